Background: an optimization exercise with open tools, aiming at small area. Do not read the settings as production practice.
The RTL was checked by simulation tests, not by an equivalence proof against the original design.
Runs are listed by start time; runs that overlapped did not see each other's results, and the first one shown may already differ from the original design.
The series may have gaps, and a smaller design here may also do less where the tests do not look.

`flow/run.sh`:
```
#!/bin/bash
# synth_recipe.tcl (not shown) runs the flow's synth.tcl, then flattens the netlist and writes it again
# the make line also repeats each setting of config.mk as NAME=value (left out here)
make -C /OpenROAD-flow-scripts/flow DESIGN_CONFIG=/design/flow/config.mk WORK_HOME=/design/flow/orfs CLKGATE_MAP_FILE= SYNTH_SCRIPT=/design/flow/synth_recipe.tcl finish
```
`flow/config.mk`:
```
export PLATFORM = sky130hd
export DESIGN_NAME = life16
export DESIGN_NICKNAME = life16
export VERILOG_FILES = /design/flow/design.v
export SDC_FILE = /design/flow/constraint.sdc
export NUM_CORES = 4
export LEC_CHECK = 0
export CAP_MARGIN = 20
export CORE_MARGIN = 2
export CORE_UTILIZATION = 40
export SLEW_MARGIN = 20
```
`flow/constraint.sdc`:
```
create_clock -name core_clock -period 5.0 [get_ports {clk}]
set_input_delay 1.0000 -clock core_clock [delete_from_list [all_inputs] [get_ports {clk}]]
set_output_delay 1.0000 -clock core_clock [all_outputs]
set_load 0.01 [all_outputs]
```
`flow/design.v`:
```
module life16(
    input clk,
    input load,
    input [255:0] data,
    output reg [255:0] q);
reg [3:0] sum;    
always @(posedge clk) begin
    if (load) begin q <= data; end
    else begin
        for (integer count = 0 ; count < 256 ; count++) begin
        if (count == 0) begin
            sum = q[1] + q[15] + q[16] + q[17] + q[31] + q[240] + q[241] +  q[255]; 
        end else if (count == 15) begin
            sum = q[14] + q[16] + q[0] + q[31] + q[240] + q[254] + q[30]  + q[255];
        end else if (count == 240) begin
            sum = q[0] + q[1] + q[15] + q[239] + q[241] + q[224] + q[225] + q[255];
        end else if (count == 255) begin
            sum = q[0] + q[14] +  q[15] + q[224] + q[238] + q[240] + q[239] + q[254];
        end else if (count > 0 && count < 15) begin
            sum = q[count -1] + q[count +1] + q[count +16] + q[count +15] + q[count +17] + q[count + 240] + q[count +239] + q[count +241];
        end else if (count % 16 == 0) begin 
            sum = q[count -1] + q[count +1] + q[count +15] + q[count +16] + q[count +17] + q[count -15] + q[count -16] + q[count +31];
        end else if (count % 16 == 15)  begin
            sum = q[count -1] + q[count +1] + q[count +15] + q[count -15]  + q[count +16] + q[count -16] + q[count -17]  + q[count -31];
        end else if (count > 240 && count < 255) begin
            sum = q[count -1] + q[count +1] + q[count - 15] + q[count - 16] + q[count - 17] + q[count - 240] + q[count - 241] + q[count - 239];
        end else begin
            sum = q[count -1] + q[count +1] + q[count -15] + q[count -16]  + q[count -17] + q[count +15] + q[count +16] + q[count +17];
        end
        if ((sum == 0 || sum == 1) || (sum >= 4)) begin
         	q[count] <= 0;
    	end else if (sum == 3) begin
         	q[count] <= 1;
    	end
    end
    end
end
endmodule
```
==> reports/results.tsv, run 1 <==
stage	metric	value	unit
synth	Synth Register Bits	256	
critical_path	worst stage delay on the critical path	560	ps
timing	Setup Viol. Count Final	0	
route	drt first pass iters	7	
global_routing	total grt overflow	0	
global_routing	first-pass GRT wire length	256000	um
global_routing	initial antenna violation count	3	
timing	RSZ-0062 raised after global routing	no	
timing	final max-slew violation count	0	
die	Die H	380	um
placed_design	DP HPWL	142000	um
clocking	TritonCTS clock tree	yes	
clocking	clock sink total	256	
placed_design	post-place setup slack	696	ps
critical_path	Setup Crit Path Kind	reg2reg	
synth	Avg Cell Area, Syn	9.95	sq um
die	die area	145000	sq um
critical_path	WP data required	5380	ps
synth	most area-consuming cells after synthesis	fa_1 (36%), ha_1 (17%), edfxtp_1 (14%)	
status	status	no timing/DRC/antenna violations	
critical_path	Crit. End Element	register	
critical_path	cells along the critical path	inv_1 -> fa_1 -> fa_1 -> fa_1 -> inv_1 -> ha_1 -> inv_1 -> fa_1 -> nor4b_1 -> a21oi_1 -> or3_1	
timing	minimum clock period	4370	ps
clocking	CTS Buf Count	44	
timing	maximum operating frequency	229	MHz
critical_path	worst r2r src	q[8]$_DFFE_PP_	
global_routing	GRT Util Overall	23.2	%
synth	Yosys warnings	1	
critical_path	worst-path fanout max	6	
synth	Gate Count Post-Synth	5687	
min_path	hold endpoint	q[2]$_DFFE_PP_	
synth	share of the synthesized area in the top cell type	36.2	%
timing	Slew headroom	32.0	%
route	Vias per Instance	4.95	
finish	antenna diode count	0	
critical_path	RR Endpoint	q[248]$_DFFE_PP_	
die	Core Box Area	141000	sq um
synth	Mapped Area	56600	sq um
clocking	Post-CTS Setup Bufs	0	
timing	Least-Margin Pin Slew	1020	ps
timing	Fin Clk Skew	12.3	ps
clocking	CTS resizes	0	
min_path	Hold Startpoint	q[17]$_DFFE_PP_	
min_path	Hold Crit Depth	2	
critical_path	worst reg-to-reg path cell count	11	
die	chip width	380	um
finish	most frequent cells in the layout	inv_1 (2047), fa_1 (1023), ha_1 (768)	
synth	area leader, netlist	fa_1	
finish	max reg flops	256	
clocking	clock latency (worst-skew pair)	630	ps
clocking	CTS H-tree depth	2	
route	drt total wl	165000	um
clocking	Root Driver	clkbuf_16	
critical_path	crit path DAT	4750	ps
finish	most common cell after layout, fill and taps aside	inv_1	
critical_path	Most common cell on crit path	fa_1	
timing	Tcrit/Tclk final	87.4	%
placed_design	Final Wtd Congestion	0.872	
finish	Layout area overhead	16.3	%
synth	synthesized net count	7736	
timing	TNS Setup	0	ps
clocking	Max clock buf depth	3	
critical_path	CP max-delay cell	fa_1	
finish	share of cells above drive strength 1	2.79	%
clocking	CTS clk-pin slew, worst paths	60	ps
die	initial core utilization	40.1	%
route	DRC viols	0	
global_routing	vias in the first global route	43800	
route	wire per inst	20.0	um
synth	post-synthesis cell type count	15	
finish	largest registers	q (256)	
critical_path	startpoint types	register	
route	Antenna Nets Post-Route	0	
route	Detailed Route Iter0 Violations	2119	
min_path	Hold Crit Class	reg2reg	
critical_path	worst reg2reg setup slack	630	ps
route	routed vias	40800	
die	num ports	514	
finish	final core occ	46.7	%
global_routing	largest net degree at the start of global routing	100	
flow_run	max cap viols	0	
timing	final-report hold violation count	0	
synth	sequential area share after synthesis	13.6	%
timing	min setup slack post-route	628	ps
finish	final net count	8366	
finish	most flop-heavy register	q	
clocking	hold_buf cts	0	
die	# rows	138	
placed_design	I/O Buffers	513	
==> metal layers <==
metal,track usage [%],vias to the layer above,share of wire (%)
met3,4.57,227,5.9
met5,0,-,0.022
met2,38.9,925,48
met1,29.9,20700,42
met4,7.77,6,3.8
li1,-,18900,-
==> worst max path at each step <==
stage / endpoint / slack, ps / depth (start not counted) / from
global placement: q[28]$_DFFE_PP_ / 720 / 11 / q[11]$_DFFE_PP_
global route: q[248]$_DFFE_PP_ / 450 / 11 / q[8]$_DFFE_PP_
floorplan: q[34]$_DFFE_PP_ / 1160 / 11 / q[33]$_DFFE_PP_
CTS: q[248]$_DFFE_PP_ / 650 / 11 / q[8]$_DFFE_PP_
finish: q[248]$_DFFE_PP_ / 630 / 11 / q[8]$_DFFE_PP_
detailed placement: q[24]$_DFFE_PP_ / 700 / 11 / q[23]$_DFFE_PP_
==> final cells by class <==
type / count / area, sq um
timing repair buffer: 641 / 6180
multi-input combinational: 3327 / 40700
clock inverter: 15 / 110
tap: 1890 / 2360
sequential: 256 / 7690
clock buffer: 56 / 1170
inverter: 2047 / 7680
fill: 13300 / 75200
==> synth_stat cells <==
master and instances:
nand2_1 256, or3_1 256, a21oi_1 250, buf_6 45
nor4b_1 256, edfxtp_1 256, inv_1 2047, nor2_1 6
buf_4 7, clkbuf_1 5, fa_1 1023, a22oi_1 6
ha_1 768, nor3b_1 250, mux2i_1 256
==> critical path: cells and delay by family, from the launching register on <==
kind	cells	cell delay (ps)
adder cells (fa/ha/maj)	5	2210
buffers and inverters	3	660
AO/OA/AOI/OAI	1	120
AND/OR/NAND/NOR	2	630
flip-flops	1	500
==> metrics by stage <==
stage               area (sq um)  cells  hold slack (ps)
floorplan                  56600   5687              748
global placement           64600   8161              704
detailed placement         64600   8161              708
CTS                        65800   8232              722
global route               65800   8232              740
finish                     65800   8232              723
==> cells by family (layout without fill, tap and decap cells) <==
kind of cell	Yosys count	in the layout	share of synthesized area, %
buffers and inverters	2104	2759	14.6
and+or+nand+nor	1024	1024	11.8
adders and majority gates	1791	1791	53.2
AOI/OAI and AO/OA	256	256	2.29
DFF	256	256	13.6
muxes	256	256	4.53
Power of run 1 is left out: the tool's default activity adds up to more than one toggle a clock period on the data nets, which glitch-free logic cannot reach.
--- run 2: outline of the changes from run 1 ---
flow/design.v: 38 -> 1028 lines; modules unchanged: 0
  life16: edited, 38 -> 1028 lines, shown in part
==> module life16 as of run 2, first 21 of 1028 lines <==
module life16(input clk, input load, input [255:0] data, output reg [255:0] q);
wire [255:0] nx, t0, t1;
assign t0[0] = q[15]^q[0]^q[1]; assign t1[0] = (q[15]&q[0])|(q[15]&q[1])|(q[0]&q[1]);
assign t0[1] = q[0]^q[1]^q[2]; assign t1[1] = (q[0]&q[1])|(q[0]&q[2])|(q[1]&q[2]);
assign t0[2] = q[1]^q[2]^q[3]; assign t1[2] = (q[1]&q[2])|(q[1]&q[3])|(q[2]&q[3]);
assign t0[3] = q[2]^q[3]^q[4]; assign t1[3] = (q[2]&q[3])|(q[2]&q[4])|(q[3]&q[4]);
assign t0[4] = q[3]^q[4]^q[5]; assign t1[4] = (q[3]&q[4])|(q[3]&q[5])|(q[4]&q[5]);
assign t0[5] = q[4]^q[5]^q[6]; assign t1[5] = (q[4]&q[5])|(q[4]&q[6])|(q[5]&q[6]);
assign t0[6] = q[5]^q[6]^q[7]; assign t1[6] = (q[5]&q[6])|(q[5]&q[7])|(q[6]&q[7]);
assign t0[7] = q[6]^q[7]^q[8]; assign t1[7] = (q[6]&q[7])|(q[6]&q[8])|(q[7]&q[8]);
assign t0[8] = q[7]^q[8]^q[9]; assign t1[8] = (q[7]&q[8])|(q[7]&q[9])|(q[8]&q[9]);
assign t0[9] = q[8]^q[9]^q[10]; assign t1[9] = (q[8]&q[9])|(q[8]&q[10])|(q[9]&q[10]);
assign t0[10] = q[9]^q[10]^q[11]; assign t1[10] = (q[9]&q[10])|(q[9]&q[11])|(q[10]&q[11]);
assign t0[11] = q[10]^q[11]^q[12]; assign t1[11] = (q[10]&q[11])|(q[10]&q[12])|(q[11]&q[12]);
assign t0[12] = q[11]^q[12]^q[13]; assign t1[12] = (q[11]&q[12])|(q[11]&q[13])|(q[12]&q[13]);
assign t0[13] = q[12]^q[13]^q[14]; assign t1[13] = (q[12]&q[13])|(q[12]&q[14])|(q[13]&q[14]);
assign t0[14] = q[13]^q[14]^q[15]; assign t1[14] = (q[13]&q[14])|(q[13]&q[15])|(q[14]&q[15]);
assign t0[15] = q[14]^q[15]^q[0]; assign t1[15] = (q[14]&q[15])|(q[14]&q[0])|(q[15]&q[0]);
assign t0[16] = q[31]^q[16]^q[17]; assign t1[16] = (q[31]&q[16])|(q[31]&q[17])|(q[16]&q[17]);
assign t0[17] = q[16]^q[17]^q[18]; assign t1[17] = (q[16]&q[17])|(q[16]&q[18])|(q[17]&q[18]);
assign t0[18] = q[17]^q[18]^q[19]; assign t1[18] = (q[17]&q[18])|(q[17]&q[19])|(q[18]&q[19]);
==> run 2 against run 1 <==
Effect of this change:
- wire length is 25% lower
- clock skew is 9.0 ps higher
- synthesized area down 37%
- register-to-register slack better by 1400 ps
==> reports/results.tsv, run 2 <==
stage	metric	value	unit
die	chip width	302	um
synth	EDFF count, synth	0	
global_routing	first-pass GRT wire length	189000	um
global_routing	GRT Util Overall	26.6	%
placed_design	DP HPWL	101000	um
timing	maximum operating frequency	340	MHz
clocking	clock sink total	256	
route	wire per inst	20.3	um
synth	Synth Register Bits	256	
timing	Slew headroom	39.9	%
die	# rows	109	
finish	most flop-heavy register	q	
placed_design	I/O Buffers	513	
synth	Gate Count Post-Synth	4485	
timing	RSZ-0062 raised after global routing	no	
timing	final-report hold violation count	0	
route	routed vias	35000	
critical_path	worst stage delay on the critical path	700	ps
clocking	hold_buf cts	0	
timing	Final Hold Slack	518	ps
critical_path	Setup Crit Path Kind	reg2out	
die	die area	90900	sq um
finish	Layout area overhead	21.0	%
synth	area leader, netlist	dfxtp_1	
timing	Setup Viol. Count Final	0	
finish	multi-input logic area	28300	sq um
finish	largest registers	q (256)	
route	drt first pass iters	5	
placed_design	placed cell count	6063	
synth	most area-consuming cells after synthesis	dfxtp_1 (14%), fa_1 (14%), ha_1 (8.7%)	
critical_path	CP max-delay cell	dfxtp_1	
timing	Least-Margin Pin Slew	901	ps
clocking	CTS clk-pin slew, worst paths	60	ps
finish	most common cell after layout, fill and taps aside	clkdlybuf4s50_1	
die	Die H	302	um
flow_run	max cap viols	0	
synth	most frequent cell after synthesis	inv_1	
clocking	CTS Buf Count	40	
global_routing	largest net degree at the start of global routing	165	
clocking	CTS resizes	0	
clocking	Root Driver	clkbuf_16	
synth	asr flop ratio synth	0	%
critical_path	cells along the critical path	clkdlybuf4s50_1	
global_routing	vias in the first global route	32700	
route	Antenna Nets Post-Route	0	
critical_path	critical path buffer and inverter count	1	
synth	synthesized net count	5246	
finish	Cell Count, Final, Fillers Out	6130	
die	initial core utilization	40.2	%
critical_path	worst-path fanout max	7	
route	drt total wl	124000	um
die	num ports	514	
finish	max reg flops	256	
synth	Avg Cell Area, Syn	7.90	sq um
synth	top post-synthesis cells by count	inv_1 (422), nand2_1 (363), a21oi_1 (359)	
critical_path	WP data required	4000	ps
timing	Tcrit/Tclk final	58.9	%
critical_path	Top delay family on crit path	flip-flops	
status	status	no timing/DRC/antenna violations	
finish	Register Area	5120	sq um
placed_design	Final Wtd Congestion	0.920	
global_routing	total grt overflow	0	
finish	most frequent cells in the layout	clkdlybuf4s50_1 (512), inv_1 (422), nand2_1 (363)	
timing	final max-slew violation count	0	
clocking	CTS H-tree depth	2	
route	Detailed Route Iter0 Violations	2575	
clocking	Post-CTS Setup Bufs	0	
finish	share of cells above drive strength 1	2.56	%
route	Vias per Instance	5.70	
synth	Main synth FF type	dfxtp_1	
synth	Yosys warnings	1	
synth	sequential area share after synthesis	14.5	%
clocking	TritonCTS clock tree	yes	
clocking	clock latency (worst-skew pair)	580	ps
die	Core Box Area	88100	sq um
finish	Fillers	8638	
placed_design	placed cell areas	41600	sq um
finish	final net count	5701	
clocking	Max clock buf depth	3	
critical_path	Crit. End Element	output pin	
min_path	Hold Crit Class	reg2reg	
timing	TNS Setup	0	ps
finish	cell area after layout	42900	sq um
route	DRC viols	0	
synth	share of the synthesized area in the top cell type	14.5	%
critical_path	crit path DAT	1940	ps
critical_path	startpoint types	register	
synth	post-synthesis cell type count	79	
timing	Fin Clk Skew	21.3	ps
synth	Mapped Area	35400	sq um
global_routing	initial antenna violation count	1	
timing	minimum clock period	2940	ps
run 2: cell count changes in the layout (fill, tap and decap cells not counted), sizes merged, moves of 291 or more:
cell	before	now
inv	2047	425
fa	1023	256
ha	768	247
o21ai	0	300
xnor2	0	291
run 2: worst paths after layout:
kind / cells after the start / startpoint / slack [ps] / endpoint
setup / recovery: 1 / q[163]$_DFF_P_ / 2060 / q[163]
hold / removal: 2 / q[216]$_DFF_P_ / 520 / q[216]$_DFF_P_
setup reg to reg: 9 / q[208]$_DFF_P_ / 2060 / q[193]$_DFF_P_
hold reg to reg: 2 / q[216]$_DFF_P_ / 520 / q[216]$_DFF_P_
run 2: kinds of logic after synthesis:
logic type | count (synthesis) | share of synthesized area [%]
adders and majority gates | 504 | 23.2
muxes | 38 | 1.13
and+or+nand+nor | 1502 | 22.5
AOI/OAI and AO/OA | 1184 | 20.8
buffers and inverters | 527 | 5.74
xor gates and xnor gates | 474 | 12.1
DFF | 256 | 14.5
run 2: worst register-to-register path, cell delays in order (launching register included):
cell,delay [ps]
dfxtp_1,440
inv_1,160
fa_1,690
inv_1,70
ha_1,250
xnor2_1,430
mux2_2,390
and3_1,180
a21oi_1,120
o211ai_1,100
run 2: layer usage:
| metal | routed length, um | vias up | global-route usage (%) |
|---|---|---|---|
| li1 | - | 17100 | - |
| met1 | 54900 | 16700 | 35.8 |
| met2 | 56600 | 1004 | 43.0 |
| met3 | 8110 | 191 | 4.24 |
| met4 | 4600 | 0 | 9.46 |
| met5 | 0 | - | 0 |
run 2: layout make-up:
| type | count | area share, % |
|---|---|---|
| clock buffer | 59 | 2.76 |
| tap | 1165 | 3.40 |
| multi-input combinational | 3702 | 65.9 |
| clock inverter | 7 | 0.0993 |
| timing repair buffer | 517 | 12.1 |
| antenna | 1 | 0.00584 |
| inverter | 423 | 3.72 |
| sequential | 256 | 12.0 |
run 2: per-stage QoR:
step                      utilization, %  worst slack, ps
after floorplan                        -             2330
after detailed placement            47.2             2000
after global routing                48.6             1940
final                               48.6             2060
after global placement              47.2             2020
after CTS                           48.6             2040
Power of run 2 is left out for the same reason.
==> run 3, diff against run 2 <==
==> flow/flow/run.sh (new file) <==
#!/bin/bash
# Own layout flow: the standard ORFS flow (standard.sh, unchanged synthesis), with
# minimum-size port buffers and a clock tree built from smaller buffers without dummy loads.
set -euo pipefail
bash standard.sh synth > synth.log 2>&1
bash standard.sh \
  "BUFFER_PORTS_ARGS=-buffer_cell sky130_fd_sc_hd__buf_1" \
  "CTS_ARGS=-sink_clustering_enable -repair_clock_nets -dont_use_dummy_load -buf_list {sky130_fd_sc_hd__clkbuf_4 sky130_fd_sc_hd__clkbuf_8}" \
  finish > layout.log 2>&1
==> flow/standard.sh (new file) <==
#!/bin/bash
# synth_recipe.tcl (not shown) runs the flow's synth.tcl, then flattens the netlist and writes it again
# the make line also repeats each setting of config.mk as NAME=value (left out here)
make -C /OpenROAD-flow-scripts/flow DESIGN_CONFIG=/design/flow/config.mk WORK_HOME=/design/flow/orfs CLKGATE_MAP_FILE= SYNTH_SCRIPT=/design/flow/synth_recipe.tcl "${@:-finish}"
removed: flow/run.sh
==> run 3 against run 2 <==
Effect of this change:
- synthesized cell count is the same
- clock-buffer cell count is the same
- global-route usage shrank 0.65 points
- core utilization shrank 4.1 points
- critical path depth grew 8
- still clean on timing, DRC and antenna
- register-to-register slack is essentially flat
- first-iteration DRC count shrank 5.9%
- die area is the same
- cell area shrank 8.4%
- largest cell class unchanged
==> reports/results.tsv, run 3 <==
stage	metric	value	unit
status	status	no timing/DRC/antenna violations	
route	routed vias	34900	
timing	Setup Viol. Count Final	0	
synth	area leader, netlist	dfxtp_1	
synth	EDFF count, synth	0	
clocking	clock sink total	256	
finish	Cell Count, Final, Fillers Out	6127	
critical_path	worst-path fanout max	6	
timing	Slew headroom	25.2	%
finish	most common cell after layout, fill and taps aside	buf_1	
die	chip width	302	um
synth	share of the synthesized area in the top cell type	14.5	%
critical_path	WP data required	5570	ps
route	DRC viols	0	
route	wire per inst	19.9	um
timing	TNS Setup	0	ps
clocking	CTS clk-pin slew, worst paths	60	ps
flow_run	max cap viols	0	
global_routing	largest net degree at the start of global routing	195	
placed_design	Final Wtd Congestion	0.926	
clocking	TritonCTS clock tree	yes	
timing	Tcrit/Tclk final	59.1	%
min_path	Hold Crit Class	in2reg	
clocking	CTS Buf Count	59	
die	die area	90900	sq um
finish	Layout area overhead	10.9	%
synth	most frequent cell after synthesis	inv_1	
route	drt first pass iters	6	
synth	Yosys warnings	1	
critical_path	RR Endpoint	q[197]$_DFF_P_	
die	Core Box Area	88100	sq um
synth	post-synthesis cell type count	79	
timing	Final Hold Slack	476	ps
die	num ports	514	
finish	final net count	5723	
finish	final core occ	44.6	%
route	Antenna Nets Post-Route	0	
synth	Gate Count Post-Synth	4485	
synth	most area-consuming cells after synthesis	dfxtp_1 (14%), fa_1 (14%), ha_1 (8.7%)	
timing	minimum clock period	2950	ps
clocking	CTS H-tree depth	2	
min_path	Hold Startpoint	data[175]	
global_routing	GRT Util Overall	25.9	%
finish	Fillers	9088	
synth	top post-synthesis cells by count	inv_1 (422), nand2_1 (363), a21oi_1 (359)	
die	initial core utilization	40.2	%
global_routing	initial antenna violation count	3	
synth	asr flop ratio synth	0	%
die	# rows	109	
critical_path	Crit. End Element	register	
clocking	hold_buf cts	0	
clocking	clock latency (worst-skew pair)	710	ps
finish	most flop-heavy register	q	
critical_path	crit path DAT	3530	ps
die	Die H	302	um
timing	final max-slew violation count	0	
critical_path	worst r2r src	q[212]$_DFF_P_	
placed_design	placed cell count	6066	
global_routing	total grt overflow	0	
timing	Fin Clk Skew	52.5	ps
finish	max reg flops	256	
critical_path	worst reg2reg setup slack	2050	ps
route	Detailed Route Iter0 Violations	2423	
synth	Synth Register Bits	256	
critical_path	startpoint types	register	
synth	Avg Cell Area, Syn	7.90	sq um
route	drt total wl	122000	um
synth	Main synth FF type	dfxtp_1	
finish	share of cells above drive strength 1	2.66	%
placed_design	I/O Buffers	513	
clocking	CTS resizes	0	
min_path	Hold Crit Depth	2	
global_routing	vias in the first global route	32200	
clocking	Post-CTS Setup Bufs	0	
min_path	hold endpoint	q[175]$_DFF_P_	
clocking	Max clock buf depth	3	
critical_path	worst reg-to-reg path cell count	9	
timing	maximum operating frequency	339	MHz
route	Vias per Instance	5.69	
global_routing	first-pass GRT wire length	185000	um
timing	final-report hold violation count	0	
synth	synthesized net count	5246	
synth	sequential area share after synthesis	14.5	%
clocking	Root Driver	clkbuf_8	
placed_design	DP HPWL	100000	um
finish	largest registers	q (256)	
timing	Least-Margin Pin Slew	1120	ps
finish	most frequent cells in the layout	buf_1 (512), inv_1 (422), nand2_1 (363)	
critical_path	Setup Crit Path Kind	reg2reg	
timing	RSZ-0062 raised after global routing	no	
synth	Mapped Area	35400	sq um
==> run 3: worst max-delay path, cell delays in order, from the launching register on <==
cell      delay (ps)
dfxtp_1          400
inv_1            210
fa_1             700
inv_1             70
ha_1             250
xnor2_1          420
mux2_2           380
and3_1           170
a21oi_1          130
o211ai_1         110
==> run 3: cell families (layout without fill, tap and decap cells) <==
| logic type | count (synthesis) | after routing | synth area share, % |
|---|---|---|---|
| AO/OA/AOI/OAI | 1184 | 1184 | 20.8 |
| AND/OR/NAND/NOR | 1502 | 1502 | 22.5 |
| multiplexers | 38 | 38 | 1.13 |
| buffers and inverters | 527 | 1002 | 5.74 |
| adder cells (fa/ha/maj) | 504 | 504 | 23.2 |
| XOR/XNOR | 474 | 474 | 12.1 |
| other | 0 | 2 | 0 |
| flip-flops | 256 | 256 | 14.5 |
==> run 3: worst max-delay path by stage <==
stage,to,cells past startpoint,startpoint,slack [ps]
global placement,q[193]$_DFF_P_,9,q[208]$_DFF_P_,2230
global route,q[197]$_DFF_P_,9,q[212]$_DFF_P_,1860
detailed placement,q[197]$_DFF_P_,9,q[212]$_DFF_P_,2120
CTS,q[193]$_DFF_P_,9,q[208]$_DFF_P_,2110
finish,q[197]$_DFF_P_,9,q[212]$_DFF_P_,2050
floorplan,q[31]$_DFF_P_,10,q[16]$_DFF_P_,2330
==> run 3: area by class of cell <==
| cell class | instances | area [sq um] | share of cell area, % |
|---|---|---|---|
| diodes | 2 | 5.00 | 0.0127 |
| clock buffers | 59 | 812 | 2.07 |
| inverters | 423 | 1590 | 4.06 |
| multi-input cells | 3702 | 28300 | 72.0 |
| flip-flops and latches | 256 | 5120 | 13.1 |
| well taps | 1165 | 1460 | 3.71 |
| repair buffers | 520 | 2020 | 5.14 |
==> run 3: through the flow <==
stage          setup WS [ps]  area (sq um)
2_1_floorplan           2330         35400
3_3_place_gp            2230         38400
3_5_place_dp            2120         38400
4_1_cts                 2110         39300
5_1_grt                 1860         39300
6_report                2050         39300
==> run 3: per-layer routing <==
layer,routed length (um),GRT usage (%)
met1,54100,34.5
met2,55200,42.1
met3,8050,4.60
met4,4530,9.15
met5,0,0
Power of run 3 is left out for the same reason.
==> run 4, diff against run 3 <==
==> flow/design.v (replaced) <==
module life16(input clk, input load, input [255:0] data, output reg [255:0] q);
wire [255:0] t0, t1, nxt;
genvar r, c;
generate
  for (r = 0; r < 16; r = r + 1) begin : row
    for (c = 0; c < 16; c = c + 1) begin : col
      lf_fa tri3 (.a(q[r*16 + (c+15)%16]), .b(q[r*16 + c]), .c(q[r*16 + (c+1)%16]), .s(t0[r*16+c]), .co(t1[r*16+c]));
    end
  end
  for (r = 0; r < 16; r = r + 2) begin : pr
    for (c = 0; c < 16; c = c + 1) begin : col
      wire a0 = t0[r*16+c], a1 = t1[r*16+c], b0 = t0[(r+1)*16+c], b1 = t1[(r+1)*16+c];
      wire p0, k0, x1, d1, n1, nz0, o0, nk0, nr0, nr1, nr2, nr3;
      lf_ha h0 (.a(a0), .b(b0), .s(p0), .co(k0));
      lf_ha h1 (.a(a1), .b(b1), .s(x1), .co(d1));
      lf_nor2 g1 (.a(a1), .b(b1), .y(n1));
      lf_nor2 g2 (.a(a0), .b(b0), .y(nz0));
      lf_inv g3 (.a(nz0), .y(o0));
      lf_nand2 g4 (.a(a0), .b(b0), .y(nk0));
      lf_nand2 g5 (.a(n1), .b(nk0), .y(nr0));
      lf_a22oi g6 (.a1(n1), .a2(o0), .b1(x1), .b2(nz0), .y(nr1));
      lf_a22oi g7 (.a1(n1), .a2(k0), .b1(x1), .b2(nk0), .y(nr2));
      lf_a22oi g8 (.a1(x1), .a2(o0), .b1(d1), .b2(nz0), .y(nr3));
      lf_cell up (.clk(clk), .load(load), .d(data[r*16+c]), .s(q[r*16+c]), .p0(p0),
                  .t0(t0[((r+15)%16)*16+c]), .t1(t1[((r+15)%16)*16+c]),
                  .nr0(nr0), .nr1(nr1), .nr2(nr2), .nr3(nr3), .nx(nxt[r*16+c]));
      lf_cell dn (.clk(clk), .load(load), .d(data[(r+1)*16+c]), .s(q[(r+1)*16+c]), .p0(p0),
                  .t0(t0[((r+2)%16)*16+c]), .t1(t1[((r+2)%16)*16+c]),
                  .nr0(nr0), .nr1(nr1), .nr2(nr2), .nr3(nr3), .nx(nxt[(r+1)*16+c]));
    end
  end
endgenerate
always @(posedge clk) q <= nxt;
endmodule
module lf_cell(input clk, input load, input d, input s, input p0, input t0, input t1,
               input nr0, input nr1, input nr2, input nr3, output nx);
wire nf1, z, h;
lf_mux4 m (.a0(nr3), .a1(nr2), .a2(nr1), .a3(nr0), .s0(t0), .s1(t1), .y(nf1));
lf_xor2 x (.a(p0), .b(t0), .y(z));
lf_o21bai o (.a1(s), .a2(z), .b1n(load), .y(h));
lf_a2bb2o a (.a1n(nf1), .a2n(h), .b1(load), .b2(d), .x(nx));
endmodule
module lf_fa(input a, input b, input c, output s, output co); assign {co, s} = a + b + c; endmodule
module lf_ha(input a, input b, output s, output co); assign {co, s} = a + b; endmodule
module lf_inv(input a, output y); assign y = ~a; endmodule
module lf_nor2(input a, input b, output y); assign y = ~(a | b); endmodule
module lf_nand2(input a, input b, output y); assign y = ~(a & b); endmodule
module lf_xor2(input a, input b, output y); assign y = a ^ b; endmodule
module lf_a22oi(input a1, input a2, input b1, input b2, output y); assign y = ~((a1 & a2) | (b1 & b2)); endmodule
module lf_o21bai(input a1, input a2, input b1n, output y); assign y = ~((a1 | a2) & ~b1n); endmodule
module lf_a2bb2o(input a1n, input a2n, input b1, input b2, output x); assign x = (~a1n & ~a2n) | (b1 & b2); endmodule
module lf_mux4(input a0, input a1, input a2, input a3, input s0, input s1, output y);
assign y = s1 ? (s0 ? a3 : a2) : (s0 ? a1 : a0);
endmodule
==> flow/flow/run.sh (replaced) <==
#!/bin/bash
# Own layout flow, built on the standard ORFS flow (standard.sh):
#  1. the standard synthesis, unchanged;
#  2. every combinational cell of the synthesized netlist swapped for the smallest drive
#     strength of the same cell (downsize.sed; registers are left alone), since the clock
#     period leaves ample slack; the resizer fixes any slew or capacitance limit later;
#  3. the standard layout with minimum-size port buffers (every port still gets one) and a
#     clock tree of small buffers without dummy loads.
set -euo pipefail
R=orfs/results/sky130hd/life16/base
bash standard.sh synth > synth.log 2>&1
sed -i -f flow/downsize.sed $R/1_2_yosys.v
rm -f $R/1_synth.odb $R/1_synth.sdc
bash standard.sh synth > synth_odb.log 2>&1
bash standard.sh \
  "BUFFER_PORTS_ARGS=-buffer_cell sky130_fd_sc_hd__buf_1" \
  "CTS_ARGS=-sink_clustering_enable -repair_clock_nets -dont_use_dummy_load -buf_list {sky130_fd_sc_hd__clkbuf_4} -sink_clustering_size 8 -sink_clustering_max_diameter 50" \
  finish > layout.log 2>&1
==> flow/flow/downsize.sed (new file) <==
s/\bsky130_fd_sc_hd__a2111o_2\b/sky130_fd_sc_hd__a2111o_1/g
s/\bsky130_fd_sc_hd__a2111o_4\b/sky130_fd_sc_hd__a2111o_1/g
s/\bsky130_fd_sc_hd__a2111oi_1\b/sky130_fd_sc_hd__a2111oi_0/g
s/\bsky130_fd_sc_hd__a2111oi_2\b/sky130_fd_sc_hd__a2111oi_0/g
s/\bsky130_fd_sc_hd__a2111oi_4\b/sky130_fd_sc_hd__a2111oi_0/g
s/\bsky130_fd_sc_hd__a211o_2\b/sky130_fd_sc_hd__a211o_1/g
s/\bsky130_fd_sc_hd__a211o_4\b/sky130_fd_sc_hd__a211o_1/g
s/\bsky130_fd_sc_hd__a211oi_2\b/sky130_fd_sc_hd__a211oi_1/g
s/\bsky130_fd_sc_hd__a211oi_4\b/sky130_fd_sc_hd__a211oi_1/g
s/\bsky130_fd_sc_hd__a21bo_4\b/sky130_fd_sc_hd__a21bo_1/g
s/\bsky130_fd_sc_hd__a21boi_2\b/sky130_fd_sc_hd__a21boi_0/g
s/\bsky130_fd_sc_hd__a21boi_4\b/sky130_fd_sc_hd__a21boi_0/g
s/\bsky130_fd_sc_hd__a21o_2\b/sky130_fd_sc_hd__a21o_1/g
s/\bsky130_fd_sc_hd__a21o_4\b/sky130_fd_sc_hd__a21o_1/g
s/\bsky130_fd_sc_hd__a21oi_2\b/sky130_fd_sc_hd__a21oi_1/g
s/\bsky130_fd_sc_hd__a21oi_4\b/sky130_fd_sc_hd__a21oi_1/g
s/\bsky130_fd_sc_hd__a221o_2\b/sky130_fd_sc_hd__a221o_1/g
s/\bsky130_fd_sc_hd__a221o_4\b/sky130_fd_sc_hd__a221o_1/g
s/\bsky130_fd_sc_hd__a221oi_2\b/sky130_fd_sc_hd__a221oi_1/g
s/\bsky130_fd_sc_hd__a221oi_4\b/sky130_fd_sc_hd__a221oi_1/g
s/\bsky130_fd_sc_hd__a22o_2\b/sky130_fd_sc_hd__a22o_1/g
s/\bsky130_fd_sc_hd__a22o_4\b/sky130_fd_sc_hd__a22o_1/g
s/\bsky130_fd_sc_hd__a22oi_2\b/sky130_fd_sc_hd__a22oi_1/g
s/\bsky130_fd_sc_hd__a22oi_4\b/sky130_fd_sc_hd__a22oi_1/g
s/\bsky130_fd_sc_hd__a2bb2o_2\b/sky130_fd_sc_hd__a2bb2o_1/g
s/\bsky130_fd_sc_hd__a2bb2o_4\b/sky130_fd_sc_hd__a2bb2o_1/g
s/\bsky130_fd_sc_hd__a2bb2oi_2\b/sky130_fd_sc_hd__a2bb2oi_1/g
s/\bsky130_fd_sc_hd__a2bb2oi_4\b/sky130_fd_sc_hd__a2bb2oi_1/g
s/\bsky130_fd_sc_hd__a311o_2\b/sky130_fd_sc_hd__a311o_1/g
s/\bsky130_fd_sc_hd__a311o_4\b/sky130_fd_sc_hd__a311o_1/g
s/\bsky130_fd_sc_hd__a311oi_2\b/sky130_fd_sc_hd__a311oi_1/g
s/\bsky130_fd_sc_hd__a311oi_4\b/sky130_fd_sc_hd__a311oi_1/g
s/\bsky130_fd_sc_hd__a31o_4\b/sky130_fd_sc_hd__a31o_1/g
s/\bsky130_fd_sc_hd__a31oi_2\b/sky130_fd_sc_hd__a31oi_1/g
s/\bsky130_fd_sc_hd__a31oi_4\b/sky130_fd_sc_hd__a31oi_1/g
s/\bsky130_fd_sc_hd__a32o_2\b/sky130_fd_sc_hd__a32o_1/g
s/\bsky130_fd_sc_hd__a32o_4\b/sky130_fd_sc_hd__a32o_1/g
s/\bsky130_fd_sc_hd__a32oi_2\b/sky130_fd_sc_hd__a32oi_1/g
s/\bsky130_fd_sc_hd__a32oi_4\b/sky130_fd_sc_hd__a32oi_1/g
s/\bsky130_fd_sc_hd__a41o_2\b/sky130_fd_sc_hd__a41o_1/g
s/\bsky130_fd_sc_hd__a41o_4\b/sky130_fd_sc_hd__a41o_1/g
s/\bsky130_fd_sc_hd__a41oi_2\b/sky130_fd_sc_hd__a41oi_1/g
s/\bsky130_fd_sc_hd__a41oi_4\b/sky130_fd_sc_hd__a41oi_1/g
s/\bsky130_fd_sc_hd__and2_2\b/sky130_fd_sc_hd__and2_0/g
s/\bsky130_fd_sc_hd__and2_4\b/sky130_fd_sc_hd__and2_0/g
s/\bsky130_fd_sc_hd__and2b_2\b/sky130_fd_sc_hd__and2b_1/g
s/\bsky130_fd_sc_hd__and2b_4\b/sky130_fd_sc_hd__and2b_1/g
s/\bsky130_fd_sc_hd__and3_2\b/sky130_fd_sc_hd__and3_1/g
s/\bsky130_fd_sc_hd__and3_4\b/sky130_fd_sc_hd__and3_1/g
s/\bsky130_fd_sc_hd__and3b_2\b/sky130_fd_sc_hd__and3b_1/g
s/\bsky130_fd_sc_hd__and3b_4\b/sky130_fd_sc_hd__and3b_1/g
s/\bsky130_fd_sc_hd__and4_2\b/sky130_fd_sc_hd__and4_1/g
s/\bsky130_fd_sc_hd__and4_4\b/sky130_fd_sc_hd__and4_1/g
s/\bsky130_fd_sc_hd__and4b_2\b/sky130_fd_sc_hd__and4b_1/g
s/\bsky130_fd_sc_hd__and4b_4\b/sky130_fd_sc_hd__and4b_1/g
s/\bsky130_fd_sc_hd__and4bb_4\b/sky130_fd_sc_hd__and4bb_1/g
s/\bsky130_fd_sc_hd__buf_2\b/sky130_fd_sc_hd__buf_1/g
s/\bsky130_fd_sc_hd__buf_4\b/sky130_fd_sc_hd__buf_1/g
s/\bsky130_fd_sc_hd__buf_6\b/sky130_fd_sc_hd__buf_1/g
s/\bsky130_fd_sc_hd__buf_8\b/sky130_fd_sc_hd__buf_1/g
s/\bsky130_fd_sc_hd__buf_12\b/sky130_fd_sc_hd__buf_1/g
s/\bsky130_fd_sc_hd__buf_16\b/sky130_fd_sc_hd__buf_1/g
s/\bsky130_fd_sc_hd__fa_2\b/sky130_fd_sc_hd__fa_1/g
s/\bsky130_fd_sc_hd__fa_4\b/sky130_fd_sc_hd__fa_1/g
s/\bsky130_fd_sc_hd__ha_2\b/sky130_fd_sc_hd__ha_1/g
s/\bsky130_fd_sc_hd__ha_4\b/sky130_fd_sc_hd__ha_1/g
s/\bsky130_fd_sc_hd__inv_4\b/sky130_fd_sc_hd__inv_1/g
s/\bsky130_fd_sc_hd__inv_6\b/sky130_fd_sc_hd__inv_1/g
s/\bsky130_fd_sc_hd__inv_8\b/sky130_fd_sc_hd__inv_1/g
s/\bsky130_fd_sc_hd__inv_12\b/sky130_fd_sc_hd__inv_1/g
s/\bsky130_fd_sc_hd__inv_16\b/sky130_fd_sc_hd__inv_1/g
s/\bsky130_fd_sc_hd__maj3_2\b/sky130_fd_sc_hd__maj3_1/g
s/\bsky130_fd_sc_hd__maj3_4\b/sky130_fd_sc_hd__maj3_1/g
s/\bsky130_fd_sc_hd__mux2_4\b/sky130_fd_sc_hd__mux2_1/g
s/\bsky130_fd_sc_hd__mux2_8\b/sky130_fd_sc_hd__mux2_1/g
s/\bsky130_fd_sc_hd__mux2i_2\b/sky130_fd_sc_hd__mux2i_1/g
s/\bsky130_fd_sc_hd__mux2i_4\b/sky130_fd_sc_hd__mux2i_1/g
s/\bsky130_fd_sc_hd__mux4_4\b/sky130_fd_sc_hd__mux4_2/g
s/\bsky130_fd_sc_hd__mux4_1\b/sky130_fd_sc_hd__mux4_2/g
s/\bsky130_fd_sc_hd__nand2_2\b/sky130_fd_sc_hd__nand2_1/g
s/\bsky130_fd_sc_hd__nand2_4\b/sky130_fd_sc_hd__nand2_1/g
s/\bsky130_fd_sc_hd__nand2_8\b/sky130_fd_sc_hd__nand2_1/g
s/\bsky130_fd_sc_hd__nand2b_2\b/sky130_fd_sc_hd__nand2b_1/g
s/\bsky130_fd_sc_hd__nand2b_4\b/sky130_fd_sc_hd__nand2b_1/g
s/\bsky130_fd_sc_hd__nand3_2\b/sky130_fd_sc_hd__nand3_1/g
s/\bsky130_fd_sc_hd__nand3_4\b/sky130_fd_sc_hd__nand3_1/g
s/\bsky130_fd_sc_hd__nand3b_2\b/sky130_fd_sc_hd__nand3b_1/g
s/\bsky130_fd_sc_hd__nand3b_4\b/sky130_fd_sc_hd__nand3b_1/g
s/\bsky130_fd_sc_hd__nand4_2\b/sky130_fd_sc_hd__nand4_1/g
s/\bsky130_fd_sc_hd__nand4_4\b/sky130_fd_sc_hd__nand4_1/g
s/\bsky130_fd_sc_hd__nand4b_2\b/sky130_fd_sc_hd__nand4b_1/g
s/\bsky130_fd_sc_hd__nand4b_4\b/sky130_fd_sc_hd__nand4b_1/g
s/\bsky130_fd_sc_hd__nand4bb_2\b/sky130_fd_sc_hd__nand4bb_1/g
s/\bsky130_fd_sc_hd__nand4bb_4\b/sky130_fd_sc_hd__nand4bb_1/g
s/\bsky130_fd_sc_hd__nor2_2\b/sky130_fd_sc_hd__nor2_1/g
s/\bsky130_fd_sc_hd__nor2_4\b/sky130_fd_sc_hd__nor2_1/g
s/\bsky130_fd_sc_hd__nor2_8\b/sky130_fd_sc_hd__nor2_1/g
s/\bsky130_fd_sc_hd__nor2b_2\b/sky130_fd_sc_hd__nor2b_1/g
s/\bsky130_fd_sc_hd__nor2b_4\b/sky130_fd_sc_hd__nor2b_1/g
s/\bsky130_fd_sc_hd__nor3_2\b/sky130_fd_sc_hd__nor3_1/g
s/\bsky130_fd_sc_hd__nor3_4\b/sky130_fd_sc_hd__nor3_1/g
s/\bsky130_fd_sc_hd__nor3b_2\b/sky130_fd_sc_hd__nor3b_1/g
s/\bsky130_fd_sc_hd__nor3b_4\b/sky130_fd_sc_hd__nor3b_1/g
s/\bsky130_fd_sc_hd__nor4_2\b/sky130_fd_sc_hd__nor4_1/g
s/\bsky130_fd_sc_hd__nor4_4\b/sky130_fd_sc_hd__nor4_1/g
s/\bsky130_fd_sc_hd__nor4b_2\b/sky130_fd_sc_hd__nor4b_1/g
s/\bsky130_fd_sc_hd__nor4b_4\b/sky130_fd_sc_hd__nor4b_1/g
s/\bsky130_fd_sc_hd__nor4bb_2\b/sky130_fd_sc_hd__nor4bb_1/g
s/\bsky130_fd_sc_hd__nor4bb_4\b/sky130_fd_sc_hd__nor4bb_1/g
s/\bsky130_fd_sc_hd__o2111a_2\b/sky130_fd_sc_hd__o2111a_1/g
s/\bsky130_fd_sc_hd__o2111a_4\b/sky130_fd_sc_hd__o2111a_1/g
s/\bsky130_fd_sc_hd__o2111ai_2\b/sky130_fd_sc_hd__o2111ai_1/g
s/\bsky130_fd_sc_hd__o2111ai_4\b/sky130_fd_sc_hd__o2111ai_1/g
s/\bsky130_fd_sc_hd__o211a_4\b/sky130_fd_sc_hd__o211a_1/g
s/\bsky130_fd_sc_hd__o211ai_2\b/sky130_fd_sc_hd__o211ai_1/g
s/\bsky130_fd_sc_hd__o211ai_4\b/sky130_fd_sc_hd__o211ai_1/g
s/\bsky130_fd_sc_hd__o21a_2\b/sky130_fd_sc_hd__o21a_1/g
s/\bsky130_fd_sc_hd__o21a_4\b/sky130_fd_sc_hd__o21a_1/g
s/\bsky130_fd_sc_hd__o21ai_2\b/sky130_fd_sc_hd__o21ai_0/g
s/\bsky130_fd_sc_hd__o21ai_4\b/sky130_fd_sc_hd__o21ai_0/g
s/\bsky130_fd_sc_hd__o21ba_4\b/sky130_fd_sc_hd__o21ba_1/g
s/\bsky130_fd_sc_hd__o21bai_2\b/sky130_fd_sc_hd__o21bai_1/g
s/\bsky130_fd_sc_hd__o21bai_4\b/sky130_fd_sc_hd__o21bai_1/g
s/\bsky130_fd_sc_hd__o221a_4\b/sky130_fd_sc_hd__o221a_1/g
s/\bsky130_fd_sc_hd__o221ai_2\b/sky130_fd_sc_hd__o221ai_1/g
s/\bsky130_fd_sc_hd__o221ai_4\b/sky130_fd_sc_hd__o221ai_1/g
s/\bsky130_fd_sc_hd__o22a_2\b/sky130_fd_sc_hd__o22a_1/g
s/\bsky130_fd_sc_hd__o22a_4\b/sky130_fd_sc_hd__o22a_1/g
s/\bsky130_fd_sc_hd__o22ai_2\b/sky130_fd_sc_hd__o22ai_1/g
s/\bsky130_fd_sc_hd__o22ai_4\b/sky130_fd_sc_hd__o22ai_1/g
s/\bsky130_fd_sc_hd__o2bb2a_2\b/sky130_fd_sc_hd__o2bb2a_1/g
s/\bsky130_fd_sc_hd__o2bb2a_4\b/sky130_fd_sc_hd__o2bb2a_1/g
s/\bsky130_fd_sc_hd__o2bb2ai_2\b/sky130_fd_sc_hd__o2bb2ai_1/g
s/\bsky130_fd_sc_hd__o2bb2ai_4\b/sky130_fd_sc_hd__o2bb2ai_1/g
s/\bsky130_fd_sc_hd__o311a_2\b/sky130_fd_sc_hd__o311a_1/g
s/\bsky130_fd_sc_hd__o311a_4\b/sky130_fd_sc_hd__o311a_1/g
s/\bsky130_fd_sc_hd__o311ai_2\b/sky130_fd_sc_hd__o311ai_0/g
s/\bsky130_fd_sc_hd__o311ai_4\b/sky130_fd_sc_hd__o311ai_0/g
s/\bsky130_fd_sc_hd__o31a_2\b/sky130_fd_sc_hd__o31a_1/g
s/\bsky130_fd_sc_hd__o31a_4\b/sky130_fd_sc_hd__o31a_1/g
s/\bsky130_fd_sc_hd__o31ai_2\b/sky130_fd_sc_hd__o31ai_1/g
s/\bsky130_fd_sc_hd__o31ai_4\b/sky130_fd_sc_hd__o31ai_1/g
s/\bsky130_fd_sc_hd__o32a_2\b/sky130_fd_sc_hd__o32a_1/g
s/\bsky130_fd_sc_hd__o32a_4\b/sky130_fd_sc_hd__o32a_1/g
s/\bsky130_fd_sc_hd__o32ai_2\b/sky130_fd_sc_hd__o32ai_1/g
s/\bsky130_fd_sc_hd__o32ai_4\b/sky130_fd_sc_hd__o32ai_1/g
s/\bsky130_fd_sc_hd__o41a_2\b/sky130_fd_sc_hd__o41a_1/g
s/\bsky130_fd_sc_hd__o41a_4\b/sky130_fd_sc_hd__o41a_1/g
s/\bsky130_fd_sc_hd__o41ai_2\b/sky130_fd_sc_hd__o41ai_1/g
s/\bsky130_fd_sc_hd__o41ai_4\b/sky130_fd_sc_hd__o41ai_1/g
s/\bsky130_fd_sc_hd__or2_4\b/sky130_fd_sc_hd__or2_0/g
s/\bsky130_fd_sc_hd__or2b_2\b/sky130_fd_sc_hd__or2b_1/g
s/\bsky130_fd_sc_hd__or2b_4\b/sky130_fd_sc_hd__or2b_1/g
s/\bsky130_fd_sc_hd__or3_2\b/sky130_fd_sc_hd__or3_1/g
s/\bsky130_fd_sc_hd__or3_4\b/sky130_fd_sc_hd__or3_1/g
s/\bsky130_fd_sc_hd__or3b_4\b/sky130_fd_sc_hd__or3b_1/g
s/\bsky130_fd_sc_hd__or4_2\b/sky130_fd_sc_hd__or4_1/g
s/\bsky130_fd_sc_hd__or4_4\b/sky130_fd_sc_hd__or4_1/g
s/\bsky130_fd_sc_hd__or4b_4\b/sky130_fd_sc_hd__or4b_1/g
s/\bsky130_fd_sc_hd__or4bb_2\b/sky130_fd_sc_hd__or4bb_1/g
s/\bsky130_fd_sc_hd__or4bb_4\b/sky130_fd_sc_hd__or4bb_1/g
s/\bsky130_fd_sc_hd__sdlclkp_2\b/sky130_fd_sc_hd__sdlclkp_1/g
s/\bsky130_fd_sc_hd__sdlclkp_4\b/sky130_fd_sc_hd__sdlclkp_1/g
s/\bsky130_fd_sc_hd__xnor2_2\b/sky130_fd_sc_hd__xnor2_1/g
s/\bsky130_fd_sc_hd__xnor2_4\b/sky130_fd_sc_hd__xnor2_1/g
s/\bsky130_fd_sc_hd__xnor3_2\b/sky130_fd_sc_hd__xnor3_1/g
s/\bsky130_fd_sc_hd__xnor3_4\b/sky130_fd_sc_hd__xnor3_1/g
s/\bsky130_fd_sc_hd__xor2_2\b/sky130_fd_sc_hd__xor2_1/g
s/\bsky130_fd_sc_hd__xor2_4\b/sky130_fd_sc_hd__xor2_1/g
s/\bsky130_fd_sc_hd__xor3_2\b/sky130_fd_sc_hd__xor3_1/g
s/\bsky130_fd_sc_hd__xor3_4\b/sky130_fd_sc_hd__xor3_1/g
--- a/flow/config.mk
+++ b/flow/config.mk
@@ -9,3 +9,4 @@
 export CORE_MARGIN = 2
 export CORE_UTILIZATION = 40
 export SLEW_MARGIN = 20
+export SYNTH_HIERARCHICAL = 1
==> run 4 against run 3 <==
Effect of this change:
- still clean
- critical path depth down 8
- global-route usage fell by 0.31 points
- final cell count shrank 28%
- largest cell class unchanged
==> reports/results.tsv, run 4 <==
stage	metric	value	unit
finish	final net count	4166	
placed_design	Final Wtd Congestion	0.951	
finish	Cell Count, Final, Fillers Out	4435	
finish	largest registers	q (256)	
synth	Avg Cell Area, Syn	11.0	sq um
status	status	no timing/DRC/antenna violations	
clocking	Post-CTS Setup Bufs	0	
route	Antenna Nets Post-Route	0	
placed_design	post-place setup slack	2360	ps
route	wire per inst	23.2	um
synth	Gate Count Post-Synth	2816	
placed_design	I/O Buffers	513	
critical_path	WP data required	4000	ps
synth	Yosys warnings	7	
die	initial core utilization	40.6	%
global_routing	initial antenna violation count	19	
critical_path	cells along the critical path	buf_1	
finish	Layout area overhead	12.2	%
route	drt first pass iters	6	
critical_path	worst stage delay on the critical path	660	ps
timing	Slew headroom	42.3	%
route	routed vias	27100	
die	num ports	514	
timing	RSZ-0062 raised after global routing	no	
clocking	CTS H-tree depth	2	
global_routing	total grt overflow	0	
clocking	CTS clk-pin slew, worst paths	100	ps
clocking	Max clock buf depth	3	
route	Detailed Route Iter0 Violations	2157	
timing	min setup slack post-route	2250	ps
clocking	hold_buf cts	0	
die	Core Box Area	76200	sq um
route	drt total wl	103000	um
clocking	clock sink total	256	
die	# rows	101	
synth	synthesized net count	3586	
die	chip width	282	um
global_routing	first-pass GRT wire length	155000	um
global_routing	GRT Util Overall	25.6	%
critical_path	startpoint types	register	
global_routing	largest net degree at the start of global routing	164	
critical_path	critical path buffer and inverter count	1	
clocking	CTS resizes	0	
finish	most frequent cells in the layout	buf_1 (512), a22oi_1 (384)	
critical_path	CP max-delay cell	dfxtp_1	
clocking	CTS Buf Count	57	
timing	Tcrit/Tclk final	55.0	%
timing	TNS Setup	0	ps
timing	maximum operating frequency	364	MHz
route	DRC viols	0	
timing	minimum clock period	2750	ps
timing	final-report hold violation count	0	
timing	Fin Clk Skew	93.2	ps
flow_run	max cap viols	0	
clocking	TritonCTS clock tree	yes	
critical_path	Crit. End Element	output pin	
clocking	clock latency (worst-skew pair)	900	ps
critical_path	crit path DAT	1750	ps
finish	Fillers	7299	
finish	most flop-heavy register	q	
min_path	Hold Crit Class	in2reg	
critical_path	Setup Crit Path Kind	reg2out	
placed_design	DP HPWL	85400	um
synth	Mapped Area	30900	sq um
timing	Setup Viol. Count Final	0	
finish	most common cell after layout, fill and taps aside	buf_1	
timing	final max-slew violation count	0	
critical_path	Top delay family on crit path	flip-flops	
die	Die H	282	um
die	die area	79500	sq um
critical_path	worst-path fanout max	5	
clocking	Root Driver	clkbuf_4	
timing	Least-Margin Pin Slew	866	ps
finish	share of cells above drive strength 1	9.49	%
placed_design	placed cell count	4367	
finish	max reg flops	256	
global_routing	vias in the first global route	26000	
route	Vias per Instance	6.10	
run 4: through the flow:
stage / utilization (%) / cell area, sq um / hold slack [ps]
2_1_floorplan: - / 30900 / 632
3_3_place_gp: 44.9 / 34200 / 665
3_5_place_dp: 44.9 / 34200 / 680
4_1_cts: 45.5 / 34700 / 207
5_1_grt: 45.5 / 34700 / 237
6_report: 45.5 / 34700 / 305
run 4: layout make-up:
class	instances	area (sq um)	share of cell area (%)
timing repair buffer	521	2030	5.84
sequential	256	5120	14.8
inverter	128	480	1.39
antenna	11	27.5	0.0794
clock buffer	57	428	1.23
tap	1030	1290	3.72
multi-input combinational	2432	25300	73.0
run 4: layer usage:
layer | GRT usage (%) | routed length [um] | vias to the layer above
met5 | 0 | 100 | -
met4 | 7.67 | 3020 | 16
met3 | 4.24 | 7330 | 186
met2 | 43.1 | 49600 | 1034
met1 | 33.8 | 42900 | 13500
li1 | - | - | 12300
run 4: final timing paths:
check	startpoint	endpoint	slack (ps)	cells past startpoint
worst max-delay path	q[54]$_DFF_P_	q[54]	2250	1
worst min-delay path	data[195]	q[195]$_DFF_P_	300	2
worst max register to register	q[3]$_DFF_P_	q[2]$_DFF_P_	2650	5
worst min register to register	q[51]$_DFF_P_	q[51]$_DFF_P_	670	2
Power of run 4 is left out for the same reason.
==> run 5, diff against run 4 <==
--- a/flow/design.v
+++ b/flow/design.v
@@ -10,17 +10,20 @@
   for (r = 0; r < 16; r = r + 2) begin : pr
     for (c = 0; c < 16; c = c + 1) begin : col
       wire a0 = t0[r*16+c], a1 = t1[r*16+c], b0 = t0[(r+1)*16+c], b1 = t1[(r+1)*16+c];
-      wire p0, k0, x1, d1, n1, nz0, o0, nk0, nr0, nr1, nr2, nr3;
-      lf_ha h0 (.a(a0), .b(b0), .s(p0), .co(k0));
-      lf_ha h1 (.a(a1), .b(b1), .s(x1), .co(d1));
-      lf_nor2 g1 (.a(a1), .b(b1), .y(n1));
-      lf_nor2 g2 (.a(a0), .b(b0), .y(nz0));
-      lf_inv g3 (.a(nz0), .y(o0));
-      lf_nand2 g4 (.a(a0), .b(b0), .y(nk0));
+      wire p0, k0, x1, d1, nd1, n1, nz0, o0, nk0, nr0, nr1, nr2, nr3;
+      lf_nor2 g0 (.a(a0), .b(b0), .y(nz0));
+      lf_inv g1 (.a(nz0), .y(o0));
+      lf_nand2 g2 (.a(a0), .b(b0), .y(nk0));
+      lf_inv g3 (.a(nk0), .y(k0));
+      lf_nor2 g4 (.a(nz0), .b(k0), .y(p0));
+      lf_nor2 g10 (.a(a1), .b(b1), .y(n1));
+      lf_nand2 g11 (.a(a1), .b(b1), .y(nd1));
+      lf_inv g12 (.a(nd1), .y(d1));
+      lf_nor2 g13 (.a(n1), .b(d1), .y(x1));
       lf_nand2 g5 (.a(n1), .b(nk0), .y(nr0));
-      lf_a22oi g6 (.a1(n1), .a2(o0), .b1(x1), .b2(nz0), .y(nr1));
-      lf_a22oi g7 (.a1(n1), .a2(k0), .b1(x1), .b2(nk0), .y(nr2));
-      lf_a22oi g8 (.a1(x1), .a2(o0), .b1(d1), .b2(nz0), .y(nr3));
+      lf_o22ai g6 (.a1(n1), .a2(nz0), .b1(x1), .b2(o0), .y(nr1));
+      lf_o22ai g7 (.a1(n1), .a2(nk0), .b1(x1), .b2(k0), .y(nr2));
+      lf_o22ai g8 (.a1(x1), .a2(nz0), .b1(d1), .b2(o0), .y(nr3));
       lf_cell up (.clk(clk), .load(load), .d(data[r*16+c]), .s(q[r*16+c]), .p0(p0),
                   .t0(t0[((r+15)%16)*16+c]), .t1(t1[((r+15)%16)*16+c]),
                   .nr0(nr0), .nr1(nr1), .nr2(nr2), .nr3(nr3), .nx(nxt[r*16+c]));
@@ -34,11 +37,12 @@
 endmodule
 module lf_cell(input clk, input load, input d, input s, input p0, input t0, input t1,
                input nr0, input nr1, input nr2, input nr3, output nx);
-wire nf1, z, h;
+wire nf1, z, nsz, nld;
 lf_mux4 m (.a0(nr3), .a1(nr2), .a2(nr1), .a3(nr0), .s0(t0), .s1(t1), .y(nf1));
 lf_xor2 x (.a(p0), .b(t0), .y(z));
-lf_o21bai o (.a1(s), .a2(z), .b1n(load), .y(h));
-lf_a2bb2o a (.a1n(nf1), .a2n(h), .b1(load), .b2(d), .x(nx));
+lf_nor2 n (.a(s), .b(z), .y(nsz));
+lf_nand2 l (.a(load), .b(d), .y(nld));
+lf_o31ai o (.a1(load), .a2(nsz), .a3(nf1), .b1(nld), .y(nx));
 endmodule
 module lf_fa(input a, input b, input c, output s, output co); assign {co, s} = a + b + c; endmodule
 module lf_ha(input a, input b, output s, output co); assign {co, s} = a + b; endmodule
@@ -47,6 +51,8 @@
 module lf_nand2(input a, input b, output y); assign y = ~(a & b); endmodule
 module lf_xor2(input a, input b, output y); assign y = a ^ b; endmodule
 module lf_a22oi(input a1, input a2, input b1, input b2, output y); assign y = ~((a1 & a2) | (b1 & b2)); endmodule
+module lf_o22ai(input a1, input a2, input b1, input b2, output y); assign y = ~((a1 | a2) & (b1 | b2)); endmodule
+module lf_o31ai(input a1, input a2, input a3, input b1, output y); assign y = ~((a1 | a2 | a3) & b1); endmodule
 module lf_o21bai(input a1, input a2, input b1n, output y); assign y = ~((a1 | a2) & ~b1n); endmodule
 module lf_a2bb2o(input a1n, input a2n, input b1, input b2, output x); assign x = (~a1n & ~a2n) | (b1 & b2); endmodule
 module lf_mux4(input a0, input a1, input a2, input a3, input s0, input s1, output y);
--- a/flow/config.mk
+++ b/flow/config.mk
@@ -7,6 +7,6 @@
 export LEC_CHECK = 0
 export CAP_MARGIN = 20
 export CORE_MARGIN = 2
-export CORE_UTILIZATION = 40
+export CORE_UTILIZATION = 60
 export SLEW_MARGIN = 20
 export SYNTH_HIERARCHICAL = 1
==> run 5 against run 4 <==
Effect of this change:
- cell area decreased by 6.3%
- critical path depth unchanged
- core utilization up 22 points
- fmax increased by 0.41%
- setup slack better by 11 ps
- via count up 12%
- clock skew fell by 39 ps
- final cell count rose by 4.9%
- sequential cell count unchanged
==> reports/results.tsv, run 5 <==
stage	metric	value	unit
status	status	no timing/DRC/antenna violations	
route	WL met1	37500	um
route	wire per inst	22.4	um
synth	Gate Count Post-Synth	3456	
critical_path	startpoint types	register	
die	die area	50600	sq um
synth	Yosys warnings	7	
timing	Fin Clk Skew	54.3	ps
timing	minimum clock period	2740	ps
timing	maximum operating frequency	365	MHz
global_routing	vias in the first global route	29500	
synth	Mapped Area	29300	sq um
critical_path	cells along the critical path	buf_1	
timing	RSZ-0062 raised after global routing	no	
placed_design	DP HPWL	85200	um
timing	Tcrit/Tclk final	54.8	%
placed_design	placed cell areas	32100	sq um
global_routing	total grt overflow	0	
critical_path	worst-path fanout max	5	
route	DR WL met2	48300	um
clocking	Root Driver	clkbuf_4	
clocking	Post-CTS Setup Bufs	0	
clocking	clock latency (worst-skew pair)	850	ps
placed_design	post-place setup slack	2400	ps
die	Core Box Area	47900	sq um
die	chip width	225	um
placed_design	I/O Buffers	513	
finish	share of cells above drive strength 1	7.73	%
clocking	hold_buf cts	0	
critical_path	Crit. End Element	output pin	
critical_path	critical path buffer and inverter count	1	
global_routing	GRT Util Overall	40.4	%
finish	final core occ	67.8	%
die	num ports	514	
critical_path	worst stage delay on the critical path	590	ps
clocking	CTS clk-pin slew, worst paths	110	ps
clocking	CTS resizes	0	
critical_path	Setup Crit Path Kind	reg2out	
placed_design	Final Wtd Congestion	0.992	
clocking	CTS H-tree depth	2	
die	initial core utilization	61.1	%
critical_path	crit path DAT	1740	ps
route	Vias per Instance	6.51	
clocking	Max clock buf depth	3	
clocking	TritonCTS clock tree	yes	
finish	cell area after layout	32500	sq um
timing	Least-Margin Pin Slew	896	ps
route	routed wl met3	12000	um
timing	final-report hold violation count	0	
global_routing	largest net degree at the start of global routing	176	
route	DRC viols	0	
route	routed vias	30300	
clocking	CTS Buf Count	48	
finish	most common cell after layout, fill and taps aside	nor2_1	
global_routing	initial antenna violation count	18	
flow_run	max cap viols	0	
finish	largest registers	q (256)	
finish	Layout area overhead	10.8	%
timing	final max-slew violation count	0	
route	drt first pass iters	6	
synth	Avg Cell Area, Syn	8.48	sq um
timing	Setup Viol. Count Final	0	
die	Die H	225	um
route	drt total wl	104000	um
min_path	Hold Crit Class	in2reg	
die	# rows	80	
finish	most flop-heavy register	q	
finish	most frequent cells in the layout	nor2_1 (768), nand2_1 (640), buf_1 (512)	
clocking	clock sink total	256	
critical_path	WP data required	4000	ps
critical_path	Top delay family on crit path	flip-flops	
critical_path	CP max-delay cell	dfxtp_1	
finish	max reg flops	256	
finish	Fillers	3970	
synth	synthesized net count	3970	
route	Detailed Route Iter0 Violations	3194	
finish	final net count	4539	
route	Antenna Nets Post-Route	0	
route	top sig layer	met5	
timing	TNS Setup	0	ps
timing	min setup slack post-route	2260	ps
timing	Slew headroom	40.2	%
global_routing	first-pass GRT wire length	158000	um
## run 5: changes by cell type in the layout (fill, tap and decap cells not counted), sizes merged
| cell | change |
|---|---|
| clkbuf | -9 |
| o31ai | +256 |
| inv | +256 |
| nor2 | +512 |
| o21bai | -256 |
| a22oi | -384 |
| ha | -256 |
| buf | -2 |
| o2bb2ai | -256 |
| nand2 | +384 |
| diode | +3 |
| o22ai | +384 |
## run 5: layout make-up
| class | instances | area (sq um) | area share, % |
|---|---|---|---|
| Antenna cell | 14 | 35.0 | 0.108 |
| Clock buffer | 48 | 360 | 1.11 |
| Inverter | 384 | 1440 | 4.44 |
| Multi-Input combinational cell | 2816 | 22700 | 70.0 |
| Timing Repair Buffer | 519 | 2010 | 6.19 |
| Tap cell | 615 | 769 | 2.37 |
| Sequential cell | 256 | 5120 | 15.8 |
## run 5: worst paths after layout
check                                     from              to  slack, ps  cells after the start
worst max register to register  q[114]$_DFF_P_  q[113]$_DFF_P_       2490                      5
worst max-delay path            q[234]$_DFF_P_          q[234]       2260                      1
worst min-delay path                 data[164]  q[164]$_DFF_P_        320                      3
worst min register to register   q[94]$_DFF_P_   q[94]$_DFF_P_        630                      2
## run 5: metrics by stage
step | std cells | hold WS, ps
final | 4652 | 317
after global routing | 4648 | 309
after CTS | 4638 | 249
after detailed placement | 4590 | 625
after global placement | 4590 | 603
after floorplan | 3456 | 606
## run 5: metal layers
metal  vias to the layer above  GRT usage, %
met2                      1967          65.0
met5                         -             0
met1                     14500          50.9
met3                       390          9.04
met4                        12          22.3
li1                      13400             -
Power of run 5 is left out for the same reason.
==> run 6, diff against run 5 <==
--- a/flow/config.mk
+++ b/flow/config.mk
@@ -7,6 +7,6 @@
 export LEC_CHECK = 0
 export CAP_MARGIN = 20
 export CORE_MARGIN = 2
-export CORE_UTILIZATION = 60
+export CORE_UTILIZATION = 40
 export SLEW_MARGIN = 20
 export SYNTH_HIERARCHICAL = 1
==> run 6 against run 5 <==
Effect of this change:
- highest routed layer unchanged
- critical path type unchanged
- non-clock buffer count shrank 1
- fmax is essentially flat
- critical endpoint is now q[210]
- sequential share of layout area shrank 0.25 points
- die area grew 49%
- cell area grew 1.6%
- still clean on timing, DRC and antenna
- sequential cell count is the same
==> reports/results.tsv, run 6 <==
stage	metric	value	unit
clocking	Max clock buf depth	3	
clocking	TritonCTS clock tree	yes	
finish	largest registers	q (256)	
global_routing	vias in the first global route	26600	
finish	final net count	4550	
clocking	Root Driver	clkbuf_4	
critical_path	Crit. path cell count	1	
timing	TNS Setup	0	ps
route	wire per inst	20.1	um
finish	share of cells above drive strength 1	7.98	%
clocking	CTS resizes	0	
die	Core Box Area	72700	sq um
synth	synthesized net count	3970	
global_routing	total grt overflow	0	
clocking	CTS Buf Count	60	
finish	most frequent cells in the layout	nor2_1 (768), nand2_1 (640), buf_1 (512)	
placed_design	I/O Buffers	513	
route	drt total wl	101000	um
finish	Layout area overhead	12.6	%
critical_path	worst stage delay on the critical path	660	ps
placed_design	DP HPWL	83200	um
die	initial core utilization	40.3	%
critical_path	Top delay family on crit path	flip-flops	
global_routing	initial antenna violation count	10	
min_path	Hold Crit Class	in2reg	
route	top sig layer	met5	
status	status	no timing/DRC/antenna violations	
route	drt first pass iters	6	
clocking	CTS H-tree depth	2	
global_routing	GRT Util Overall	26.2	%
critical_path	Crit. End Element	output pin	
timing	final-report hold violation count	0	
timing	Least-Margin Pin Slew	914	ps
global_routing	first-pass GRT wire length	151000	um
die	die area	75500	sq um
route	Antenna Nets Post-Route	0	
critical_path	startpoint types	register	
clocking	clock sink total	256	
timing	Tcrit/Tclk final	54.8	%
timing	minimum clock period	2740	ps
timing	Fin Clk Skew	76.0	ps
route	Detailed Route Iter0 Violations	2232	
timing	final max-slew violation count	0	
timing	maximum operating frequency	365	MHz
finish	most flop-heavy register	q	
synth	Gate Count Post-Synth	3456	
clocking	clock latency (worst-skew pair)	890	ps
synth	Yosys warnings	7	
route	DRC viols	0	
die	chip width	275	um
route	routed wl met3	8000	um
route	WL met1	41200	um
clocking	hold_buf cts	0	
route	Vias per Instance	5.70	
timing	Slew headroom	39.0	%
critical_path	worst reg-to-reg path cell count	5	
finish	most common cell after layout, fill and taps aside	nor2_1	
synth	Mapped Area	29300	sq um
critical_path	CP max-delay cell	dfxtp_1	
critical_path	worst-path fanout max	5	
critical_path	Setup Crit Path Kind	reg2out	
critical_path	crit path DAT	1740	ps
die	# rows	99	
clocking	CTS clk-pin slew, worst paths	100	ps
die	num ports	514	
min_path	Hold Crit Depth	3	
timing	RSZ-0062 raised after global routing	no	
critical_path	cells along the critical path	buf_1	
critical_path	critical path buffer and inverter count	1	
timing	Setup Viol. Count Final	0	
synth	Avg Cell Area, Syn	8.48	sq um
placed_design	Final Wtd Congestion	0.968	
die	Die H	275	um
finish	final core occ	45.4	%
finish	max reg flops	256	
critical_path	WP data required	4000	ps
route	routed vias	28500	
flow_run	max cap viols	0	
clocking	Post-CTS Setup Bufs	0	
global_routing	largest net degree at the start of global routing	123	
route	DR WL met2	46400	um
## run 6: worst paths after layout
kind | endpoint | slack, ps | from
max | q[210] | 2260 | q[210]$_DFF_P_
max reg2reg | q[195]$_DFF_P_ | 2530 | q[210]$_DFF_P_
min | q[113]$_DFF_P_ | 300 | data[113]
min reg2reg | q[101]$_DFF_P_ | 650 | q[101]$_DFF_P_
## run 6: worst register-to-register path, stage by stage, from the launching register on
cell and delay [ps]:
dfxtp_1 660, fa_1 580, nor2_1 280, o22ai_1 150, mux4_2 470, o31ai_1 210
## run 6: layout make-up
type	instances	area (sq um)
fill	7251	39700
clock buffer	60	450
antenna	5	12.5
multi-input combinational	2816	22700
timing repair buffer	518	2030
sequential	256	5120
inverter	384	1440
tap	959	1200
## run 6: metrics by stage
| step | area (sq um) | hold WS [ps] | setup slack [ps] | instances |
|---|---|---|---|---|
| finish | 33000 | 297 | 2260 | 4998 |
| global route | 33000 | 250 | 2170 | 4998 |
| CTS | 33000 | 197 | 2160 | 4993 |
| floorplan | 29300 | 606 | 2960 | 3456 |
| global placement | 32500 | 631 | 2430 | 4933 |
| detailed placement | 32500 | 638 | 2390 | 4933 |
## run 6: metal layers
| metal | up-vias | track usage (%) |
|---|---|---|
| met5 | - | 0 |
| met4 | 10 | 12.0 |
| met3 | 258 | 5.04 |
| met2 | 1174 | 42.3 |
| met1 | 13600 | 34.0 |
| li1 | 13400 | - |
Power of run 6 is left out for the same reason.
==> run 7, diff against run 6 <==
--- a/flow/flow/run.sh
+++ b/flow/flow/run.sh
@@ -14,5 +14,5 @@
 bash standard.sh synth > synth_odb.log 2>&1
 bash standard.sh \
   "BUFFER_PORTS_ARGS=-buffer_cell sky130_fd_sc_hd__buf_1" \
-  "CTS_ARGS=-sink_clustering_enable -repair_clock_nets -dont_use_dummy_load -buf_list {sky130_fd_sc_hd__clkbuf_4} -sink_clustering_size 8 -sink_clustering_max_diameter 50" \
+  "CTS_ARGS=-sink_clustering_enable -repair_clock_nets -dont_use_dummy_load -buf_list {sky130_fd_sc_hd__clkbuf_8} -sink_clustering_size 16 -sink_clustering_max_diameter 80" \
   finish > layout.log 2>&1
==> run 7 against run 6 <==
Effect of this change:
- wire length decreased by 0.54%
- clock skew decreased by 23 ps
- first-iteration DRC count increased by 0.18%
- setup slack improved by 180 ps
- die area unchanged
- sequential cell count unchanged
- clock-buffer cell count decreased by 29
- critical path type unchanged
- fmax increased by 6.9%
- register-to-register slack improved by 30 ps
- final cell count decreased by 0.58%
- global-route usage decreased by 0.24 points
- via count decreased by 0.60%
==> reports/results.tsv, run 7 <==
stage	metric	value	unit
clocking	CTS resizes	0	
flow_run	max cap viols	0	
timing	final-report hold violation count	0	
finish	share of cells above drive strength 1	7.32	%
route	DRC viols	0	
critical_path	worst reg-to-reg path cell count	5	
status	status	no timing/DRC/antenna violations	
global_routing	GRT Util Overall	25.9	%
critical_path	startpoint types	register	
synth	Yosys warnings	7	
die	die area	75500	sq um
route	Detailed Route Iter0 Violations	2236	
finish	largest registers	q (256)	
timing	RSZ-0062 raised after global routing	no	
route	wire per inst	20.1	um
clocking	CTS H-tree depth	1	
finish	max reg flops	256	
placed_design	placed cell areas	32500	sq um
route	Vias per Instance	5.70	
finish	Register Area	5120	sq um
global_routing	initial antenna violation count	9	
critical_path	Crit. End Element	output pin	
timing	Slew headroom	39.0	%
die	num ports	514	
timing	final max-slew violation count	0	
clocking	TritonCTS clock tree	yes	
finish	multi-input logic area	22700	sq um
finish	Layout area overhead	12.5	%
global_routing	first-pass GRT wire length	151000	um
clocking	clock sink total	256	
clocking	hold_buf cts	0	
timing	TNS Setup	0	ps
finish	cell area after layout	33000	sq um
timing	Setup Viol. Count Final	0	
clocking	CTS clk-pin slew, worst paths	110	ps
clocking	Post-CTS Setup Bufs	0	
synth	synthesized net count	3970	
timing	Fin Clk Skew	53.0	ps
clocking	clock latency (worst-skew pair)	690	ps
finish	Cell Count, Final, Fillers Out	4969	
critical_path	crit path DAT	1560	ps
critical_path	critical path buffer and inverter count	1	
finish	Fillers	7236	
finish	most flop-heavy register	q	
synth	Avg Cell Area, Syn	8.48	sq um
clocking	Root Driver	clkbuf_8	
placed_design	DP HPWL	83200	um
die	Core Box Area	72700	sq um
route	Antenna Nets Post-Route	0	
timing	minimum clock period	2560	ps
timing	maximum operating frequency	390	MHz
finish	most common cell after layout, fill and taps aside	nor2_1	
critical_path	Top delay family on crit path	flip-flops	
critical_path	WP data required	4000	ps
placed_design	Final Wtd Congestion	0.968	
die	# rows	99	
global_routing	largest net degree at the start of global routing	123	
clocking	Max clock buf depth	3	
min_path	Hold Crit Depth	3	
critical_path	Setup Crit Path Kind	reg2out	
finish	most frequent cells in the layout	nor2_1 (768), nand2_1 (640), buf_1 (512)	
critical_path	CP max-delay cell	dfxtp_1	
placed_design	I/O Buffers	513	
route	drt total wl	100000	um
timing	Tcrit/Tclk final	51.2	%
die	chip width	275	um
die	Die H	275	um
critical_path	Crit. path cell count	1	
critical_path	worst-path fanout max	5	
global_routing	vias in the first global route	26300	
die	initial core utilization	40.3	%
route	routed vias	28300	
placed_design	placed cell count	4933	
finish	final net count	4521	
global_routing	total grt overflow	0	
synth	Gate Count Post-Synth	3456	
timing	Least-Margin Pin Slew	914	ps
synth	Mapped Area	29300	sq um
clocking	CTS Buf Count	31	
critical_path	cells along the critical path	buf_1	
route	drt first pass iters	6	
min_path	Hold Crit Class	in2reg	
critical_path	worst stage delay on the critical path	670	ps
-- run 7: stage by stage --
stage	util, %	setup WS, ps	hold WS, ps
final	45.4	2440	488
after CTS	45.3	2370	424
after global placement	44.7	2430	631
after floorplan	-	2960	606
after detailed placement	44.7	2390	638
after global routing	45.4	2370	468
-- run 7: path summary, 6_finish.rpt --
| check | startpoint | endpoint | slack [ps] |
|---|---|---|---|
| worst max-delay path | q[58]$_DFF_P_ | q[58] | 2440 |
| worst min-delay path | data[80] | q[80]$_DFF_P_ | 490 |
| worst max register to register | q[210]$_DFF_P_ | q[193]$_DFF_P_ | 2560 |
| worst min register to register | q[101]$_DFF_P_ | q[101]$_DFF_P_ | 650 |
-- run 7: per-layer routing --
metal | global-route usage (%) | up-vias | wire, um | part of all wire, %
met5 | 0 | - | 51 | 0.051
met4 | 9.91 | 8 | 4180 | 4.2
met3 | 3.68 | 213 | 7910 | 7.9
met2 | 42.9 | 1171 | 46700 | 47
met1 | 34.4 | 13600 | 41200 | 41
li1 | - | 13400 | - | -
-- run 7: area by class of cell --
cell class	count	share of cell area, %
tap	959	3.64
timing repair buffer	518	6.15
clock buffer	31	1.29
antenna	5	0.0379
multi-input combinational	2816	69.0
sequential	256	15.5
inverter	384	4.37
Power of run 7 is left out for the same reason.
==> run 8, diff against run 7 <==
--- a/flow/config.mk
+++ b/flow/config.mk
@@ -7,6 +7,6 @@
 export LEC_CHECK = 0
 export CAP_MARGIN = 20
 export CORE_MARGIN = 2
-export CORE_UTILIZATION = 40
+export CORE_UTILIZATION = 50
 export SLEW_MARGIN = 20
 export SYNTH_HIERARCHICAL = 1
==> run 8 against run 7 <==
Effect of this change:
- clock skew grew 3.4 ps
- core utilization increased by 11 points
- synthesized cell count is the same
- setup slack gained 75 ps
- critical path depth unchanged
- synthesized area stayed put
- still clean
- sequential cell count unchanged
- first-iteration DRC count up 19%
- critical path type unchanged
- die area shrank 20%
==> reports/results.tsv, run 8 <==
stage	metric	value	unit
status	status	no timing/DRC/antenna violations	
clocking	CTS Buf Count	34	
clocking	clock sink total	256	
critical_path	Crit. End Element	output pin	
die	initial core utilization	50.7	%
flow_run	max cap viols	0	
synth	Avg Cell Area, Syn	8.48	sq um
global_routing	vias in the first global route	28700	
route	drt first pass iters	8	
global_routing	total grt overflow	0	
global_routing	largest net degree at the start of global routing	104	
synth	Yosys warnings	7	
timing	final-report hold violation count	0	
finish	most common cell after layout, fill and taps aside	nor2_1	
critical_path	worst stage delay on the critical path	540	ps
critical_path	startpoint types	register	
finish	Register Area	5120	sq um
critical_path	cells along the critical path	buf_1	
critical_path	worst-path fanout max	5	
die	# rows	88	
placed_design	DP HPWL	89600	um
synth	synthesized net count	3970	
critical_path	WP data required	4000	ps
route	drt total wl	108000	um
timing	maximum operating frequency	402	MHz
route	Antenna Nets Post-Route	0	
die	num ports	514	
critical_path	crit path DAT	1490	ps
timing	Tcrit/Tclk final	49.7	%
timing	Setup Viol. Count Final	0	
global_routing	first-pass GRT wire length	162000	um
die	Die H	246	um
clocking	Root Driver	clkbuf_8	
critical_path	critical path buffer and inverter count	1	
timing	minimum clock period	2490	ps
timing	Least-Margin Pin Slew	883	ps
finish	most frequent cells in the layout	nor2_1 (768), nand2_1 (640), buf_1 (512)	
route	wire per inst	22.5	um
route	Vias per Instance	6.14	
placed_design	Final Wtd Congestion	0.982	
route	Detailed Route Iter0 Violations	2652	
clocking	hold_buf cts	0	
clocking	clock latency (worst-skew pair)	620	ps
finish	largest registers	q (256)	
global_routing	initial antenna violation count	14	
clocking	CTS H-tree depth	2	
finish	final net count	4525	
die	chip width	246	um
placed_design	I/O Buffers	513	
route	DRC viols	0	
timing	RSZ-0062 raised after global routing	no	
finish	share of cells above drive strength 1	7.41	%
timing	Fin Clk Skew	56.5	ps
clocking	Post-CTS Setup Bufs	0	
clocking	CTS resizes	0	
finish	Fillers	5280	
route	routed vias	29400	
die	die area	60600	sq um
min_path	Hold Crit Class	in2reg	
critical_path	Setup Crit Path Kind	reg2out	
synth	Mapped Area	29300	sq um
critical_path	CP max-delay cell	dfxtp_1	
timing	TNS Setup	0	ps
finish	multi-input logic area	22700	sq um
timing	final max-slew violation count	0	
clocking	TritonCTS clock tree	yes	
clocking	CTS clk-pin slew, worst paths	110	ps
global_routing	GRT Util Overall	34.9	%
die	Core Box Area	57800	sq um
finish	Layout area overhead	11.9	%
finish	most flop-heavy register	q	
clocking	Max clock buf depth	3	
critical_path	Top delay family on crit path	flip-flops	
finish	max reg flops	256	
timing	Slew headroom	41.1	%
synth	Gate Count Post-Synth	3456	
==> run 8: layout make-up <==
class                   instances  share of cell area [%]
diodes                         10                  0.0763
multi-input cells            2816                    69.3
repair buffers                519                    6.21
inverters                     384                    4.40
flip-flops and latches        256                    15.6
clock buffers                  34                    1.43
well taps                     765                    2.92
==> run 8: final timing paths <==
check | from | end | slack (ps) | depth (start not counted)
max | q[5]$_DFF_P_ | q[5] | 2510 | 1
min | data[48] | q[48]$_DFF_P_ | 550 | 3
max reg2reg | q[148]$_DFF_P_ | q[149]$_DFF_P_ | 2520 | 5
min reg2reg | q[78]$_DFF_P_ | q[78]$_DFF_P_ | 620 | 2
==> run 8: metrics by stage <==
step / area (sq um) / std cells / hold slack, ps / setup WS (ps) / util (%)
final: 32800 / 4784 / 554 / 2510 / 56.7
after global routing: 32800 / 4779 / 552 / 2370 / 56.7
after CTS: 32800 / 4774 / 513 / 2460 / 56.7
after detailed placement: 32300 / 4740 / 615 / 2470 / 55.9
after global placement: 32300 / 4740 / 606 / 2540 / 55.9
after floorplan: 29300 / 3456 / 606 / 2960 / -
==> run 8: worst reg2reg max path, cell delays in order (launching register included) <==
cell	delay [ps]
dfxtp_1	630
fa_1	610
nor2_1	300
o22ai_1	170
mux4_2	470
o31ai_1	200
==> run 8: layer usage <==
layer | vias up | part of all wire, % | track usage, %
li1 | 13400 | - | -
met1 | 14200 | 38 | 43.4
met3 | 303 | 9.8 | 8.76
met5 | - | 0.085 | 0
met2 | 1473 | 47 | 57.1
met4 | 14 | 5.0 | 16.4
Power of run 8 is left out for the same reason.
==> run 9, diff against run 8 <==
==> flow/design.v (replaced) <==
module life16(
    input clk,
    input load,
    input [255:0] data,
    output reg [255:0] q);
wire [255:0] t0, t1, nxt;
genvar r, c;
generate
  for (r = 0; r < 16; r = r + 1) begin : row
    for (c = 0; c < 16; c = c + 1) begin : col
      lf_fa tri3 (.a(q[r*16 + (c+15)%16]), .b(q[r*16 + c]), .c(q[r*16 + (c+1)%16]),
                  .s(t0[r*16 + c]), .co(t1[r*16 + c]));
    end
  end
  for (r = 0; r < 16; r = r + 2) begin : pr
    for (c = 0; c < 16; c = c + 1) begin : col
      wire a0 = t0[r*16 + c], a1 = t1[r*16 + c];
      wire b0 = t0[(r+1)*16 + c], b1 = t1[(r+1)*16 + c];
      wire nz0, o0, nk0, k0, p0, n1, nd1, d1, x1, nr0, nr1, nr2, nr3;
      lf_nor2  g0 (.a(a0), .b(b0), .y(nz0));
      lf_inv   g1 (.a(nz0), .y(o0));
      lf_nand2 g2 (.a(a0), .b(b0), .y(nk0));
      lf_inv   g3 (.a(nk0), .y(k0));
      lf_nor2  g4 (.a(nz0), .b(k0), .y(p0));
      lf_nor2  g5 (.a(a1), .b(b1), .y(n1));
      lf_nand2 g6 (.a(a1), .b(b1), .y(nd1));
      lf_inv   g7 (.a(nd1), .y(d1));
      lf_nor2  g8 (.a(n1), .b(d1), .y(x1));
      lf_nand2 g9  (.a(n1), .b(nk0), .y(nr0));                         
      lf_o22ai g10 (.a1(n1), .a2(nz0), .b1(x1), .b2(o0), .y(nr1));     
      lf_o22ai g11 (.a1(n1), .a2(nk0), .b1(x1), .b2(k0), .y(nr2));     
      lf_o22ai g12 (.a1(x1), .a2(nz0), .b1(d1), .b2(o0), .y(nr3));     
      lf_cell up (.load(load), .d(data[r*16 + c]), .s(q[r*16 + c]), .p0(p0),
                  .t0(t0[((r+15)%16)*16 + c]), .t1(t1[((r+15)%16)*16 + c]),
                  .nr0(nr0), .nr1(nr1), .nr2(nr2), .nr3(nr3), .nx(nxt[r*16 + c]));
      lf_cell dn (.load(load), .d(data[(r+1)*16 + c]), .s(q[(r+1)*16 + c]), .p0(p0),
                  .t0(t0[((r+2)%16)*16 + c]), .t1(t1[((r+2)%16)*16 + c]),
                  .nr0(nr0), .nr1(nr1), .nr2(nr2), .nr3(nr3), .nx(nxt[(r+1)*16 + c]));
    end
  end
endgenerate
always @(posedge clk) q <= nxt;
endmodule
module lf_cell(input load, input d, input s, input p0, input t0, input t1,
               input nr0, input nr1, input nr2, input nr3, output nx);
wire nf1, z, nsz, nld;
lf_mux4  m (.a0(nr3), .a1(nr2), .a2(nr1), .a3(nr0), .s0(t0), .s1(t1), .y(nf1));  
lf_xor2  x (.a(p0), .b(t0), .y(z));                                             
lf_nor2  n (.a(s), .b(z), .y(nsz));
lf_nand2 l (.a(load), .b(d), .y(nld));
lf_o31ai o (.a1(load), .a2(nsz), .a3(nf1), .b1(nld), .y(nx));
endmodule
module lf_fa(input a, input b, input c, output s, output co); assign {co, s} = a + b + c; endmodule
module lf_inv(input a, output y); assign y = ~a; endmodule
module lf_nor2(input a, input b, output y); assign y = ~(a | b); endmodule
module lf_nand2(input a, input b, output y); assign y = ~(a & b); endmodule
module lf_xor2(input a, input b, output y); assign y = a ^ b; endmodule
module lf_o22ai(input a1, input a2, input b1, input b2, output y); assign y = ~((a1 | a2) & (b1 | b2)); endmodule
module lf_o31ai(input a1, input a2, input a3, input b1, output y); assign y = ~((a1 | a2 | a3) & b1); endmodule
module lf_mux4(input a0, input a1, input a2, input a3, input s0, input s1, output y);
assign y = s1 ? (s0 ? a3 : a2) : (s0 ? a1 : a0);
endmodule
--- a/flow/flow/run.sh
+++ b/flow/flow/run.sh
@@ -14,5 +14,5 @@
 bash standard.sh synth > synth_odb.log 2>&1
 bash standard.sh \
   "BUFFER_PORTS_ARGS=-buffer_cell sky130_fd_sc_hd__buf_1" \
-  "CTS_ARGS=-sink_clustering_enable -repair_clock_nets -dont_use_dummy_load -buf_list {sky130_fd_sc_hd__clkbuf_8} -sink_clustering_size 16 -sink_clustering_max_diameter 80" \
+  "CTS_ARGS=-sink_clustering_enable -repair_clock_nets -dont_use_dummy_load -buf_list {sky130_fd_sc_hd__clkbuf_4} -sink_clustering_size 8 -sink_clustering_max_diameter 50" \
   finish > layout.log 2>&1
--- a/flow/config.mk
+++ b/flow/config.mk
@@ -7,6 +7,6 @@
 export LEC_CHECK = 0
 export CAP_MARGIN = 20
 export CORE_MARGIN = 2
-export CORE_UTILIZATION = 50
+export CORE_UTILIZATION = 40
 export SLEW_MARGIN = 20
 export SYNTH_HIERARCHICAL = 1
==> run 9 against run 8 <==
Effect of this change:
- still clean on timing, DRC and antenna
- setup slack got worse by 280 ps
- cell area increased by 0.57%
- register-to-register slack improved by 30 ps
- worst hold slack got worse by 240 ps
- synthesized area unchanged
- sequential share of layout area decreased by 0.089 points
- clock-buffer cell count increased by 24
- wire length decreased by 6.6%
- first-iteration DRC count decreased by 13%
- critical path depth unchanged
==> reports/results.tsv, run 9 <==
stage	metric	value	unit
status	status	no timing/DRC/antenna violations	
clocking	CTS resizes	0	
clocking	CTS Buf Count	58	
critical_path	Top delay family on crit path	flip-flops	
route	wire per inst	20.1	um
critical_path	crit path DAT	1770	ps
timing	maximum operating frequency	361	MHz
finish	largest registers	q (256)	
route	drt first pass iters	6	
die	Die H	275	um
route	DRC viols	0	
critical_path	cells along the critical path	buf_1	
placed_design	Final Wtd Congestion	0.949	
placed_design	placed cell areas	32500	sq um
placed_design	post-place setup slack	2460	ps
route	Antenna Nets Post-Route	0	
synth	Yosys warnings	7	
global_routing	largest net degree at the start of global routing	129	
clocking	clock sink total	256	
finish	cell area after layout	33000	sq um
global_routing	initial antenna violation count	7	
min_path	Hold Crit Class	in2reg	
route	Vias per Instance	5.71	
timing	TNS Setup	0	ps
global_routing	vias in the first global route	26400	
synth	Mapped Area	29300	sq um
die	chip width	275	um
timing	Final Hold Slack	313	ps
finish	max reg flops	256	
placed_design	DP HPWL	83200	um
die	Core Box Area	72700	sq um
critical_path	worst stage delay on the critical path	600	ps
clocking	Post-CTS Setup Bufs	0	
global_routing	GRT Util Overall	26.0	%
clocking	TritonCTS clock tree	yes	
flow_run	max cap viols	0	
timing	final-report hold violation count	0	
timing	minimum clock period	2770	ps
clocking	clock latency (worst-skew pair)	880	ps
critical_path	WP data required	4000	ps
clocking	CTS H-tree depth	2	
critical_path	critical path buffer and inverter count	1	
placed_design	I/O Buffers	513	
finish	most flop-heavy register	q	
timing	Slew headroom	46.8	%
route	Detailed Route Iter0 Violations	2303	
timing	Least-Margin Pin Slew	798	ps
global_routing	total grt overflow	0	
finish	most frequent cells in the layout	nor2_1 (768), nand2_1 (640), buf_1 (512)	
critical_path	Setup Crit Path Kind	reg2out	
critical_path	worst r2r src	q[106]$_DFF_P_	
route	routed vias	28500	
synth	Gate Count Post-Synth	3456	
timing	RSZ-0062 raised after global routing	no	
clocking	Root Driver	clkbuf_4	
finish	Layout area overhead	12.5	%
global_routing	first-pass GRT wire length	150000	um
timing	final max-slew violation count	0	
clocking	CTS clk-pin slew, worst paths	90	ps
critical_path	worst-path fanout max	5	
min_path	Hold Startpoint	data[12]	
critical_path	Crit. End Element	output pin	
critical_path	Critical path origin	q[21]$_DFF_P_	
synth	synthesized net count	3970	
timing	Fin Clk Skew	68.0	ps
synth	Avg Cell Area, Syn	8.48	sq um
critical_path	startpoint types	register	
die	die area	75500	sq um
timing	Tcrit/Tclk final	55.4	%
timing	min setup slack post-route	2230	ps
clocking	Max clock buf depth	3	
finish	share of cells above drive strength 1	7.98	%
finish	final net count	4550	
die	# rows	99	
finish	most common cell after layout, fill and taps aside	nor2_1	
timing	Setup Viol. Count Final	0	
critical_path	CP max-delay cell	dfxtp_1	
die	initial core utilization	40.3	%
clocking	hold_buf cts	0	
die	num ports	514	
route	drt total wl	101000	um
run 9: cell types whose count changed in the layout (fill, tap and decap cells not counted):
cell | previous run | this run
buf_12 | 5 | 4
buf_4 | 1 | 3
clkbuf_4 | 1 | 59
clkbuf_8 | 34 | 0
diode_2 | 10 | 3
run 9: layer usage:
| layer | vias up | GRT usage [%] | share of wire, % |
|---|---|---|---|
| li1 | 13400 | - | - |
| met1 | 13700 | 34.5 | 41 |
| met2 | 1216 | 42.9 | 47 |
| met3 | 236 | 3.83 | 7.6 |
| met4 | 6 | 10.4 | 4.1 |
| met5 | - | 0 | 0.044 |
run 9: worst paths after layout:
path                    endpoint  slack, ps  depth (start not counted)
setup / recovery           q[21]       2230                          1
hold / removal     q[12]$_DFF_P_        310                          3
setup reg to reg  q[105]$_DFF_P_       2550                          5
hold reg to reg   q[141]$_DFF_P_        650                          2
run 9: through the flow:
stage	instances	utilization, %
floorplan	3456	-
global placement	4935	44.8
detailed placement	4935	44.8
CTS	4993	45.4
global route	4996	45.4
finish	4996	45.4
run 9: cell type report:
cell class              instances  area [sq um]
fillers                      7209         39700
multi-input cells            2816         22700
flip-flops and latches        256          5120
repair buffers                520          2030
inverters                     384          1440
well taps                     959          1200
clock buffers                  58           435
diodes                          3          7.51
Power of run 9 is left out for the same reason.
==> run 10, diff against run 9 <==
--- a/flow/design.v
+++ b/flow/design.v
@@ -16,15 +16,14 @@
     for (c = 0; c < 16; c = c + 1) begin : col
       wire a0 = t0[r*16 + c], a1 = t1[r*16 + c];
       wire b0 = t0[(r+1)*16 + c], b1 = t1[(r+1)*16 + c];
-      wire nz0, o0, nk0, k0, p0, n1, nd1, d1, x1, nr0, nr1, nr2, nr3;
+      wire nz0, o0, nk0, k0, p0, n1, d1, x1, nr0, nr1, nr2, nr3;
       lf_nor2  g0 (.a(a0), .b(b0), .y(nz0));
       lf_inv   g1 (.a(nz0), .y(o0));
       lf_nand2 g2 (.a(a0), .b(b0), .y(nk0));
       lf_inv   g3 (.a(nk0), .y(k0));
       lf_nor2  g4 (.a(nz0), .b(k0), .y(p0));
       lf_nor2  g5 (.a(a1), .b(b1), .y(n1));
-      lf_nand2 g6 (.a(a1), .b(b1), .y(nd1));
-      lf_inv   g7 (.a(nd1), .y(d1));
+      lf_and2  g6 (.a(a1), .b(b1), .y(d1));
       lf_nor2  g8 (.a(n1), .b(d1), .y(x1));
       lf_nand2 g9  (.a(n1), .b(nk0), .y(nr0));                         
       lf_o22ai g10 (.a1(n1), .a2(nz0), .b1(x1), .b2(o0), .y(nr1));     
@@ -53,6 +52,7 @@
 module lf_fa(input a, input b, input c, output s, output co); assign {co, s} = a + b + c; endmodule
 module lf_inv(input a, output y); assign y = ~a; endmodule
 module lf_nor2(input a, input b, output y); assign y = ~(a | b); endmodule
+module lf_and2(input a, input b, output y); assign y = a & b; endmodule
 module lf_nand2(input a, input b, output y); assign y = ~(a & b); endmodule
 module lf_xor2(input a, input b, output y); assign y = a ^ b; endmodule
 module lf_o22ai(input a1, input a2, input b1, input b2, output y); assign y = ~((a1 | a2) & (b1 | b2)); endmodule
==> run 10 against run 9 <==
Effect of this change:
- sequential share of layout area up 0.073 points
- wire length down 0.80%
- still clean
- clock skew down 19 ps
- via count down 1.1%
- clock-buffer cell count unchanged
- synthesized area down 0.55%
- cell area down 0.47%
- critical path depth unchanged
- fmax up 1.7%
==> reports/results.tsv, run 10 <==
stage	metric	value	unit
finish	max reg flops	256	
clocking	clock latency (worst-skew pair)	860	ps
clocking	hold_buf cts	0	
finish	Layout area overhead	12.6	%
timing	Setup Viol. Count Final	0	
critical_path	WP data required	4000	ps
critical_path	Crit. End Element	output pin	
timing	Least-Margin Pin Slew	873	ps
flow_run	max cap viols	0	
finish	most common cell after layout, fill and taps aside	nor2_1	
critical_path	Setup Crit Path Kind	reg2out	
die	Die H	274	um
global_routing	GRT met1 Usage	34.3	%
finish	share of cells above drive strength 1	8.29	%
global_routing	layer with the highest usage	met2	
global_routing	total grt overflow	0	
status	status	no timing/DRC/antenna violations	
clocking	CTS resizes	0	
timing	Fin Clk Skew	49.0	ps
timing	Slew headroom	41.8	%
global_routing	GRT met2 Usage	42.8	%
critical_path	critical path buffer and inverter count	1	
synth	Gate Count Post-Synth	3328	
timing	final max-slew violation count	0	
route	drt first pass iters	8	
synth	Mapped Area	29100	sq um
global_routing	first-pass GRT wire length	150000	um
clocking	clock sink total	256	
finish	most frequent cells in the layout	nor2_1 (768), nand2_1 (512), buf_1 (512)	
die	chip width	274	um
global_routing	initial antenna violation count	9	
clocking	Root Driver	clkbuf_4	
min_path	Hold Crit Class	in2reg	
clocking	Max clock buf depth	3	
timing	RSZ-0062 raised after global routing	no	
route	wire per inst	20.5	um
critical_path	CP max-delay cell	dfxtp_1	
synth	Yosys warnings	7	
die	# rows	98	
timing	final-report hold violation count	0	
critical_path	cells along the critical path	buf_1	
finish	largest registers	q (256)	
route	Antenna Nets Post-Route	0	
route	Vias per Instance	5.80	
finish	Fillers	7139	
placed_design	Final Wtd Congestion	0.969	
timing	TNS Setup	0	ps
timing	maximum operating frequency	367	MHz
clocking	CTS clk-pin slew, worst paths	100	ps
synth	synthesized net count	3842	
critical_path	crit path DAT	1720	ps
global_routing	largest net degree at the start of global routing	121	
critical_path	worst-path fanout max	5	
timing	Tcrit/Tclk final	54.4	%
critical_path	startpoint types	register	
finish	final net count	4424	
clocking	Post-CTS Setup Bufs	0	
die	Core Box Area	71900	sq um
critical_path	worst stage delay on the critical path	600	ps
clocking	TritonCTS clock tree	yes	
die	initial core utilization	40.6	%
die	die area	75000	sq um
global_routing	met3 Usage GRT	3.67	%
route	routed vias	28200	
critical_path	Top delay family on crit path	flip-flops	
route	Detailed Route Iter0 Violations	2418	
route	drt total wl	99700	um
synth	Avg Cell Area, Syn	8.76	sq um
clocking	CTS H-tree depth	2	
placed_design	DP HPWL	83100	um
placed_design	I/O Buffers	513	
global_routing	GRT Util Overall	26.0	%
timing	minimum clock period	2720	ps
route	DRC viols	0	
global_routing	vias in the first global route	26200	
finish	most flop-heavy register	q	
die	num ports	514	
clocking	CTS Buf Count	58	
## run 10: cell count changes in the layout (fill, tap and decap cells not counted)
cell	change
and2_1	+128
inv_1	-128
nand2_1	-128
diode_2	+6
buf_4	+3
buf_12	-1
## run 10: through the flow
step / cells / worst slack (ps) / cell area [sq um] / hold WS (ps) / util [%]
after floorplan: 3328 / 2960 / 29100 / 606 / -
after global placement: 4800 / 2510 / 32400 / 627 / 45.1
after detailed placement: 4800 / 2440 / 32400 / 632 / 45.1
after CTS: 4858 / 2160 / 32800 / 218 / 45.7
after global routing: 4867 / 2200 / 32800 / 280 / 45.7
final: 4867 / 2280 / 32800 / 334 / 45.7
## run 10: layout make-up
type / instances / area, sq um / area share (%)
repair buffers: 522 / 2030 / 6.20
multi-input cells: 2816 / 23100 / 70.2
clock buffers: 58 / 435 / 1.33
inverters: 256 / 961 / 2.93
flip-flops and latches: 256 / 5120 / 15.6
diodes: 9 / 22.5 / 0.0686
well taps: 950 / 1190 / 3.62
## run 10: path summary, 6_finish.rpt
path / endpoint / depth (start not counted) / slack [ps] / from
worst max-delay path: q[117] / 1 / 2280 / q[117]$_DFF_P_
worst min-delay path: q[21]$_DFF_P_ / 3 / 330 / data[21]
worst max register to register: q[100]$_DFF_P_ / 5 / 2540 / q[116]$_DFF_P_
worst min register to register: q[194]$_DFF_P_ / 2 / 640 / q[194]$_DFF_P_
## run 10: routing by layer
| metal | up-vias | part of all wire, % |
|---|---|---|
| li1 | 13200 | - |
| met1 | 13600 | 41 |
| met2 | 1200 | 47 |
| met3 | 233 | 7.1 |
| met4 | 0 | 4.5 |
| met5 | - | 0 |
Power of run 10 is left out for the same reason.
==> run 11, diff against run 10 <==
--- a/flow/config.mk
+++ b/flow/config.mk
@@ -7,6 +7,6 @@
 export LEC_CHECK = 0
 export CAP_MARGIN = 20
 export CORE_MARGIN = 2
-export CORE_UTILIZATION = 40
+export CORE_UTILIZATION = 50
 export SLEW_MARGIN = 20
 export SYNTH_HIERARCHICAL = 1
==> run 11 against run 10 <==
Effect of this change:
- via count up 3.7%
- non-clock buffer count grew 3
- synthesized area is the same
- die area shrank 20%
- core utilization increased by 11 points
- clock skew rose by 71 ps
- register-to-register slack worse by 90 ps
==> reports/results.tsv, run 11 <==
stage	metric	value	unit
status	status	no timing/DRC/antenna violations	
placed_design	Final Wtd Congestion	0.971	
critical_path	worst stage delay on the critical path	590	ps
die	Die H	245	um
clocking	CTS clk-pin slew, worst paths	100	ps
clocking	CTS resizes	0	
die	# rows	88	
clocking	CTS H-tree depth	2	
global_routing	initial antenna violation count	13	
route	wire per inst	22.5	um
clocking	hold_buf cts	0	
clocking	clock sink total	256	
timing	final-report hold violation count	0	
die	chip width	245	um
route	Detailed Route Iter0 Violations	2332	
synth	Mapped Area	29100	sq um
timing	TNS Setup	0	ps
die	die area	60200	sq um
timing	final max-slew violation count	0	
timing	Setup Viol. Count Final	0	
critical_path	Setup Crit Path Kind	reg2out	
critical_path	crit path DAT	1770	ps
route	drt total wl	106000	um
clocking	CTS Buf Count	55	
finish	most common cell after layout, fill and taps aside	nor2_1	
critical_path	Crit. path cell count	1	
critical_path	cells along the critical path	buf_1	
global_routing	largest net degree at the start of global routing	111	
synth	Gate Count Post-Synth	3328	
global_routing	layer with the highest usage	met2	
timing	RSZ-0062 raised after global routing	no	
global_routing	GRT met1 Usage	44.7	%
critical_path	CP max-delay cell	dfxtp_1	
finish	max reg flops	256	
die	num ports	514	
critical_path	WP data required	4000	ps
route	routed vias	29300	
synth	Avg Cell Area, Syn	8.76	sq um
clocking	Max clock buf depth	3	
route	drt first pass iters	8	
critical_path	startpoint types	register	
clocking	Post-CTS Setup Bufs	0	
die	initial core utilization	50.5	%
route	Vias per Instance	6.25	
finish	Layout area overhead	11.9	%
finish	most flop-heavy register	q	
global_routing	vias in the first global route	29000	
clocking	TritonCTS clock tree	yes	
finish	final net count	4424	
global_routing	first-pass GRT wire length	161000	um
timing	Fin Clk Skew	120	ps
placed_design	DP HPWL	87200	um
finish	largest registers	q (256)	
min_path	Hold Crit Class	in2reg	
global_routing	total grt overflow	0	
global_routing	GRT Util Overall	34.6	%
synth	synthesized net count	3842	
timing	Least-Margin Pin Slew	835	ps
timing	minimum clock period	2770	ps
clocking	Root Driver	clkbuf_4	
timing	Final Hold Slack	313	ps
route	DRC viols	0	
critical_path	Top delay family on crit path	flip-flops	
timing	Slew headroom	44.4	%
timing	maximum operating frequency	361	MHz
finish	most frequent cells in the layout	nor2_1 (768), nand2_1 (512), buf_1 (512)	
critical_path	Crit. End Element	output pin	
synth	Yosys warnings	7	
global_routing	met3 Usage GRT	6.84	%
flow_run	max cap viols	0	
critical_path	worst-path fanout max	5	
clocking	clock latency (worst-skew pair)	880	ps
finish	share of cells above drive strength 1	8.29	%
global_routing	GRT met2 Usage	55.7	%
critical_path	worst reg-to-reg path cell count	5	
min_path	Hold Crit Depth	3	
timing	Tcrit/Tclk final	55.4	%
placed_design	I/O Buffers	513	
route	Antenna Nets Post-Route	0	
die	Core Box Area	57700	sq um
critical_path	critical path buffer and inverter count	1	
==> run 11: area by class of cell <==
class | instances | area [sq um]
fill | 5395 | 25100
antenna | 10 | 25.0
multi-input combinational | 2816 | 23100
inverter | 256 | 961
timing repair buffer | 525 | 2070
tap | 765 | 957
sequential | 256 | 5120
clock buffer | 55 | 413
==> run 11: worst paths after layout <==
kind,slack [ps],to,startpoint
hold reg to reg,640,q[101]$_DFF_P_,q[101]$_DFF_P_
setup / recovery,2230,q[132],q[132]$_DFF_P_
setup reg to reg,2450,q[195]$_DFF_P_,q[212]$_DFF_P_
hold / removal,310,q[183]$_DFF_P_,data[183]
==> run 11: routing by layer <==
layer | wire, um | up-vias | part of all wire (%)
met5 | 40 | - | 0.038
li1 | - | 13200 | -
met2 | 49100 | 1426 | 47
met3 | 9520 | 298 | 9.0
met4 | 5510 | 6 | 5.2
met1 | 41400 | 14300 | 39
==> run 11: per-stage QoR <==
stage          util (%)  instance area (sq um)  worst slack [ps]  instances
3_5_place_dp       55.8                  32200              2480       4618
5_1_grt            56.5                  32600              2130       4682
4_1_cts            56.5                  32600              2150       4673
6_report           56.5                  32600              2230       4683
3_3_place_gp       55.8                  32200              2520       4618
2_1_floorplan         -                  29100              2960       3328
Power of run 11 is left out for the same reason.
==> run 12, diff against run 11 <==
--- a/flow/config.mk
+++ b/flow/config.mk
@@ -7,6 +7,6 @@
 export LEC_CHECK = 0
 export CAP_MARGIN = 20
 export CORE_MARGIN = 2
-export CORE_UTILIZATION = 50
+export CORE_UTILIZATION = 60
 export SLEW_MARGIN = 20
 export SYNTH_HIERARCHICAL = 1
==> run 12 against run 11 <==
Effect of this change:
- still clean
- sequential cell count stayed put
- final cell count is 3.6% lower
- cell area is 0.94% lower
- synthesized cell count stayed put
- setup slack worse by 22 ps
- critical path depth stayed put
- critical path type unchanged
==> reports/results.tsv, run 12 <==
stage	metric	value	unit
placed_design	I/O Buffers	513	
finish	max reg flops	256	
clocking	CTS H-tree depth	2	
critical_path	startpoint types	register	
die	chip width	224	um
route	drt first pass iters	9	
global_routing	initial antenna violation count	11	
die	num ports	514	
critical_path	crit path DAT	1790	ps
timing	final max-slew violation count	0	
synth	synthesized net count	3842	
clocking	CTS resizes	0	
timing	final-report hold violation count	0	
finish	largest registers	q (256)	
critical_path	Critical path origin	q[183]$_DFF_P_	
finish	cell area after layout	32300	sq um
global_routing	first-pass GRT wire length	159000	um
timing	Setup Viol. Count Final	0	
status	status	no timing/DRC/antenna violations	
critical_path	Crit. End Element	output pin	
critical_path	worst reg2reg setup slack	2440	ps
finish	Register Area	5120	sq um
finish	share of cells above drive strength 1	7.94	%
timing	Least-Margin Pin Slew	727	ps
synth	Avg Cell Area, Syn	8.76	sq um
critical_path	worst-path fanout max	5	
global_routing	largest net degree at the start of global routing	128	
die	# rows	80	
finish	Fillers	4012	
placed_design	placed cell areas	31900	sq um
route	Antenna Nets Post-Route	0	
critical_path	crit path capture	q[183]	
clocking	CTS Buf Count	47	
timing	TNS Setup	0	ps
finish	multi-input logic area	23100	sq um
critical_path	Setup Crit Path Kind	reg2out	
clocking	hold_buf cts	0	
finish	most frequent cells in the layout	nor2_1 (768), nand2_1 (512), buf_1 (512)	
route	DRC viols	0	
critical_path	Top delay family on crit path	flip-flops	
min_path	Hold Crit Class	in2reg	
clocking	TritonCTS clock tree	yes	
global_routing	GRT Util Overall	40.7	%
critical_path	critical path buffer and inverter count	1	
clocking	Root Driver	clkbuf_4	
timing	Tcrit/Tclk final	55.9	%
timing	maximum operating frequency	358	MHz
synth	Gate Count Post-Synth	3328	
min_path	Hold Crit Depth	3	
placed_design	DP HPWL	85300	um
die	Die H	224	um
synth	Yosys warnings	7	
timing	RSZ-0062 raised after global routing	no	
timing	Final Hold Slack	308	ps
synth	Mapped Area	29100	sq um
die	initial core utilization	60.9	%
critical_path	worst r2r src	q[35]$_DFF_P_	
critical_path	cells along the critical path	buf_1	
clocking	CTS clk-pin slew, worst paths	110	ps
timing	minimum clock period	2790	ps
global_routing	total grt overflow	0	
finish	most common cell after layout, fill and taps aside	nor2_1	
route	drt total wl	103000	um
finish	final net count	4409	
global_routing	vias in the first global route	29600	
critical_path	WP data required	4000	ps
route	routed vias	30100	
timing	Fin Clk Skew	116	ps
die	die area	50400	sq um
clocking	Post-CTS Setup Bufs	0	
timing	Slew headroom	51.6	%
critical_path	worst stage delay on the critical path	690	ps
critical_path	worst reg-to-reg path cell count	5	
clocking	clock sink total	256	
critical_path	Crit. path cell count	1	
critical_path	CP max-delay cell	dfxtp_1	
critical_path	RR Endpoint	q[50]$_DFF_P_	
placed_design	Final Wtd Congestion	0.995	
route	wire per inst	22.9	um
die	Core Box Area	47800	sq um
finish	Layout area overhead	10.8	%
clocking	clock latency (worst-skew pair)	880	ps
finish	most flop-heavy register	q	
route	Detailed Route Iter0 Violations	3447	
flow_run	max cap viols	0	
clocking	Max clock buf depth	3	
route	Vias per Instance	6.66	
run 12: cell types whose count changed in the layout (fill, tap and decap cells not counted), sizes merged:
cell	change
diode	-2
clkbuf	-8
buf	-7
run 12: layout make-up:
cell class	count	share of cell area, %
timing repair buffer	518	6.24
tap	615	2.38
inverter	256	2.97
antenna	8	0.0620
sequential	256	15.9
multi-input combinational	2816	71.4
clock buffer	47	1.09
run 12: worst register-to-register path, cell delays in order (launching register included):
cell and delay, ps:
dfxtp_1 640, fa_1 590, nor2_1 280, o22ai_1 170
mux4_2 480, o31ai_1 240
run 12: how the worst min path moves through the flow:
stage / startpoint / to / slack (ps)
2_1_floorplan: q[0]$_DFF_P_ / q[0]$_DFF_P_ / 610
3_3_place_gp: q[142]$_DFF_P_ / q[142]$_DFF_P_ / 620
3_5_place_dp: q[163]$_DFF_P_ / q[163]$_DFF_P_ / 620
4_1_cts: data[214] / q[214]$_DFF_P_ / 260
5_1_grt: data[132] / q[132]$_DFF_P_ / 320
6_report: data[214] / q[214]$_DFF_P_ / 310
run 12: through the flow:
step | std cells | worst slack, ps | utilization (%)
5_1_grt | 4516 | 2150 | 67.5
3_3_place_gp | 4461 | 2590 | 66.7
6_report | 4516 | 2210 | 67.5
2_1_floorplan | 3328 | 2960 | -
4_1_cts | 4508 | 2200 | 67.5
3_5_place_dp | 4461 | 2510 | 66.7
run 12: per-layer routing:
layer	global-route usage, %	vias to the layer above	share of wire, %
met2	65.1	2031	46
li1	-	13200	-
met1	51.6	14500	36
met4	20.7	6	5.4
met3	10.3	383	12
met5	0	-	0.031
Power of run 12 is left out for the same reason.
==> run 13, diff against run 12 <==
--- a/flow/config.mk
+++ b/flow/config.mk
@@ -7,6 +7,6 @@
 export LEC_CHECK = 0
 export CAP_MARGIN = 20
 export CORE_MARGIN = 2
-export CORE_UTILIZATION = 60
+export CORE_UTILIZATION = 70
 export SLEW_MARGIN = 20
 export SYNTH_HIERARCHICAL = 1
==> run 13 against run 12 <==
Effect of this change:
- still clean
- critical path depth unchanged
- fmax increased by 1.1%
- synthesized area unchanged
- via count increased by 2.5%
- clock-buffer cell count decreased by 3
- register-to-register slack about the same
- critical endpoint is now q[118]
- largest cell class unchanged
==> reports/results.tsv, run 13 <==
stage	metric	value	unit
route	Vias per Instance	6.95	
critical_path	critical path buffer and inverter count	1	
clocking	CTS resizes	0	
critical_path	Top delay family on crit path	flip-flops	
timing	RSZ-0062 raised after global routing	no	
global_routing	initial antenna violation count	10	
finish	cell area after layout	32200	sq um
placed_design	placed cell areas	31900	sq um
timing	Tcrit/Tclk final	55.3	%
finish	Layout area overhead	10.5	%
timing	Least-Margin Pin Slew	1060	ps
die	chip width	208	um
critical_path	WP data required	4000	ps
timing	Final Hold Slack	307	ps
flow_run	max cap viols	0	
timing	final-report hold violation count	0	
critical_path	Setup Crit Path Kind	reg2out	
synth	Mapped Area	29100	sq um
die	Core Box Area	40900	sq um
timing	Setup Viol. Count Final	0	
finish	max reg flops	256	
synth	synthesized net count	3842	
route	Antenna Nets Post-Route	0	
critical_path	startpoint types	register	
route	drt total wl	103000	um
global_routing	vias in the first global route	30200	
critical_path	Crit. End Element	output pin	
clocking	CTS clk-pin slew, worst paths	110	ps
timing	min setup slack post-route	2240	ps
route	wire per inst	23.2	um
clocking	Post-CTS Setup Bufs	0	
timing	final max-slew violation count	0	
timing	Fin Clk Skew	53.5	ps
clocking	hold_buf cts	0	
finish	share of cells above drive strength 1	7.89	%
min_path	Hold Crit Class	in2reg	
global_routing	total grt overflow	0	
clocking	CTS Buf Count	44	
placed_design	post-place setup slack	2420	ps
route	Detailed Route Iter0 Violations	4209	
finish	multi-input logic area	23100	sq um
die	Die H	208	um
synth	Avg Cell Area, Syn	8.76	sq um
route	drt first pass iters	9	
clocking	TritonCTS clock tree	yes	
finish	final net count	4407	
timing	maximum operating frequency	362	MHz
placed_design	DP HPWL	83900	um
finish	most frequent cells in the layout	nor2_1 (768), nand2_1 (512), buf_1 (512)	
critical_path	cells along the critical path	buf_1	
critical_path	crit path DAT	1760	ps
timing	minimum clock period	2760	ps
synth	Yosys warnings	7	
die	initial core utilization	71.2	%
timing	TNS Setup	0	ps
finish	most common cell after layout, fill and taps aside	nor2_1	
route	routed vias	30800	
placed_design	Final Wtd Congestion	1.03	
timing	Slew headroom	29.4	%
die	# rows	74	
clocking	Root Driver	clkbuf_4	
finish	Fillers	2779	
clocking	Max clock buf depth	3	
synth	Gate Count Post-Synth	3328	
die	num ports	514	
finish	Register Area	5120	sq um
route	DRC viols	0	
global_routing	first-pass GRT wire length	158000	um
placed_design	I/O Buffers	513	
finish	largest registers	q (256)	
global_routing	GRT Util Overall	46.6	%
die	die area	43300	sq um
clocking	clock latency (worst-skew pair)	870	ps
critical_path	worst stage delay on the critical path	540	ps
clocking	clock sink total	256	
global_routing	largest net degree at the start of global routing	91	
critical_path	CP max-delay cell	dfxtp_1	
finish	most flop-heavy register	q	
clocking	CTS H-tree depth	2	
status	status	no timing/DRC/antenna violations	
critical_path	worst-path fanout max	5	
run 13: metrics by stage:
step           instances  utilization [%]
6_report            4433             78.7
2_1_floorplan       3328                -
5_1_grt             4431             78.7
4_1_cts             4423             78.6
3_3_place_gp        4379             77.8
3_5_place_dp        4379             77.8
run 13: final cells by class:
type / instances / area share, %
well taps: 532 / 2.07
inverters: 256 / 2.98
repair buffers: 519 / 6.32
multi-input cells: 2816 / 71.6
diodes: 10 / 0.0777
clock buffers: 44 / 1.03
flip-flops and latches: 256 / 15.9
run 13: path summary, 6_finish.rpt:
| kind | from | cells past startpoint | slack [ps] | end |
|---|---|---|---|---|
| max | q[118]$_DFF_P_ | 1 | 2240 | q[118] |
| min | data[22] | 3 | 310 | q[22]$_DFF_P_ |
| max reg2reg | q[198]$_DFF_P_ | 5 | 2440 | q[213]$_DFF_P_ |
| min reg2reg | q[125]$_DFF_P_ | 2 | 640 | q[125]$_DFF_P_ |
run 13: routing by layer:
| layer | wire (um) | share of wire [%] | vias to the layer above | track usage [%] |
|---|---|---|---|---|
| met5 | 23 | 0.022 | - | 0 |
| met1 | 33900 | 33 | 14400 | 56.8 |
| met2 | 46100 | 45 | 2638 | 72.5 |
| li1 | - | - | 13200 | - |
| met3 | 14500 | 14 | 611 | 13.5 |
| met4 | 8170 | 8.0 | 4 | 30.9 |
Power of run 13 is left out for the same reason.

==> port drivers added, routing unchanged <==
In the flow no input, the clock included, has a driving cell. The finished layouts below were timed again as built, in two steps. Step 1, drivers: a clkbuf_16 drives clk and a buf_2 each remaining input, both assumed. Step 2 times the ports against the registers' clock, not the clock port: input delays grow and output delays shrink by t, the midpoint of the rising clock arrivals with the driver on. a / b / c = ideal / step 1 / step 2; a / b = the first two.
| run | t, ns | slack for setup (ns) | hold slack, ns | worst register clock-pin slew, ns |
|---|---|---|---|---|
| run 1 | 0.696 | 0.628 / 0.628 / 0.628 | 0.723 / 0.723 / 0.723 | 0.06 / 0.06 |
| run 2 | 0.635 | 2.057 / 1.990 / 1.960 | 0.518 / 0.518 / 0.518 | 0.06 / 0.06 |
| run 3 | 0.748 | 2.046 / 2.046 / 2.046 | 0.476 / 0.441 / 0.511 | 0.06 / 0.06 |
| run 4 | 0.903 | 2.251 / 2.197 / 2.321 | 0.305 / 0.283 / 0.672 | 0.11 / 0.11 |
| run 5 | 0.889 | 2.262 / 2.203 / 2.316 | 0.317 / 0.285 / 0.629 | 0.12 / 0.12 |
| run 6 | 0.915 | 2.260 / 2.198 / 2.322 | 0.297 / 0.264 / 0.646 | 0.10 / 0.10 |
| run 7 | 0.732 | 2.438 / 2.373 / 2.317 | 0.488 / 0.449 / 0.648 | 0.11 / 0.11 |
| run 8 | 0.658 | 2.513 / 2.448 / 2.426 | 0.554 / 0.525 / 0.625 | 0.11 / 0.11 |
| run 9 | 0.897 | 2.232 / 2.170 / 2.423 | 0.313 / 0.273 / 0.650 | 0.10 / 0.10 |
| run 10 | 0.881 | 2.279 / 2.224 / 2.358 | 0.334 / 0.303 / 0.636 | 0.10 / 0.10 |
| run 11 | 0.884 | 2.229 / 2.168 / 2.447 | 0.313 / 0.280 / 0.639 | 0.11 / 0.11 |
| run 12 | 0.875 | 2.206 / 2.147 / 2.376 | 0.308 / 0.275 / 0.637 | 0.11 / 0.11 |
| run 13 | 0.913 | 2.237 / 2.180 / 2.316 | 0.307 / 0.276 / 0.636 | 0.11 / 0.11 |
After both steps setup and hold are still met in every run listed. The setup slack of run 7, which loses most, moves by -0.065 ns with the drivers and by -0.121 ns with both steps.
